From an optimization exercise on the open Yosys and OpenROAD flow, aimed at small area; shortcuts taken in it are not production practice.
Function was checked by simulation only, so behaviour that the tests miss may differ from the original.
Order is by start time. A run may have started before the one above it ended, and the first run may already hold edits.
Not every run is shown, and edits may drop behaviour that the tests do not exercise.
No driver is modelled on the clock port, so clocking that relies on it looks cheaper here than on a real chip.
No activity file was given, so power comes from the tool's default toggle rates.

==> design/flow/run.sh <==
#!/bin/bash
# synth_recipe.tcl (not shown) runs the flow's synth.tcl, then flattens the netlist and writes it again
# the make line also repeats each setting of config.mk as NAME=value (left out here)
make -C /OpenROAD-flow-scripts/flow DESIGN_CONFIG=/design/flow/config.mk WORK_HOME=/design/flow/orfs CLKGATE_MAP_FILE= SYNTH_SCRIPT=/design/flow/synth_recipe.tcl finish
==> design/flow/config.mk <==
export PLATFORM = sky130hd
export DESIGN_NAME = top
export DESIGN_NICKNAME = top
export VERILOG_FILES = /design/flow/design.v
export SDC_FILE = /design/flow/constraint.sdc
export NUM_CORES = 4
export LEC_CHECK = 0
export CAP_MARGIN = 20
export CORE_MARGIN = 2
export CORE_UTILIZATION = 40
export SLEW_MARGIN = 20
==> design/flow/constraint.sdc <==
create_clock -name core_clock -period 20.0 [get_ports {clk}]
set_input_delay 4.0000 -clock core_clock [delete_from_list [all_inputs] [get_ports {clk}]]
set_output_delay 4.0000 -clock core_clock [all_outputs]
set_load 0.01 [all_outputs]
==> design/flow/design.v <==
module clock(
    input clk,                           
    input reset,                         
    input tick,                          
    input set_time_mode,
    input inc_minutes,
    input inc_hours,
    input inc_seconds,
    input stopwatch_mode,
    input start_stopwatch,
    input stop_stopwatch,
    input reset_stopwatch,             
    input timer_mode,
    input set_timer_mode,
    input inc_timer_hours,
    input inc_timer_minutes,
    input inc_timer_seconds,
    input start_timer,
    input stop_timer,
    input reset_timer,                 
    input set_alarm_mode,
    input inc_alarm_hours,
    input inc_alarm_minutes,
    input alarm_reset,
    output reg [5:0] seconds,
    output reg [5:0] minutes,
    output reg [4:0] hours,
    output reg [5:0] stopwatch_seconds,
    output reg [5:0] stopwatch_minutes,
    output reg [4:0] stopwatch_hours,
    output reg [5:0] timer_seconds,
    output reg [5:0] timer_minutes,
    output reg [4:0] timer_hours,
    output reg is_stopwatch_running,
    output reg is_timer_running,
    output reg timer_done,
    output reg alarm_trigger,
    output reg [4:0] debug_alarm_hours,
    output reg [5:0] debug_alarm_minutes,
    output reg [4:0] alarm_hours,
    output reg [5:0] alarm_minutes
);
    reg stopwatch_running;
    reg timer_running;
    reg prev_start_stopwatch;
    reg prev_stop_stopwatch;
    reg prev_reset_stopwatch;
    reg prev_start_timer;
    reg prev_stop_timer;
    reg prev_reset_timer;
    reg prev_alarm_reset;
    always @(posedge clk or posedge reset) begin
        if (reset) begin
            seconds <= 0;
            minutes <= 0;
            hours <= 0;
            stopwatch_seconds <= 0;
            stopwatch_minutes <= 0;
            stopwatch_hours <= 0;
            stopwatch_running <= 0;
            is_stopwatch_running <= 0;
            timer_seconds <= 0;
            timer_minutes <= 0;
            timer_hours <= 0;
            timer_running <= 0;
            is_timer_running <= 0;
            timer_done <= 0;
            alarm_hours <= 0;
            alarm_minutes <= 0;
            alarm_trigger <= 0;
            prev_start_stopwatch <= 0;
            prev_stop_stopwatch <= 0;
            prev_reset_stopwatch <= 0;
            prev_start_timer <= 0;
            prev_stop_timer <= 0;
            prev_reset_timer <= 0;
            prev_alarm_reset <= 0;
            debug_alarm_hours <= 0;
            debug_alarm_minutes <= 0;
        end else if (tick) begin
            if (stopwatch_mode && !set_alarm_mode) begin
                if (start_stopwatch && !prev_start_stopwatch)
                    stopwatch_running <= 1;
                if (stop_stopwatch && !prev_stop_stopwatch)
                    stopwatch_running <= 0;
					 if (reset_stopwatch && !prev_reset_stopwatch) begin
                    stopwatch_seconds <= 0;
                    stopwatch_minutes <= 0;
                    stopwatch_hours <= 0;
                    stopwatch_running <= 0;
                end
            end
            prev_start_stopwatch <= start_stopwatch;
            prev_stop_stopwatch <= stop_stopwatch;
            prev_reset_stopwatch <= reset_stopwatch;
            if (set_timer_mode && !set_alarm_mode) begin
                if (inc_timer_seconds)
                    timer_seconds <= (timer_seconds == 6'd59) ? 0 : timer_seconds + 1;
                if (inc_timer_minutes)
                    timer_minutes <= (timer_minutes == 6'd59) ? 0 : timer_minutes + 1;
                if (inc_timer_hours)
                    timer_hours <= (timer_hours == 5'd23) ? 0 : timer_hours + 1;
                timer_done <= 0;
            end
            if (timer_mode && !set_alarm_mode) begin
                if (start_timer && !prev_start_timer) begin
                    timer_running <= 1;
                    timer_done <= 0;
                end
                if (stop_timer && !prev_stop_timer)
                    timer_running <= 0;
                if (reset_timer && !prev_reset_timer) begin
                    timer_hours <= 0;
                    timer_minutes <= 0;
                    timer_seconds <= 0;
                    timer_running <= 0;
                    timer_done <= 0;
                end
            end
            prev_start_timer <= start_timer;
            prev_stop_timer <= stop_timer;
            prev_reset_timer <= reset_timer;
            if (set_time_mode && !set_alarm_mode) begin
                if (inc_minutes)
                    minutes <= (minutes == 6'd59) ? 0 : minutes + 1;
                if (inc_hours)
                    hours <= (hours == 5'd23) ? 0 : hours + 1;
                if (inc_seconds)
                    seconds <= (seconds == 6'd59) ? 0 : seconds + 1;
            end
            if (!set_time_mode && !set_alarm_mode) begin
                if (seconds == 6'd59) begin
                    seconds <= 0;
                    if (minutes == 6'd59) begin
                        minutes <= 0;
                        if (hours == 5'd23)
                            hours <= 0;
                        else
                            hours <= hours + 1;
                    end else begin
                        minutes <= minutes + 1;
                    end
                end else begin
                    seconds <= seconds + 1;
                end
            end
            if (stopwatch_mode && stopwatch_running && !set_alarm_mode) begin
                if (stopwatch_seconds == 6'd59) begin
                    stopwatch_seconds <= 0;
                    if (stopwatch_minutes == 6'd59) begin
                        stopwatch_minutes <= 0;
                        if (stopwatch_hours == 5'd23)
                            stopwatch_hours <= 0;
                        else
                            stopwatch_hours <= stopwatch_hours + 1;
                    end else begin
                        stopwatch_minutes <= stopwatch_minutes + 1;
                    end
                end else begin
                    stopwatch_seconds <= stopwatch_seconds + 1;
                end
            end
            if (timer_mode && timer_running && !timer_done && !set_alarm_mode) begin
                if (timer_hours == 0 && timer_minutes == 0 && timer_seconds == 0) begin
                    timer_done <= 1;
                    timer_running <= 0;
                end else begin
                    if (timer_seconds == 0) begin
                        timer_seconds <= 6'd59;
                        if (timer_minutes == 0) begin
                            timer_minutes <= 6'd59;
                            if (timer_hours != 0)
                                timer_hours <= timer_hours - 1;
                        end else begin
                            timer_minutes <= timer_minutes - 1;
                        end
                    end else begin
                        timer_seconds <= timer_seconds - 1;
                    end
                end
            end
            if (set_alarm_mode) begin
                if (inc_alarm_hours)
                    alarm_hours <= (alarm_hours == 5'd23) ? 0 : alarm_hours + 1;
                if (inc_alarm_minutes)
                    alarm_minutes <= (alarm_minutes == 6'd59) ? 0 : alarm_minutes + 1;
                alarm_trigger <= 0;
            end
            if (!alarm_trigger && !set_alarm_mode) begin
                if (hours == alarm_hours && minutes == alarm_minutes && seconds == 0)
                    alarm_trigger <= 1;
            end
            if (alarm_reset && !prev_alarm_reset)
                alarm_trigger <= 0;
            prev_alarm_reset <= alarm_reset;
            is_stopwatch_running <= stopwatch_running;
            is_timer_running <= timer_running;
            debug_alarm_hours <= alarm_hours;
            debug_alarm_minutes <= alarm_minutes;
        end
    end
endmodule
module top(
    input clk,                           
    input reset,                         
    input tick,                          
    input [5:0] SW,                      
    input [3:1] KEY,                     
    output [6:0] HEX0, HEX1, HEX2,
                   HEX3, HEX4, HEX5,
    output [16:0] LEDR
);
	wire [5:0] seconds, minutes, stopwatch_seconds, stopwatch_minutes, timer_seconds, timer_minutes;
	wire [4:0] hours, stopwatch_hours, timer_hours;
	wire [5:0] alarm_minutes;
	wire [4:0] alarm_hours;
	wire alarm_trigger;
	wire [4:0] debug_alarm_hours;
	wire [5:0] debug_alarm_minutes;
	wire stopwatch_mode = SW[1];
	wire timer_mode = SW[2] && !SW[3];
	wire set_timer_mode = SW[3];
	wire set_time_mode = SW[0];
	wire alarm_display_mode = SW[4];
	wire set_alarm_mode = SW[5];
	wire timer_display_mode = timer_mode || set_timer_mode;
	wire key1_pressed = ~KEY[1];
	wire key2_pressed = ~KEY[2];
	wire key3_pressed = ~KEY[3];
	clock clock_inst(
		 .clk(clk),
		 .reset(reset),
		 .tick(tick),
		 .set_time_mode(set_time_mode),
		 .inc_minutes(key1_pressed && set_time_mode),
		 .inc_hours(key2_pressed && set_time_mode),
		 .inc_seconds(key3_pressed && set_time_mode),
		 .stopwatch_mode(stopwatch_mode),
		 .start_stopwatch(stopwatch_mode && key3_pressed),
		 .stop_stopwatch(stopwatch_mode && key2_pressed),
		 .reset_stopwatch(stopwatch_mode && key1_pressed),
		 .timer_mode(timer_mode),
		 .set_timer_mode(set_timer_mode),
		 .inc_timer_hours(set_timer_mode && key2_pressed),
		 .inc_timer_minutes(set_timer_mode && key1_pressed),
		 .inc_timer_seconds(set_timer_mode && key3_pressed),
		 .start_timer(timer_mode && key3_pressed),
		 .stop_timer(timer_mode && key2_pressed),
		 .reset_timer(timer_mode && key1_pressed),
		 .set_alarm_mode(set_alarm_mode),
		 .inc_alarm_hours(set_alarm_mode && key2_pressed),
		 .inc_alarm_minutes(set_alarm_mode && key1_pressed),
		 .alarm_reset(key3_pressed),
		 .seconds(seconds), .minutes(minutes), .hours(hours),
		 .stopwatch_seconds(stopwatch_seconds), .stopwatch_minutes(stopwatch_minutes), .stopwatch_hours(stopwatch_hours),
		 .timer_seconds(timer_seconds), .timer_minutes(timer_minutes), .timer_hours(timer_hours),
		 .is_stopwatch_running(), .is_timer_running(), .timer_done(),
		 .alarm_trigger(alarm_trigger),
		 .debug_alarm_hours(debug_alarm_hours),
		 .debug_alarm_minutes(debug_alarm_minutes),
		 .alarm_hours(alarm_hours),
		 .alarm_minutes(alarm_minutes)
	);
	wire [5:0] display_sec = (alarm_display_mode || set_alarm_mode) ? 6'd0 :
									 stopwatch_mode ? stopwatch_seconds :
									 timer_display_mode ? timer_seconds : seconds;
	wire [5:0] display_min = (alarm_display_mode || set_alarm_mode) ? alarm_minutes :
									 stopwatch_mode ? stopwatch_minutes :
									 timer_display_mode ? timer_minutes : minutes;
	wire [4:0] display_hr  = (alarm_display_mode || set_alarm_mode) ? alarm_hours :
									 stopwatch_mode ? stopwatch_hours :
									 timer_display_mode ? timer_hours : hours;
	wire [3:0] sec_ones = display_sec % 10;
	wire [3:0] sec_tens = display_sec / 10;
	wire [3:0] min_ones = display_min % 10;
	wire [3:0] min_tens = display_min / 10;
	wire [3:0] hr_ones  = display_hr % 10;
	wire [3:0] hr_tens  = display_hr / 10;
    reg [6:0] hex0_out, hex1_out, hex2_out, hex3_out, hex4_out, hex5_out;
    always @(*) begin
        case (sec_ones)
            4'd0: hex0_out = 7'b1000000;
            4'd1: hex0_out = 7'b1111001;
            4'd2: hex0_out = 7'b0100100;
            4'd3: hex0_out = 7'b0110000;
            4'd4: hex0_out = 7'b0011001;
            4'd5: hex0_out = 7'b0010010;
            4'd6: hex0_out = 7'b0000010;
            4'd7: hex0_out = 7'b1111000;
            4'd8: hex0_out = 7'b0000000;
            4'd9: hex0_out = 7'b0010000;
            default: hex0_out = 7'b1111111;
        endcase
        case (sec_tens)
            4'd0: hex1_out = 7'b1000000;
            4'd1: hex1_out = 7'b1111001;
            4'd2: hex1_out = 7'b0100100;
            4'd3: hex1_out = 7'b0110000;
            4'd4: hex1_out = 7'b0011001;
            4'd5: hex1_out = 7'b0010010;
            4'd6: hex1_out = 7'b0000010;
            4'd7: hex1_out = 7'b1111000;
            4'd8: hex1_out = 7'b0000000;
            4'd9: hex1_out = 7'b0010000;
            default: hex1_out = 7'b1111111;
        endcase
        case (min_ones)
            4'd0: hex2_out = 7'b1000000;
            4'd1: hex2_out = 7'b1111001;
            4'd2: hex2_out = 7'b0100100;
            4'd3: hex2_out = 7'b0110000;
            4'd4: hex2_out = 7'b0011001;
            4'd5: hex2_out = 7'b0010010;
            4'd6: hex2_out = 7'b0000010;
            4'd7: hex2_out = 7'b1111000;
            4'd8: hex2_out = 7'b0000000;
            4'd9: hex2_out = 7'b0010000;
            default: hex2_out = 7'b1111111;
        endcase
        case (min_tens)
            4'd0: hex3_out = 7'b1000000;
            4'd1: hex3_out = 7'b1111001;
            4'd2: hex3_out = 7'b0100100;
            4'd3: hex3_out = 7'b0110000;
            4'd4: hex3_out = 7'b0011001;
            4'd5: hex3_out = 7'b0010010;
            4'd6: hex3_out = 7'b0000010;
            4'd7: hex3_out = 7'b1111000;
            4'd8: hex3_out = 7'b0000000;
            4'd9: hex3_out = 7'b0010000;
            default: hex3_out = 7'b1111111;
        endcase
        case (hr_ones)
            4'd0: hex4_out = 7'b1000000;
            4'd1: hex4_out = 7'b1111001;
            4'd2: hex4_out = 7'b0100100;
            4'd3: hex4_out = 7'b0110000;
            4'd4: hex4_out = 7'b0011001;
            4'd5: hex4_out = 7'b0010010;
            4'd6: hex4_out = 7'b0000010;
            4'd7: hex4_out = 7'b1111000;
            4'd8: hex4_out = 7'b0000000;
            4'd9: hex4_out = 7'b0010000;
            default: hex4_out = 7'b1111111;
        endcase
        case (hr_tens)
            4'd0: hex5_out = 7'b1000000;
            4'd1: hex5_out = 7'b1111001;
            4'd2: hex5_out = 7'b0100100;
            4'd3: hex5_out = 7'b0110000;
            4'd4: hex5_out = 7'b0011001;
            4'd5: hex5_out = 7'b0010010;
            4'd6: hex5_out = 7'b0000010;
            4'd7: hex5_out = 7'b1111000;
            4'd8: hex5_out = 7'b0000000;
            4'd9: hex5_out = 7'b0010000;
            default: hex5_out = 7'b1111111;
        endcase
    end
	assign HEX0 = hex0_out;
	assign HEX1 = hex1_out;
	assign HEX2 = hex2_out;
	assign HEX3 = hex3_out;
	assign HEX4 = hex4_out;
	assign HEX5 = hex5_out;
	assign LEDR[4] = SW[4];
	assign LEDR[5] = SW[5];
	assign LEDR[1] = ~KEY[1];
	assign LEDR[2] = ~KEY[2];
	assign LEDR[3] = ~KEY[3];
	assign LEDR[0] = alarm_trigger;
	assign LEDR[10:6] = debug_alarm_hours;
	assign LEDR[16:11] = debug_alarm_minutes;
endmodule
==> results of run 1 <==
cells in the mapped netlist (11+ instances only):
cell type,instances
nand3_1,32
o31ai_1,11
o21a_1,22
nand2b_1,19
mux2_2,18
nor2_1,67
a21oi_1,44
nand4_1,16
inv_1,54
ha_1,53
dfrtp_1,84
a21o_1,14
o21ai_0,98
nand2_1,106
xnor2_1,18
nor3_1,18
nor2b_1,14
buf_4,13
clkbuf_1,26
state kept, by name (all words and copies together), names as in the netlist, 6 cells and up:
register and flops:
clock_inst.alarm_minutes 6, clock_inst.timer_seconds 6, clock_inst.timer_minutes 6, clock_inst.minutes 6
clock_inst.stopwatch_seconds 6, clock_inst.seconds 6, clock_inst.stopwatch_minutes 6, clock_inst.debug_alarm_minutes 6
path summary, 6_finish.rpt:
path	startpoint	end	slack, ps	cells after the start
hold reg to reg	clock_inst.debug_alarm_hours[0]	clock_inst.debug_alarm_hours[0]	510	1
max in group asynchronous	reset	clock_inst.stopwatch_minutes[3]	14920	3
setup / recovery	SW[2]	HEX2[4]	6480	20
setup reg to reg	clock_inst.timer_seconds[1]	clock_inst.timer_minutes[2]	17080	12
hold / removal	clock_inst.debug_alarm_hours[0]	clock_inst.debug_alarm_hours[0]	510	1
min in group asynchronous	reset	clock_inst.timer_minutes[0]	3890	2
per-layer routing:
metal / global-route usage / wire length (um) / vias to the layer above
li1: - / - / 3439
met1: 0.263 / 9030 / 3145
met2: 0.316 / 8850 / 151
met3: 0.0219 / 680 / 20
met4: 0.0642 / 304 / 0
met5: 0 / 0 / -
power by group:
group	total, mW	switching [mW]	internal (mW)
clock	0.195	0.0723	0.122
sequential	0.277	0.0684	0.209
combinational	0.596	0.298	0.298
total	1.07	0.439	0.629
through the flow:
step                power [mW]  hold WS, ps  instances  cell area (um^2)  setup WS (ps)
floorplan                0.662          458        936              7570           8340
global placement         0.876          490       1191              8310           6600
detailed placement       0.876          494       1191              8310           6500
CTS                       1.08          515       1207              8650           6480
global route              1.15          530       1207              8650           5960
finish                    1.07          511       1207              8650           6480
cells by family after synthesis:
logic type,Yosys count,share of synthesized area
xor gates and xnor gates,27,0.0322
AOI/OAI and AO/OA,290,0.268
DFF,84,0.278
adders and majority gates,53,0.0876
muxes,31,0.0459
and+or+nand+nor,335,0.221
other,1,0.000495
buffers and inverters,115,0.0681
final cells by class:
| class | count | area, um^2 |
|---|---|---|
| Clock inverter | 6 | 113 |
| Fill cell | 1828 | 9990 |
| Inverter | 61 | 233 |
| Clock buffer | 10 | 229 |
| Tap cell | 234 | 293 |
| Multi-Input combinational cell | 737 | 4950 |
| Timing Repair Buffer | 75 | 731 |
| Sequential cell | 84 | 2100 |
==> flow_metrics.env, run 1 <==
export IMPL_grt_overflow_total=0
export IMPL_hpwl_um=13800
export IMPL_min_period_ps=13520
export IMPL_yosysUniqueCellTypes=97
export IMPL_yosysTopAreaCellShare=0.278
export IMPL_antenna_found_initial=0
export IMPL_worst_path_buf_inv=5
export IMPL_drtIter0Drc=402
export IMPL_min_delay_path_class="flip-flop to flip-flop"
export IMPL_max_vdd_ir_drop_uv=75.0
export IMPL_synth_edf_count=0
export IMPL_drtPass1Iterations=5
export IMPL_drt_wl_total_um=18900
export IMPL_diodes=0
export IMPL_fp_row_count=50
export IMPL_cpPeakStageDelay_ps=910
export IMPL_setup_viol=0
export IMPL_wire_per_inst_um=15.6
export IMPL_synth_seq_cells=84
export IMPL_final_antenna_net_count=0
export IMPL_crit_chain="clkdlybuf4s50_1, nor2_4, a211oi_2, o21ai_2, inv_1, ha_1, inv_1, ha_1, nor2b_1, nand4_1, a31oi_4, mux2i_2, a21oi_1, nor2_2, xnor2_1, inv_1, ha_1, o21a_1, a2bb2oi_1, clkdlybuf4s50_1"
export IMPL_cts_max_level=3
export IMPL_slew_viol_final=0
export IMPL_syn_area_um2=7570
export IMPL_clk_pin_slew_ps=70
export IMPL_dieArea_um2=20000
export IMPL_vias=6755
export IMPL_post_route_period_util=0.676
export IMPL_rsz0062_at_grt="false"
export IMPL_route_detailed_drc=0
export IMPL_root_buffer="clkbuf_16"
export IMPL_cp_end_kind="output pin"
export IMPL_maxSlewHeadroom=0.350
export IMPL_cts_resized=0
export IMPL_path_delay_family="buffers and inverters"
export IMPL_final_common_cell="nand2_1"
export IMPL_power_density_nw_per_um2=123
export IMPL_pin_count=71
export IMPL_grt_pass1_vias=6339
export IMPL_final_nets=1033
export IMPL_cellLeakagePower_nw=3.69
export IMPL_grt_total_usage=0.192
export IMPL_postCtsSetupBuffers=0
export IMPL_cts_hold_buf=0
export IMPL_crit_fanout=23
export IMPL_max_slew_worst_pin_slew_ps=972
export IMPL_initial_core_util=0.406
export IMPL_netlist_instances=936
export IMPL_synth_seq_area_share=0.278
export IMPL_grt_pass1_wl_um=31300
export IMPL_viasPerCell=5.60
export IMPL_synthTopCellsByArea="dfrtp_1 28%, ha_1 8.8%, o21ai_0 6.5%"
export IMPL_skew_ps=7.59
export IMPL_grt_max_degree=72
export IMPL_numCtsBuffers=9
export IMPL_cap_viol_max_count=0
export IMPL_die_y_um=142
export IMPL_ys_async_sr_fraction=1.00
export IMPL_tritoncts="done"
export IMPL_avgSynthCellArea_um2=8.09
export IMPL_yosysTopAreaCell="dfrtp_1"
export IMPL_synth_top_flop_cell="dfrtp_1"
export IMPL_crit_type="input port to output pin"
export IMPL_status="complete, no violations"
export IMPL_drive_gt1_frac=0.0935
export IMPL_final_core_util=0.464
export IMPL_slowest_stage="clkdlybuf4s50_1"
export IMPL_die_x_um=142
export IMPL_fin_tns_setup_ps=0
export IMPL_final_cell_mix="106 x nand2_1, 98 x o21ai_0, 84 x dfrtp_1, 68 x clkdlybuf4s50_1, 67 x nor2_1"
export IMPL_clkLatencyLatePin_ps=350
export IMPL_hold_violations=0
export IMPL_arrival_ps=9520
export IMPL_portBuffers=69
export IMPL_cts_max_path_buffers=2
export IMPL_area_growth_pct=14.3
export IMPL_gp_congestion=0.869
export IMPL_fmax_ghz=0.0739
export IMPL_yosysWarningCount=2
export IMPL_startpoint_type="input port"
export IMPL_required_ps=16000
export IMPL_cts_sinks=84
export IMPL_core_area_um2=18600
==> run 2, diff against run 1 <==
==> design/flow/design.v (replaced) <==
module clock(
    input clk,
    input reset,
    input tick,
    input [5:0] SW,
    input k1, k2, k3,                    
    output reg [6:0] seconds,            
    output reg [6:0] minutes,
    output reg [5:0] hours,              
    output reg [6:0] stopwatch_seconds,
    output reg [6:0] stopwatch_minutes,
    output reg [5:0] stopwatch_hours,
    output reg [6:0] timer_seconds,
    output reg [6:0] timer_minutes,
    output reg [5:0] timer_hours,
    output reg alarm_trigger,
    output reg [5:0] debug_alarm_hours,
    output reg [6:0] debug_alarm_minutes,
    output [5:0] alarm_hours,
    output [6:0] alarm_minutes
);
    function [6:0] inc60(input [6:0] v);
        if (v[3:0] == 4'd9)
            inc60 = (v[6:4] == 3'd5) ? 7'd0 : {v[6:4] + 3'd1, 4'd0};
        else
            inc60 = {v[6:4], v[3:0] + 4'd1};
    endfunction
    function [6:0] dec60(input [6:0] v);
        if (v[3:0] == 4'd0)
            dec60 = (v[6:4] == 3'd0) ? {3'd5, 4'd9} : {v[6:4] - 3'd1, 4'd9};
        else
            dec60 = {v[6:4], v[3:0] - 4'd1};
    endfunction
    function [5:0] inc24(input [5:0] v);
        if (v == {2'd2, 4'd3})
            inc24 = 6'd0;
        else if (v[3:0] == 4'd9)
            inc24 = {v[5:4] + 2'd1, 4'd0};
        else
            inc24 = {v[5:4], v[3:0] + 4'd1};
    endfunction
    function [5:0] dec24(input [5:0] v);    
        if (v[3:0] == 4'd0)
            dec24 = {v[5:4] - 2'd1, 4'd9};
        else
            dec24 = {v[5:4], v[3:0] - 4'd1};
    endfunction
    reg stopwatch_running, timer_running;
    reg pk1, pk2, pk3;                   
    reg psw1, ptm, psw5;                 
    wire set_time  = SW[0];
    wire sw_mode   = SW[1];
    wire set_timer = SW[3];
    wire tmr_mode  = SW[2] & ~SW[3];
    wire set_alarm = SW[5];
    wire run       = ~set_alarm;
    wire alarm_h_inc = pk2 & psw5;
    wire alarm_m_inc = pk1 & psw5;
    assign alarm_hours   = alarm_h_inc ? inc24(debug_alarm_hours) : debug_alarm_hours;
    assign alarm_minutes = alarm_m_inc ? inc60(debug_alarm_minutes) : debug_alarm_minutes;
    wire sw_start  = sw_mode & k3 & ~(pk3 & psw1);
    wire sw_stop   = sw_mode & k2 & ~(pk2 & psw1);
    wire sw_clear  = sw_mode & k1 & ~(pk1 & psw1);
    wire t_start   = tmr_mode & k3 & ~(pk3 & ptm);
    wire t_stop    = tmr_mode & k2 & ~(pk2 & ptm);
    wire t_clear   = tmr_mode & k1 & ~(pk1 & ptm);
    wire al_clear  = k3 & ~pk3;
    wire s59 = seconds == {3'd5, 4'd9};
    wire m59 = minutes == {3'd5, 4'd9};
    wire t_s_en = set_time ? k3 : 1'b1;
    wire t_m_en = set_time ? k1 : s59;
    wire t_h_en = set_time ? k2 : s59 & m59;
    wire sw_cnt = sw_mode & stopwatch_running;
    wire sws59 = stopwatch_seconds == {3'd5, 4'd9};
    wire swm59 = stopwatch_minutes == {3'd5, 4'd9};
    wire ts0 = timer_seconds == 7'd0;
    wire tm0 = timer_minutes == 7'd0;
    wire th0 = timer_hours == 6'd0;
    wire t_zero = ts0 & tm0 & th0;
    wire t_cnt = tmr_mode & timer_running;
    wire t_dec = t_cnt & ~t_zero;
    always @(posedge clk or posedge reset) begin
        if (reset) begin
            seconds <= 0;
            minutes <= 0;
            hours <= 0;
            stopwatch_seconds <= 0;
            stopwatch_minutes <= 0;
            stopwatch_hours <= 0;
            stopwatch_running <= 0;
            timer_seconds <= 0;
            timer_minutes <= 0;
            timer_hours <= 0;
            timer_running <= 0;
            alarm_trigger <= 0;
            debug_alarm_hours <= 0;
            debug_alarm_minutes <= 0;
            pk1 <= 0;
            pk2 <= 0;
            pk3 <= 0;
            psw1 <= 0;
            ptm <= 0;
            psw5 <= 0;
        end else if (tick) begin
            pk1 <= k1;
            pk2 <= k2;
            pk3 <= k3;
            psw1 <= sw_mode;
            ptm <= tmr_mode;
            psw5 <= set_alarm;
            debug_alarm_hours <= alarm_hours;
            debug_alarm_minutes <= alarm_minutes;
            alarm_trigger <= ~al_clear & run &
                             (alarm_trigger | (hours == alarm_hours && minutes == alarm_minutes && seconds == 7'd0));
            if (run) begin
                if (t_s_en) seconds <= inc60(seconds);
                if (t_m_en) minutes <= inc60(minutes);
                if (t_h_en) hours <= inc24(hours);
                if (sw_cnt)
                    stopwatch_seconds <= inc60(stopwatch_seconds);
                else if (sw_clear)
                    stopwatch_seconds <= 7'd0;
                if (sw_cnt & sws59)
                    stopwatch_minutes <= inc60(stopwatch_minutes);
                else if (sw_clear)
                    stopwatch_minutes <= 7'd0;
                if (sw_cnt & sws59 & swm59)
                    stopwatch_hours <= inc24(stopwatch_hours);
                else if (sw_clear)
                    stopwatch_hours <= 6'd0;
                if (sw_stop | sw_clear)
                    stopwatch_running <= 1'b0;
                else if (sw_start)
                    stopwatch_running <= 1'b1;
                if (set_timer & k3)
                    timer_seconds <= inc60(timer_seconds);
                else if (t_dec)
                    timer_seconds <= dec60(timer_seconds);
                else if (t_clear)
                    timer_seconds <= 7'd0;
                if (set_timer & k1)
                    timer_minutes <= inc60(timer_minutes);
                else if (t_dec & ts0)
                    timer_minutes <= dec60(timer_minutes);
                else if (t_clear)
                    timer_minutes <= 7'd0;
                if (set_timer & k2)
                    timer_hours <= inc24(timer_hours);
                else if (t_dec & ts0 & tm0)
                    timer_hours <= dec24(timer_hours);
                else if (t_clear)
                    timer_hours <= 6'd0;
                if (t_stop | t_clear | (t_cnt & t_zero))
                    timer_running <= 1'b0;
                else if (t_start)
                    timer_running <= 1'b1;
            end
        end
    end
endmodule
module top(
    input clk,                           
    input reset,                         
    input tick,                          
    input [5:0] SW,                      
    input [3:1] KEY,                     
    output [6:0] HEX0, HEX1, HEX2,
                   HEX3, HEX4, HEX5,
    output [16:0] LEDR
);
	wire [6:0] seconds, minutes, stopwatch_seconds, stopwatch_minutes, timer_seconds, timer_minutes;
	wire [5:0] hours, stopwatch_hours, timer_hours;
	wire [6:0] alarm_minutes, debug_alarm_minutes;
	wire [5:0] alarm_hours, debug_alarm_hours;
	wire alarm_trigger;
	clock clock_inst(
		.clk(clk), .reset(reset), .tick(tick), .SW(SW),
		.k1(~KEY[1]), .k2(~KEY[2]), .k3(~KEY[3]),
		.seconds(seconds), .minutes(minutes), .hours(hours),
		.stopwatch_seconds(stopwatch_seconds), .stopwatch_minutes(stopwatch_minutes), .stopwatch_hours(stopwatch_hours),
		.timer_seconds(timer_seconds), .timer_minutes(timer_minutes), .timer_hours(timer_hours),
		.alarm_trigger(alarm_trigger),
		.debug_alarm_hours(debug_alarm_hours), .debug_alarm_minutes(debug_alarm_minutes),
		.alarm_hours(alarm_hours), .alarm_minutes(alarm_minutes)
	);
	wire show_alarm = SW[4] | SW[5];
	wire show_sw    = SW[1];
	wire show_timer = SW[2] | SW[3];
	wire [6:0] display_sec = show_alarm ? 7'd0 : show_sw ? stopwatch_seconds : show_timer ? timer_seconds : seconds;
	wire [6:0] display_min = show_alarm ? alarm_minutes : show_sw ? stopwatch_minutes : show_timer ? timer_minutes : minutes;
	wire [5:0] display_hr  = show_alarm ? alarm_hours : show_sw ? stopwatch_hours : show_timer ? timer_hours : hours;
	function [6:0] seg7(input [3:0] d);
		reg a, b, c, e, f, g, dd;
		begin
			a  = d[3] | d[1] | (d[2] & d[0]) | (~d[2] & ~d[0]);
			b  = ~d[2] | (d[1] & d[0]) | (~d[1] & ~d[0]);
			c  = d[2] | ~d[1] | d[0];
			dd = d[3] | (~d[2] & ~d[0]) | (d[1] & ~d[0]) | (~d[2] & d[1]) | (d[2] & ~d[1] & d[0]);
			e  = (~d[2] & ~d[0]) | (d[1] & ~d[0]);
			f  = d[3] | (~d[1] & ~d[0]) | (d[2] & ~d[1]) | (d[2] & ~d[0]);
			g  = d[3] | (d[2] & ~d[1]) | (~d[2] & d[1]) | (d[1] & ~d[0]);
			seg7 = ~{g, f, e, dd, c, b, a};
		end
	endfunction
	assign HEX0 = seg7(display_sec[3:0]);
	assign HEX1 = seg7({1'b0, display_sec[6:4]});
	assign HEX2 = seg7(display_min[3:0]);
	assign HEX3 = seg7({1'b0, display_min[6:4]});
	assign HEX4 = seg7(display_hr[3:0]);
	assign HEX5 = seg7({2'b0, display_hr[5:4]});
	assign LEDR[0] = alarm_trigger;
	assign LEDR[1] = ~KEY[1];
	assign LEDR[2] = ~KEY[2];
	assign LEDR[3] = ~KEY[3];
	assign LEDR[4] = SW[4];
	assign LEDR[5] = SW[5];
	assign LEDR[10:6] = {debug_alarm_hours[5:4], 3'b0} + {debug_alarm_hours[5:4], 1'b0} + debug_alarm_hours[3:0];
	assign LEDR[16:11] = {debug_alarm_minutes[6:4], 3'b0} + {debug_alarm_minutes[6:4], 1'b0} + debug_alarm_minutes[3:0];
endmodule
--- a/design/flow/config.mk
+++ b/design/flow/config.mk
@@ -5,7 +5,8 @@
 export SDC_FILE = /design/flow/constraint.sdc
 export NUM_CORES = 4
 export LEC_CHECK = 0
+export ABC_AREA = 1
 export CAP_MARGIN = 20
 export CORE_MARGIN = 2
-export CORE_UTILIZATION = 40
+export CORE_UTILIZATION = 60
 export SLEW_MARGIN = 20
==> flow_metrics.env, run 2 <==
export IMPL_maxSlewHeadroom=0.313
export IMPL_r2r_cells=14
export IMPL_drt_wl_total_um=16900
export IMPL_rsz0062_at_grt="false"
export IMPL_tritoncts="done"
export IMPL_grt_max_degree=83
export IMPL_stdcell_count=1196
export IMPL_synth_top_flop_cell="dfrtp_1"
export IMPL_fp_row_count=38
export IMPL_syn_area_um2=6560
export IMPL_root_buffer="clkbuf_8"
export IMPL_startpoint_type="input port"
export IMPL_synth_seq_area_share=0.313
export IMPL_min_delay_start="clock_inst.minutes[6]"
export IMPL_dp_cells=1181
export IMPL_grt_pass1_wl_um=28100
export IMPL_clkLatencyLatePin_ps=370
export IMPL_fin_area_um2=7470
export IMPL_reg2reg_from="clock_inst.stopwatch_seconds[1]"
export IMPL_die_x_um=109
export IMPL_yosysTopAreaCellShare=0.313
export IMPL_max_slew_worst_pin_slew_ps=1030
export IMPL_cts_max_level=3
export IMPL_netlist_instances=995
export IMPL_grt_pass1_vias=5911
export IMPL_slew_viol_final=0
export IMPL_hold_path_end="clock_inst.minutes[6]"
export IMPL_initial_core_util=0.610
export IMPL_final_cell_mix="246 x nand2_1, 135 x inv_1, 97 x nor2_1, 92 x o21ai_0, 82 x dfrtp_1"
export IMPL_route_detailed_drc=0
export IMPL_fmax_ghz=0.0903
export IMPL_ff2ff_setup_slack_ps=17890
export IMPL_hpwl_um=13100
export IMPL_cts_max_path_buffers=2
export IMPL_max_vdd_ir_drop_uv=51.8
export IMPL_drtPass1Iterations=6
export IMPL_portBuffers=69
export IMPL_diodes=0
export IMPL_cts_sinks=82
export IMPL_required_ps=16000
export IMPL_final_nets=1092
export IMPL_power_density_nw_per_um2=98.3
export IMPL_final_antenna_net_count=0
export IMPL_core_area_um2=10700
export IMPL_cts_hold_buf=0
export IMPL_cp_end_kind="output pin"
export IMPL_cellLeakagePower_nw=3.71
export IMPL_yosysWarningCount=2
export IMPL_avgSynthCellArea_um2=6.59
export IMPL_wire_per_inst_um=14.2
export IMPL_synth_most_common_cell="nand2_1"
export IMPL_crit_fanout=21
export IMPL_hold_violations=0
export IMPL_nFillCells=966
export IMPL_arrival_ps=7070
export IMPL_postCtsSetupBuffers=0
export IMPL_place_area_um2=7300
export IMPL_clk_pin_slew_ps=80
export IMPL_synth_edf_count=0
export IMPL_min_path_cells=2
export IMPL_post_route_period_util=0.554
export IMPL_numCtsBuffers=9
export IMPL_vias=6598
export IMPL_cts_resized=0
export IMPL_fin_total_pwr_mw=0.734
export IMPL_dieArea_um2=11800
export IMPL_cap_viol_max_count=0
export IMPL_yosysTopAreaCell="dfrtp_1"
export IMPL_min_delay_path_class="flip-flop to flip-flop"
export IMPL_status="complete, no violations"
export IMPL_area_growth_pct=13.9
export IMPL_synthTopCellsByCount="246 x nand2_1, 136 x inv_1, 98 x nor2_1"
export IMPL_gp_congestion=0.907
export IMPL_die_y_um=109
export IMPL_fin_tns_setup_ps=0
export IMPL_ys_async_sr_fraction=1.00
export IMPL_grt_overflow_total=0
export IMPL_final_common_cell="nand2_1"
export IMPL_rr_endpoint="clock_inst.stopwatch_hours[4]"
export IMPL_antenna_found_initial=0
export IMPL_yosysUniqueCellTypes=46
export IMPL_viasPerCell=5.52
export IMPL_pin_count=71
export IMPL_drtIter0Drc=519
export IMPL_crit_type="input port to output pin"
export IMPL_grt_total_usage=0.306
export IMPL_synth_seq_cells=82
export IMPL_holdWs_ps=514
export IMPL_synthTopCellsByArea="dfrtp_1 31%, nand2_1 14%, inv_1 7.8%"
export IMPL_drive_gt1_frac=0.0682
export IMPL_skew_ps=11.4
export IMPL_min_period_ps=11070
export IMPL_setup_viol=0
run 2: kinds of logic (layout without fill, tap and decap cells):
group	after synthesis	after routing	share of synthesized area
simple gates	492	492	0.328
compound gates	194	194	0.166
buf+inv	181	242	0.112
flops	82	82	0.313
fa+ha+maj	28	28	0.0569
xor+xnor	17	17	0.0227
other cells	1	1	0.000572
run 2: metal layers:
metal | share of wire | vias to the layer above | GRT usage
met3 | 0.057 | 27 | 0.0422
li1 | - | 3353 | -
met2 | 0.47 | 187 | 0.502
met1 | 0.45 | 3031 | 0.414
met5 | 0 | - | 0
met4 | 0.023 | 0 | 0.106
run 2: metrics by stage:
stage	utilization	setup WS (ps)
CTS	0.695	8960
global placement	0.679	9060
global route	0.695	8580
finish	0.695	8930
detailed placement	0.679	8960
floorplan	-	10570
run 2: critical path: stages:
cell	delay, ps
clkdlybuf4s50_1	480
nor2_2	830
inv_2	320
a21oi_1	200
o21ai_0	110
o21ai_1	190
inv_1	130
o21ai_2	160
and2_1	140
clkdlybuf4s50_1	520
run 2: report_power, final:
group	internal (mW)	switching, mW	leakage, nW
Combinational	0.150	0.212	2.57
Clock	0.0512	0.0606	0.0855
Sequential	0.208	0.0529	1.05
run 2: area by class of cell:
cell class	instances	area (um^2)	share of cell area
well taps	140	175	0.0234
clock inverters	2	12.5	0.00167
repair buffers	72	717	0.0960
multi-input cells	732	3770	0.505
clock buffers	13	159	0.0213
inverters	155	583	0.0780
flip-flops and latches	82	2050	0.275
run 2: worst max path at each step:
stage	start	endpoint	cells past startpoint
after floorplan	SW[5]	HEX3[3]	10
after global placement	SW[5]	HEX4[1]	10
after detailed placement	SW[5]	HEX4[1]	10
after CTS	SW[5]	HEX4[1]	10
after global routing	SW[5]	HEX4[0]	11
final	SW[5]	HEX4[1]	10
==> run 3, diff against run 2 <==
==> design/flow/design.v (replaced) <==
module clock(
    input clk,
    input reset,
    input tick,
    input [5:0] SW,
    input k1, k2, k3,                    
    output reg [5:0] seconds,
    output reg [5:0] minutes,
    output reg [4:0] hours,
    output reg [5:0] stopwatch_seconds,
    output reg [5:0] stopwatch_minutes,
    output reg [4:0] stopwatch_hours,
    output reg [5:0] timer_seconds,
    output reg [5:0] timer_minutes,
    output reg [4:0] timer_hours,
    output reg alarm_trigger,
    output reg [4:0] debug_alarm_hours,
    output reg [5:0] debug_alarm_minutes,
    output [4:0] alarm_hours,
    output [5:0] alarm_minutes
);
    reg stopwatch_running, timer_running;
    reg pk1, pk2, pk3;                   
    reg psw1, ptm, psw5;                 
    wire set_time  = SW[0];
    wire sw_mode   = SW[1];
    wire set_timer = SW[3];
    wire tmr_mode  = SW[2] & ~SW[3];
    wire set_alarm = SW[5];
    wire run       = ~set_alarm;
    wire alarm_h_inc = pk2 & psw5;
    wire alarm_m_inc = pk1 & psw5;
    assign alarm_hours   = alarm_h_inc ? ((debug_alarm_hours == 5'd23) ? 5'd0 : debug_alarm_hours + 5'd1) : debug_alarm_hours;
    assign alarm_minutes = alarm_m_inc ? ((debug_alarm_minutes == 6'd59) ? 6'd0 : debug_alarm_minutes + 6'd1) : debug_alarm_minutes;
    wire sw_start  = sw_mode & k3 & ~(pk3 & psw1);
    wire sw_stop   = sw_mode & k2 & ~(pk2 & psw1);
    wire sw_clear  = sw_mode & k1 & ~(pk1 & psw1);
    wire t_start   = tmr_mode & k3 & ~(pk3 & ptm);
    wire t_stop    = tmr_mode & k2 & ~(pk2 & ptm);
    wire t_clear   = tmr_mode & k1 & ~(pk1 & ptm);
    wire al_clear  = k3 & ~pk3;
    wire s59 = seconds == 6'd59;
    wire m59 = minutes == 6'd59;
    wire h23 = hours == 5'd23;
    wire t_s_en = set_time ? k3 : 1'b1;
    wire t_m_en = set_time ? k1 : s59;
    wire t_h_en = set_time ? k2 : s59 & m59;
    wire sw_cnt = sw_mode & stopwatch_running;
    wire sw_clr = sw_clear;
    wire sws59 = stopwatch_seconds == 6'd59;
    wire swm59 = stopwatch_minutes == 6'd59;
    wire ts0 = timer_seconds == 6'd0;
    wire tm0 = timer_minutes == 6'd0;
    wire th0 = timer_hours == 5'd0;
    wire t_zero = ts0 & tm0 & th0;
    wire t_cnt = tmr_mode & timer_running;
    wire t_dec = t_cnt & ~t_zero;
    wire ts_inc = set_timer & k3;
    wire tm_inc = set_timer & k1;
    wire th_inc = set_timer & k2;
    wire ts_dec = t_dec;
    wire tm_dec = t_dec & ts0;
    wire th_dec = t_dec & ts0 & tm0;
    always @(posedge clk or posedge reset) begin
        if (reset) begin
            seconds <= 0;
            minutes <= 0;
            hours <= 0;
            stopwatch_seconds <= 0;
            stopwatch_minutes <= 0;
            stopwatch_hours <= 0;
            stopwatch_running <= 0;
            timer_seconds <= 0;
            timer_minutes <= 0;
            timer_hours <= 0;
            timer_running <= 0;
            alarm_trigger <= 0;
            debug_alarm_hours <= 0;
            debug_alarm_minutes <= 0;
            pk1 <= 0;
            pk2 <= 0;
            pk3 <= 0;
            psw1 <= 0;
            ptm <= 0;
            psw5 <= 0;
        end else if (tick) begin
            pk1 <= k1;
            pk2 <= k2;
            pk3 <= k3;
            psw1 <= sw_mode;
            ptm <= tmr_mode;
            psw5 <= set_alarm;
            debug_alarm_hours <= alarm_hours;
            debug_alarm_minutes <= alarm_minutes;
            alarm_trigger <= ~al_clear & run &
                             (alarm_trigger | (hours == alarm_hours && minutes == alarm_minutes && seconds == 6'd0));
            if (run) begin
                if (t_s_en) seconds <= s59 ? 6'd0 : seconds + 6'd1;
                if (t_m_en) minutes <= m59 ? 6'd0 : minutes + 6'd1;
                if (t_h_en) hours <= h23 ? 5'd0 : hours + 5'd1;
                if (sw_cnt)
                    stopwatch_seconds <= sws59 ? 6'd0 : stopwatch_seconds + 6'd1;
                else if (sw_clr)
                    stopwatch_seconds <= 6'd0;
                if (sw_cnt & sws59)
                    stopwatch_minutes <= swm59 ? 6'd0 : stopwatch_minutes + 6'd1;
                else if (sw_clr)
                    stopwatch_minutes <= 6'd0;
                if (sw_cnt & sws59 & swm59)
                    stopwatch_hours <= (stopwatch_hours == 5'd23) ? 5'd0 : stopwatch_hours + 5'd1;
                else if (sw_clr)
                    stopwatch_hours <= 5'd0;
                if (sw_stop | sw_clear)
                    stopwatch_running <= 1'b0;
                else if (sw_start)
                    stopwatch_running <= 1'b1;
                if (ts_inc)
                    timer_seconds <= (timer_seconds == 6'd59) ? 6'd0 : timer_seconds + 6'd1;
                else if (ts_dec)
                    timer_seconds <= ts0 ? 6'd59 : timer_seconds - 6'd1;
                else if (t_clear)
                    timer_seconds <= 6'd0;
                if (tm_inc)
                    timer_minutes <= (timer_minutes == 6'd59) ? 6'd0 : timer_minutes + 6'd1;
                else if (tm_dec)
                    timer_minutes <= tm0 ? 6'd59 : timer_minutes - 6'd1;
                else if (t_clear)
                    timer_minutes <= 6'd0;
                if (th_inc)
                    timer_hours <= (timer_hours == 5'd23) ? 5'd0 : timer_hours + 5'd1;
                else if (th_dec)
                    timer_hours <= timer_hours - 5'd1;
                else if (t_clear)
                    timer_hours <= 5'd0;
                if (t_stop | t_clear | (t_cnt & t_zero))
                    timer_running <= 1'b0;
                else if (t_start)
                    timer_running <= 1'b1;
            end
        end
    end
endmodule
module top(
    input clk,                           
    input reset,                         
    input tick,                          
    input [5:0] SW,                      
    input [3:1] KEY,                     
    output [6:0] HEX0, HEX1, HEX2,
                   HEX3, HEX4, HEX5,
    output [16:0] LEDR
);
	wire [5:0] seconds, minutes, stopwatch_seconds, stopwatch_minutes, timer_seconds, timer_minutes;
	wire [4:0] hours, stopwatch_hours, timer_hours;
	wire [5:0] alarm_minutes, debug_alarm_minutes;
	wire [4:0] alarm_hours, debug_alarm_hours;
	wire alarm_trigger;
	clock clock_inst(
		.clk(clk), .reset(reset), .tick(tick), .SW(SW),
		.k1(~KEY[1]), .k2(~KEY[2]), .k3(~KEY[3]),
		.seconds(seconds), .minutes(minutes), .hours(hours),
		.stopwatch_seconds(stopwatch_seconds), .stopwatch_minutes(stopwatch_minutes), .stopwatch_hours(stopwatch_hours),
		.timer_seconds(timer_seconds), .timer_minutes(timer_minutes), .timer_hours(timer_hours),
		.alarm_trigger(alarm_trigger),
		.debug_alarm_hours(debug_alarm_hours), .debug_alarm_minutes(debug_alarm_minutes),
		.alarm_hours(alarm_hours), .alarm_minutes(alarm_minutes)
	);
	wire show_alarm = SW[4] | SW[5];
	wire show_sw    = SW[1];
	wire show_timer = SW[2] | SW[3];
	wire [5:0] display_sec = show_alarm ? 6'd0 : show_sw ? stopwatch_seconds : show_timer ? timer_seconds : seconds;
	wire [5:0] display_min = show_alarm ? alarm_minutes : show_sw ? stopwatch_minutes : show_timer ? timer_minutes : minutes;
	wire [4:0] display_hr  = show_alarm ? alarm_hours : show_sw ? stopwatch_hours : show_timer ? timer_hours : hours;
	seg2 d_sec(.v(display_sec), .tens(HEX1), .ones(HEX0));
	seg2 d_min(.v(display_min), .tens(HEX3), .ones(HEX2));
	seg2 d_hr (.v({1'b0, display_hr}), .tens(HEX5), .ones(HEX4));
	assign LEDR[0] = alarm_trigger;
	assign LEDR[1] = ~KEY[1];
	assign LEDR[2] = ~KEY[2];
	assign LEDR[3] = ~KEY[3];
	assign LEDR[4] = SW[4];
	assign LEDR[5] = SW[5];
	assign LEDR[10:6] = debug_alarm_hours;
	assign LEDR[16:11] = debug_alarm_minutes;
endmodule
module seg2(input [5:0] v, output [6:0] tens, output [6:0] ones);
	wire [3:0] t = v / 10;
	wire [3:0] o = v % 10;
	seg7 st(.d(t), .seg(tens));
	seg7 so(.d(o), .seg(ones));
endmodule
module seg7(input [3:0] d, output reg [6:0] seg);
	always @(*) begin
		case (d)
			4'd0: seg = 7'b1000000;
			4'd1: seg = 7'b1111001;
			4'd2: seg = 7'b0100100;
			4'd3: seg = 7'b0110000;
			4'd4: seg = 7'b0011001;
			4'd5: seg = 7'b0010010;
			4'd6: seg = 7'b0000010;
			4'd7: seg = 7'b1111000;
			4'd8: seg = 7'b0000000;
			4'd9: seg = 7'b0010000;
			default: seg = 7'b1111111;
		endcase
	end
endmodule
==> design/flow/flow/run.sh (new file) <==
#!/bin/bash
# Layout flow: the standard ORFS flow (standard.sh) with these changes:
#  * synthesis is the standard flow's own script (synth_recipe.tcl) except that ABC maps the
#    logic with an area-oriented script (flow/area.abc) and adder cells are not
#    extracted first; registers are left exactly as the standard synthesis makes them;
#  * ports are buffered with the smallest buffer cell.
# Every tool's output goes to a log file in this folder (ORFS's own per-step logs
# are under orfs/logs).
set -euo pipefail
W=$(pwd)
{
  echo 'proc abc {args} {'
  echo '  set i [lsearch -exact $args -script]'
  echo "  if {\$i >= 0} { lset args [expr {\$i + 1}] {$W/flow/area.abc} }"
  echo '  yosys abc {*}$args'
  echo '}'
  cat synth_recipe.tcl
} > area_synth.tcl
sed "s#SYNTH_SCRIPT=[^ ]*#SYNTH_SCRIPT=$W/area_synth.tcl#" standard.sh > area_standard.sh
grep -q "SYNTH_SCRIPT=$W/area_synth.tcl" area_standard.sh
export ADDER_MAP_FILE=
export BUFFER_PORTS_ARGS="-buffer_cell sky130_fd_sc_hd__buf_1"
bash area_standard.sh > flow.log 2>&1
==> design/flow/flow/area.abc (new file) <==
strash
&get -n
&deepsyn -T 60
&put
&get -n
&dch -f
&nf -R 1000
&put
==> design/flow/standard.sh (new file) <==
#!/bin/bash
# synth_recipe.tcl (not shown) runs the flow's synth.tcl, then flattens the netlist and writes it again
# the make line also repeats each setting of config.mk as NAME=value (left out here)
make -C /OpenROAD-flow-scripts/flow DESIGN_CONFIG=/design/flow/config.mk WORK_HOME=/design/flow/orfs CLKGATE_MAP_FILE= SYNTH_SCRIPT=/design/flow/synth_recipe.tcl "${@:-finish}"
--- a/design/flow/config.mk
+++ b/design/flow/config.mk
@@ -5,7 +5,6 @@
 export SDC_FILE = /design/flow/constraint.sdc
 export NUM_CORES = 4
 export LEC_CHECK = 0
-export ABC_AREA = 1
 export CAP_MARGIN = 20
 export CORE_MARGIN = 2
 export CORE_UTILIZATION = 60
removed: design/flow/run.sh
==> flow_metrics.env, run 3 <==
export IMPL_drtIter0Drc=339
export IMPL_core_area_um2=7330
export IMPL_die_y_um=91.4
export IMPL_grt_pass1_wl_um=20600
export IMPL_cellLeakagePower_nw=2.17
export IMPL_synth_top_flop_cell="dfrtp_1"
export IMPL_yosys_area_share_adder=0.00218
export IMPL_fin_area_um2=5180
export IMPL_ys_async_sr_fraction=1.00
export IMPL_required_ps=16000
export IMPL_viasPerCell=6.23
export IMPL_crit_fanout=10
export IMPL_grt_total_usage=0.307
export IMPL_fp_row_count=31
export IMPL_postCtsSetupBuffers=0
export IMPL_cp_end_kind="output pin"
export IMPL_cts_resized=0
export IMPL_yosys_area_share_xor_xnor=0.0458
export IMPL_synthTopCellsByCount="87 x nor2_1, 71 x dfrtp_1, 54 x nand2_1"
export IMPL_syn_area_um2=4590
export IMPL_fmax_ghz=0.0834
export IMPL_route_detailed_drc=0
export IMPL_maxSlewHeadroom=0.326
export IMPL_cts_sinks=71
export IMPL_yosysTopAreaCell="dfrtp_1"
export IMPL_fin_tns_setup_ps=0
export IMPL_fin_total_pwr_mw=0.685
export IMPL_synth_most_common_cell="nor2_1"
export IMPL_clkLatencyLatePin_ps=350
export IMPL_wire_per_inst_um=16.5
export IMPL_crit_type="input port to output pin"
export IMPL_synth_seq_area_share=0.387
export IMPL_cap_viol_max_count=0
export IMPL_drtPass1Iterations=5
export IMPL_tritoncts="done"
export IMPL_synth_edf_count=0
export IMPL_portBuffers=69
export IMPL_place_area_um2=4940
export IMPL_hold_violations=0
export IMPL_nFillCells=619
export IMPL_grt_max_degree=72
export IMPL_gp_congestion=0.891
export IMPL_dieArea_um2=8360
export IMPL_numCtsBuffers=9
export IMPL_die_x_um=91.4
export IMPL_synth_top_family_by_area="simple AND/OR/NAND/NOR gates"
export IMPL_power_density_nw_per_um2=132
export IMPL_diodes=0
export IMPL_grt_pass1_vias=4122
export IMPL_pin_count=71
export IMPL_min_path_cells=1
export IMPL_startpoint_type="input port"
export IMPL_final_antenna_net_count=0
export IMPL_synth_area_mux_share=0.0308
export IMPL_area_growth_pct=13.0
export IMPL_synth_simple_gate_area_frac=0.258
export IMPL_max_slew_worst_pin_slew_ps=1010
export IMPL_drt_wl_total_um=12300
export IMPL_synth_seq_cells=71
export IMPL_setup_viol=0
export IMPL_cts_max_path_buffers=2
export IMPL_skew_ps=9.51
export IMPL_synth_compound_area_frac=0.247
export IMPL_final_nets=653
export IMPL_cts_max_level=3
export IMPL_synthTopCellsByArea="dfrtp_1 39%, nor2_1 7.1%, a21oi_1 5.7%"
export IMPL_final_cell_mix="87 x nor2_1, 71 x dfrtp_1, 69 x buf_1, 54 x nand2_1, 52 x a21oi_1"
export IMPL_cts_hold_buf=0
export IMPL_antenna_found_initial=0
export IMPL_post_route_period_util=0.600
export IMPL_rsz0062_at_grt="false"
export IMPL_initial_core_util=0.626
export IMPL_vias=4644
export IMPL_min_period_ps=11990
export IMPL_r2r_cells=11
export IMPL_final_common_cell="nor2_1"
export IMPL_clk_pin_slew_ps=80
export IMPL_root_buffer="clkbuf_8"
export IMPL_avgSynthCellArea_um2=8.12
export IMPL_grt_overflow_total=0
export IMPL_status="complete, no violations"
export IMPL_hpwl_um=8940
export IMPL_yosysTopAreaCellShare=0.387
export IMPL_max_vdd_ir_drop_uv=72.9
export IMPL_netlist_instances=565
export IMPL_slew_viol_final=0
export IMPL_drive_gt1_frac=0.0325
export IMPL_yosysUniqueCellTypes=50
export IMPL_yosysWarningCount=2
export IMPL_min_delay_path_class="flip-flop to flip-flop"
export IMPL_arrival_ps=7990
[run 3: layer usage]
layer  vias up  track usage  routed length, um
li1       2232            -                  -
met1      2208        0.430               5510
met2       182        0.501               5730
met3        22       0.0332                825
met4         0       0.0922                190
met5         -            0                  0
[run 3: stage by stage]
step           utilization  worst slack (ps)  hold WS [ps]  cells
2_1_floorplan            -              8940           474    565
3_3_place_gp         0.674              8420           491    729
3_5_place_dp         0.674              8210           503    729
4_1_cts              0.707              8160           521    745
5_1_grt              0.707              7700           544    745
6_report             0.707              8010           512    745
[run 3: worst paths after layout]
kind	slack, ps	to	start
min in group asynchronous	3870	clock_inst.debug_alarm_hours[1]	reset
setup reg to reg	17000	clock_inst.timer_seconds[4]	clock_inst.timer_minutes[0]
setup / recovery	8010	HEX3[2]	SW[5]
hold / removal	510	clock_inst.alarm_trigger	clock_inst.alarm_trigger
max in group asynchronous	15520	clock_inst.stopwatch_minutes[0]	reset
hold reg to reg	510	clock_inst.alarm_trigger	clock_inst.alarm_trigger
[run 3: cells by family after synthesis]
| family | Yosys count |
|---|---|
| mux | 13 |
| flops | 71 |
| xor+xnor | 24 |
| fa+ha+maj | 1 |
| buf+inv | 25 |
| other cells | 1 |
| compound gates | 180 |
| simple gates | 250 |
[run 3: worst max-delay path: stages]
cell and delay (ps):
buf_1 220, or2_0 490, nor3_1 830, a222oi_1 260, a21boi_0 300, or3_1 500, nor2b_1 180, nor3_1 80
a31oi_1 310, clkinv_1 110, o21ai_0 170, o211ai_1 150, nor3_1 200, buf_1 170
[run 3: final cells by class]
cell class / count / area [um^2] / share of cell area
Inverter: 17 / 63.8 / 0.0123
Clock inverter: 7 / 120 / 0.0232
Clock buffer: 9 / 124 / 0.0239
Sequential cell: 71 / 1780 / 0.343
Tap cell: 99 / 124 / 0.0239
Multi-Input combinational cell: 469 / 2690 / 0.518
Timing Repair Buffer: 73 / 289 / 0.0558
[run 3: power by group]
| part | switching, mW | internal (mW) | leakage (nW) |
|---|---|---|---|
| registers | 0.0639 | 0.182 | 0.897 |
| clock network | 0.0570 | 0.0832 | 0.120 |
| logic | 0.181 | 0.118 | 1.15 |
==> run 4, diff against run 3 <==
--- a/design/flow/flow/run.sh
+++ b/design/flow/flow/run.sh
@@ -20,4 +20,5 @@
 grep -q "SYNTH_SCRIPT=$W/area_synth.tcl" area_standard.sh
 export ADDER_MAP_FILE=
 export BUFFER_PORTS_ARGS="-buffer_cell sky130_fd_sc_hd__buf_1"
+export CTS_ARGS="-sink_clustering_enable -repair_clock_nets -dont_use_dummy_load"
 bash area_standard.sh > flow.log 2>&1
==> flow_metrics.env, run 4 <==
export IMPL_required_ps=16000
export IMPL_grt_pass1_wl_um=20500
export IMPL_initial_core_util=0.626
export IMPL_yosysWarningCount=2
export IMPL_avgSynthCellArea_um2=8.12
export IMPL_clkLatencyLatePin_ps=350
export IMPL_grt_pass1_vias=4102
export IMPL_cellLeakagePower_nw=2.12
export IMPL_min_period_ps=11920
export IMPL_skew_ps=22.1
export IMPL_rsz0062_at_grt="false"
export IMPL_tritoncts="done"
export IMPL_nFillCells=628
export IMPL_drtIter0Drc=399
export IMPL_root_buffer="clkbuf_8"
export IMPL_slew_viol_final=0
export IMPL_final_cell_mix="87 x nor2_1, 71 x dfrtp_1, 69 x buf_1, 54 x nand2_1, 52 x a21oi_1"
export IMPL_min_delay_start="clock_inst.alarm_trigger"
export IMPL_synth_seq_area_share=0.387
export IMPL_gp_congestion=0.891
export IMPL_arrival_ps=7920
export IMPL_place_area_um2=4940
export IMPL_synth_seq_cells=71
export IMPL_slowest_stage="nor3_1"
export IMPL_final_common_cell="nor2_1"
export IMPL_post_route_period_util=0.596
export IMPL_max_vdd_ir_drop_uv=67.3
export IMPL_path_delay_family="simple AND/OR/NAND/NOR gates"
export IMPL_yosysTopAreaCellShare=0.387
export IMPL_die_y_um=91.4
export IMPL_area_growth_pct=10.4
export IMPL_crit_fanout=10
export IMPL_ff2ff_setup_slack_ps=16970
export IMPL_die_x_um=91.4
export IMPL_final_core_util=0.691
export IMPL_fin_ws_ps=8080
export IMPL_fmax_ghz=0.0839
export IMPL_min_delay_path_class="flip-flop to flip-flop"
export IMPL_hpwl_um=8940
export IMPL_final_nets=653
export IMPL_route_detailed_drc=0
export IMPL_multi_input_area_um2=2690
export IMPL_syn_area_um2=4590
export IMPL_cpPeakStageDelay_ps=810
export IMPL_cts_sinks=71
export IMPL_drtPass1Iterations=5
export IMPL_ys_async_sr_fraction=1.00
export IMPL_cts_max_path_buffers=2
export IMPL_worst_path_buf_inv=3
export IMPL_yosysTopAreaCell="dfrtp_1"
export IMPL_dieArea_um2=8360
export IMPL_cts_resized=0
export IMPL_netlist_instances=565
export IMPL_yosysUniqueCellTypes=50
export IMPL_rr_endpoint="clock_inst.timer_seconds[4]"
export IMPL_synth_edf_count=0
export IMPL_r2r_cells=11
export IMPL_wire_per_inst_um=16.4
export IMPL_drive_gt1_frac=0.0219
export IMPL_fp_row_count=31
export IMPL_status="complete, no violations"
export IMPL_synth_top_flop_cell="dfrtp_1"
export IMPL_grt_total_usage=0.305
export IMPL_reg2reg_from="clock_inst.timer_minutes[0]"
export IMPL_fin_total_pwr_mw=0.630
export IMPL_grt_max_degree=72
export IMPL_hold_path_end="clock_inst.alarm_trigger"
export IMPL_vias=4589
export IMPL_maxSlewHeadroom=0.324
export IMPL_synthTopCellsByArea="dfrtp_1 39%, nor2_1 7.1%, a21oi_1 5.7%"
export IMPL_crit_chain="buf_1, or2_0, nor3_1, a222oi_1, a21boi_0, or3_1, nor2b_1, nor3_1, a31oi_1, clkinv_1, o21ai_0, o211ai_1, nor3_1, buf_1"
export IMPL_diodes=0
export IMPL_place_ws_ps=8210
export IMPL_path_common_cell="nor3_1"
export IMPL_worstSetupStartpoint="SW[5]"
export IMPL_viasPerCell=6.22
export IMPL_synth_most_common_cell="nor2_1"
export IMPL_grt_overflow_total=0
export IMPL_cap_viol_max_count=0
export IMPL_portBuffers=69
export IMPL_fin_tns_setup_ps=0
export IMPL_crit_type="input port to output pin"
export IMPL_pin_count=71
export IMPL_antenna_found_initial=0
export IMPL_clk_pin_slew_ps=60
export IMPL_cts_max_level=3
export IMPL_postCtsSetupBuffers=0
export IMPL_setup_viol=0
export IMPL_fin_area_um2=5060
export IMPL_startpoint_type="input port"
export IMPL_regArea_um2=1780
export IMPL_cp_end_kind="output pin"
export IMPL_final_antenna_net_count=0
export IMPL_max_slew_worst_pin_slew_ps=1010
export IMPL_power_density_nw_per_um2=124
export IMPL_numCtsBuffers=9
export IMPL_min_path_cells=1
export IMPL_core_area_um2=7330
export IMPL_drt_wl_total_um=12100
export IMPL_cts_hold_buf=0
export IMPL_synthTopCellsByCount="87 x nor2_1, 71 x dfrtp_1, 54 x nand2_1"
export IMPL_hold_violations=0
==> run 4: cell types whose count changed in the layout (fill, tap and decap cells not counted) <==
cell        before  now
bufinv_16        3    0
clkinv_2         1    0
clkinv_4         1    0
clkinvlp_4       1    0
inv_6            1    0
==> run 4: worst max path at each step <==
| stage | end | cells past startpoint |
|---|---|---|
| 6_report | HEX3[2] | 14 |
| 3_5_place_dp | HEX3[2] | 14 |
| 3_3_place_gp | HEX2[5] | 13 |
| 2_1_floorplan | HEX3[2] | 12 |
| 5_1_grt | HEX2[5] | 13 |
| 4_1_cts | HEX3[2] | 14 |
==> run 4: layer usage <==
metal | vias to the layer above | GRT usage | wire [um]
met5 | - | 0 | 0
met4 | 0 | 0.0960 | 209
met3 | 18 | 0.0415 | 920
met2 | 181 | 0.491 | 5660
met1 | 2172 | 0.428 | 5280
li1 | 2218 | - | -
==> run 4: stage by stage <==
step	hold slack, ps	instances
6_report	509	738
5_1_grt	541	738
4_1_cts	518	738
3_5_place_dp	503	729
3_3_place_gp	491	729
2_1_floorplan	474	565
==> run 4: logic make-up after synthesis <==
kind of cell | Yosys count | synth area share
AOI/OAI and AO/OA | 180 | 0.247
xor gates and xnor gates | 24 | 0.0458
adders and majority gates | 1 | 0.00218
buffers and inverters | 25 | 0.0270
DFF | 71 | 0.387
muxes | 13 | 0.0308
other | 1 | 0.000818
and+or+nand+nor | 250 | 0.258
==> run 4: worst reg2reg max path, delay by kind of cell (launching register included) <==
family | cells | cell delay (ps)
flops | 1 | 480
simple gates | 7 | 1810
compound gates | 4 | 630
==> run 4: power breakdown <==
group | internal [mW] | total (mW) | switching, mW
registers | 0.182 | 0.245 | 0.0632
clock network | 0.0401 | 0.0863 | 0.0462
logic | 0.118 | 0.299 | 0.180
total | 0.341 | 0.630 | 0.289
==> run 4: area by class of cell <==
class	count	share of cell area
Tap cell	99	0.0245
Sequential cell	71	0.351
Inverter	17	0.0126
Clock buffer	9	0.0245
Multi-Input combinational cell	469	0.530
Timing Repair Buffer	73	0.0571
==> run 5, diff against run 4 <==
--- a/design/flow/flow/run.sh
+++ b/design/flow/flow/run.sh
@@ -3,7 +3,8 @@
 #  * synthesis is the standard flow's own script (synth_recipe.tcl) except that ABC maps the
 #    logic with an area-oriented script (flow/area.abc) and adder cells are not
 #    extracted first; registers are left exactly as the standard synthesis makes them;
-#  * ports are buffered with the smallest buffer cell.
+#  * ports are buffered with the smallest buffer cell;
+#  * the clock tree inserts no dummy loads.
 # Every tool's output goes to a log file in this folder (ORFS's own per-step logs
 # are under orfs/logs).
 set -euo pipefail
==> flow_metrics.env, run 5 <==
export IMPL_status="complete, no violations"
export IMPL_cts_sinks=71
export IMPL_route_detailed_drc=0
export IMPL_numCtsBuffers=9
export IMPL_path_common_cell="nor3_1"
export IMPL_fmax_ghz=0.0839
export IMPL_final_common_cell="nor2_1"
export IMPL_synthTopCellsByArea="dfrtp_1 39%, nor2_1 7.1%, a21oi_1 5.7%"
export IMPL_drtIter0Drc=399
export IMPL_synth_most_common_cell="nor2_1"
export IMPL_cts_hold_buf=0
export IMPL_fp_row_count=31
export IMPL_postCtsSetupBuffers=0
export IMPL_swShare=0.459
export IMPL_rsz0062_at_grt="false"
export IMPL_cts_max_path_buffers=2
export IMPL_yosysTopAreaCellShare=0.387
export IMPL_final_nets=653
export IMPL_vias=4589
export IMPL_slew_viol_final=0
export IMPL_ff2ff_setup_slack_ps=16970
export IMPL_fin_total_pwr_mw=0.630
export IMPL_hpwl_um=8940
export IMPL_root_buffer="clkbuf_8"
export IMPL_portBuffers=69
export IMPL_grt_pass1_wl_um=20500
export IMPL_netlist_instances=565
export IMPL_initial_core_util=0.626
export IMPL_cap_viol_max_count=0
export IMPL_drtPass1Iterations=5
export IMPL_pin_count=71
export IMPL_skew_ps=22.1
export IMPL_cp_end_kind="output pin"
export IMPL_synth_edf_count=0
export IMPL_max_vdd_ir_drop_uv=67.3
export IMPL_grt_pass1_vias=4102
export IMPL_yosysUniqueCellTypes=50
export IMPL_final_antenna_net_count=0
export IMPL_drt_wl_total_um=12100
export IMPL_clkPwrFrac=0.137
export IMPL_power_density_nw_per_um2=124
export IMPL_min_period_ps=11920
export IMPL_yosysWarningCount=2
export IMPL_cts_resized=0
export IMPL_gp_congestion=0.891
export IMPL_grt_total_usage=0.305
export IMPL_slowest_stage="nor3_1"
export IMPL_power_switching_mw=0.289
export IMPL_viasPerCell=6.22
export IMPL_grt_max_degree=72
export IMPL_clk_pin_slew_ps=60
export IMPL_dieArea_um2=8360
export IMPL_wire_per_inst_um=16.4
export IMPL_stdcell_count=738
export IMPL_syn_area_um2=4590
export IMPL_fin_area_um2=5060
export IMPL_synth_seq_area_share=0.387
export IMPL_cpPeakStageDelay_ps=810
export IMPL_yosysTopAreaCell="dfrtp_1"
export IMPL_combPwrFrac=0.474
export IMPL_drive_gt1_frac=0.0219
export IMPL_clkLatencyLatePin_ps=350
export IMPL_synth_top_flop_cell="dfrtp_1"
export IMPL_cell_internal_pwr_mw=0.341
export IMPL_diodes=0
export IMPL_max_slew_worst_pin_slew_ps=1010
export IMPL_die_x_um=91.4
export IMPL_min_delay_path_class="flip-flop to flip-flop"
export IMPL_arrival_ps=7920
export IMPL_dp_cells=729
export IMPL_post_route_period_util=0.596
export IMPL_crit_fanout=10
export IMPL_synthTopCellsByCount="87 x nor2_1, 71 x dfrtp_1, 54 x nand2_1"
export IMPL_holdWs_ps=509
export IMPL_fin_tns_setup_ps=0
export IMPL_crit_type="input port to output pin"
export IMPL_required_ps=16000
export IMPL_maxSlewHeadroom=0.324
export IMPL_ys_async_sr_fraction=1.00
export IMPL_crit_chain="buf_1, or2_0, nor3_1, a222oi_1, a21boi_0, or3_1, nor2b_1, nor3_1, a31oi_1, clkinv_1, o21ai_0, o211ai_1, nor3_1, buf_1"
export IMPL_hold_violations=0
export IMPL_synth_seq_cells=71
export IMPL_tritoncts="done"
export IMPL_grt_overflow_total=0
export IMPL_antenna_found_initial=0
export IMPL_cts_max_level=3
export IMPL_core_area_um2=7330
export IMPL_place_area_um2=4940
export IMPL_avgSynthCellArea_um2=8.12
export IMPL_pwr_share_seq=0.389
export IMPL_cellLeakagePower_nw=2.12
export IMPL_area_growth_pct=10.4
export IMPL_setup_viol=0
export IMPL_final_cell_mix="87 x nor2_1, 71 x dfrtp_1, 69 x buf_1, 54 x nand2_1, 52 x a21oi_1"
export IMPL_die_y_um=91.4
export IMPL_startpoint_type="input port"
==> run 5: cell families after synthesis <==
family | after synthesis | share of synthesized area
other | 1 | 0.000818
multiplexers | 13 | 0.0308
AND/OR/NAND/NOR | 250 | 0.258
buffers and inverters | 25 | 0.0270
flip-flops | 71 | 0.387
XOR/XNOR | 24 | 0.0458
AO/OA/AOI/OAI | 180 | 0.247
adder cells (fa/ha/maj) | 1 | 0.00218
==> run 5: path summary, 6_finish.rpt <==
check                                                 start                            end  depth (start not counted)
worst min-delay path               clock_inst.alarm_trigger       clock_inst.alarm_trigger                          1
worst max register to register  clock_inst.timer_minutes[0]    clock_inst.timer_seconds[4]                         11
max in group asynchronous                             reset    clock_inst.timer_seconds[4]                          3
worst max-delay path                                  SW[5]                        HEX3[2]                         14
min in group asynchronous                             reset  clock_inst.stopwatch_hours[4]                          3
worst min register to register     clock_inst.alarm_trigger       clock_inst.alarm_trigger                          1
==> run 5: area by class of cell <==
type / instances / area, um^2
Tap cell: 99 / 124
Clock buffer: 9 / 124
Fill cell: 628 / 2270
Sequential cell: 71 / 1780
Inverter: 17 / 63.8
Multi-Input combinational cell: 469 / 2690
Timing Repair Buffer: 73 / 289
==> run 5: worst max-delay path, delay by kind of cell <==
| family | cells | cell delay, ps |
|---|---|---|
| buffers and inverters | 3 | 500 |
| AO/OA/AOI/OAI | 5 | 1170 |
| AND/OR/NAND/NOR | 6 | 2240 |
==> run 5: power groups by stage <==
stage | logic [mW] | registers (mW) | clock network (mW)
2_1_floorplan | 0.219 | 0.231 | 0
3_3_place_gp | 0.289 | 0.244 | 0
3_5_place_dp | 0.297 | 0.246 | 0
4_1_cts | 0.298 | 0.243 | 0.0881
5_1_grt | 0.338 | 0.253 | 0.0944
6_report | 0.299 | 0.245 | 0.0863
==> run 5: metrics by stage <==
stage	worst slack (ps)	utilization
final	8080	0.691
after global routing	7700	0.691
after CTS	8180	0.691
after detailed placement	8210	0.674
after global placement	8420	0.674
after floorplan	8940	-
==> run 5: layer usage <==
layer / track usage / vias to the layer above / share of wire
met5: 0 / - / 0
met4: 0.0960 / 0 / 0.017
met3: 0.0415 / 18 / 0.076
met2: 0.491 / 181 / 0.47
met1: 0.428 / 2172 / 0.44
li1: - / 2218 / -
==> run 6, diff against run 5 <==
==> design/flow/flow/run.sh (replaced) <==
#!/bin/bash
# Layout flow: the standard ORFS flow (standard.sh) with these changes:
#  * synthesis is the standard flow's own script (synth_recipe.tcl) except for the logic
#    mapping: ABC runs an area-oriented script (deepsyn, then mapping with
#    &nf) with several random seeds and the smallest result is kept, and
#    adder cells are not extracted first. Registers are not touched by ABC,
#    so they are exactly the standard synthesis's;
#  * ports are buffered with the smallest buffer cell;
#  * clock tree: clkbuf_8 cells only and no dummy loads.
# Every tool's output goes to a log file in this folder (ORFS's own per-step
# logs are under orfs/logs; flow.log has make's output).
set -euo pipefail
W=$(pwd)
SEEDS="1 2 3 4"
for s in $SEEDS; do
  printf 'strash\n&get -n\n&deepsyn -T 45 -S %s\n&put\n&get -n\n&dch -f\n&nf -R 1000\n&put\n' "$s" > "$W/area_$s.abc"
done
{
  echo "set area_seeds {$SEEDS}"
  echo "set area_dir {$W}"
  cat <<'EOT'
proc abc {args} {
  global area_seeds area_dir
  set i [lsearch -exact $args -script]
  set lib [lindex $args [expr {[lsearch -exact $args -liberty] + 1}]]
  yosys design -save area_pre_abc
  set best ""
  foreach s $area_seeds {
    yosys design -load area_pre_abc
    lset args [expr {$i + 1}] "$area_dir/area_$s.abc"
    yosys abc {*}$args
    set st [tee -q -s result.string stat -liberty $lib]
    regexp {Chip area for module[^:]*:\s*([0-9.]+)} $st -> a
    puts "AREA_SEED $s: $a"
    if {$best eq "" || $a < $best} {
      set best $a
      yosys design -save area_best
    }
  }
  yosys design -load area_best
  puts "AREA_BEST $best"
}
EOT
  cat synth_recipe.tcl
} > area_synth.tcl
sed "s#SYNTH_SCRIPT=[^ ]*#SYNTH_SCRIPT=$W/area_synth.tcl REMOVE_ABC_BUFFERS=1#" standard.sh > area_standard.sh
grep -q "SYNTH_SCRIPT=$W/area_synth.tcl" area_standard.sh
export ADDER_MAP_FILE=
export BUFFER_PORTS_ARGS="-buffer_cell sky130_fd_sc_hd__buf_1"
export CTS_ARGS="-sink_clustering_enable -repair_clock_nets -dont_use_dummy_load -buf_list sky130_fd_sc_hd__clkbuf_8"
bash area_standard.sh > flow.log 2>&1
--- a/design/flow/config.mk
+++ b/design/flow/config.mk
@@ -8,4 +8,5 @@
 export CAP_MARGIN = 20
 export CORE_MARGIN = 2
 export CORE_UTILIZATION = 60
+export GPL_TIMING_DRIVEN = 0
 export SLEW_MARGIN = 20
removed: design/flow/flow/area.abc
==> flow_metrics.env, run 6 <==
export IMPL_status="complete, no violations"
export IMPL_place_area_um2=4880
export IMPL_skew_ps=17.3
export IMPL_max_vdd_ir_drop_uv=156
export IMPL_core_area_um2=7290
export IMPL_cts_max_path_buffers=2
export IMPL_drtIter0Drc=389
export IMPL_viasPerCell=6.12
export IMPL_critPathCapture="HEX2[2]"
export IMPL_yosysWarningCount=2
export IMPL_final_cell_mix="77 x nor2_1, 74 x nand2_1, 71 x dfrtp_1, 68 x a21oi_1, 68 x buf_1"
export IMPL_numCtsBuffers=9
export IMPL_tritoncts="done"
export IMPL_initial_core_util=0.621
export IMPL_holdWs_ps=495
export IMPL_hpwl_um=8680
export IMPL_ff2ff_setup_slack_ps=16560
export IMPL_final_core_util=0.686
export IMPL_synthTopCellsByCount="77 x nor2_1, 74 x nand2_1, 71 x dfrtp_1"
export IMPL_crit_fanout=11
export IMPL_clk_pin_slew_ps=50
export IMPL_area_growth_pct=10.4
export IMPL_synth_seq_area_share=0.392
export IMPL_post_route_period_util=0.601
export IMPL_cts_sinks=71
export IMPL_gp_congestion=0.865
export IMPL_rr_endpoint="clock_inst.timer_hours[4]"
export IMPL_slew_viol_final=0
export IMPL_wire_per_inst_um=15.5
export IMPL_drt_wl_total_um=11500
export IMPL_vias=4526
export IMPL_clkLatencyLatePin_ps=360
export IMPL_startpoint_type="input port"
export IMPL_die_y_um=90.9
export IMPL_route_detailed_drc=0
export IMPL_cts_hold_buf=0
export IMPL_synth_seq_cells=71
export IMPL_syn_area_um2=4530
export IMPL_grt_pass1_wl_um=19200
export IMPL_max_slew_worst_pin_slew_ps=940
export IMPL_final_common_cell="nor2_1"
export IMPL_fp_row_count=31
export IMPL_grt_max_degree=72
export IMPL_fmax_ghz=0.0832
export IMPL_drive_gt1_frac=0.0218
export IMPL_min_delay_path_class="flip-flop to flip-flop"
export IMPL_ys_async_sr_fraction=1.00
export IMPL_cp_end_kind="output pin"
export IMPL_cts_resized=0
export IMPL_synth_most_common_cell="nor2_1"
export IMPL_avgSynthCellArea_um2=7.94
export IMPL_cts_max_level=3
export IMPL_drtPass1Iterations=5
export IMPL_fin_area_um2=5000
export IMPL_yosysTopAreaCell="dfrtp_1"
export IMPL_synth_top_flop_cell="dfrtp_1"
export IMPL_synth_edf_count=0
export IMPL_final_antenna_net_count=0
export IMPL_nFillCells=647
export IMPL_cellLeakagePower_nw=2.09
export IMPL_yosysTopAreaCellShare=0.392
export IMPL_min_period_ps=12020
export IMPL_cap_viol_max_count=0
export IMPL_required_ps=16000
export IMPL_die_x_um=90.9
export IMPL_grt_pass1_vias=4040
export IMPL_reg2reg_from="clock_inst.timer_seconds[2]"
export IMPL_setup_viol=0
export IMPL_pin_count=71
export IMPL_crit_type="input port to output pin"
export IMPL_netlist_instances=570
export IMPL_final_nets=655
export IMPL_arrival_ps=8020
export IMPL_grt_total_usage=0.287
export IMPL_postCtsSetupBuffers=0
export IMPL_diodes=0
export IMPL_yosysUniqueCellTypes=51
export IMPL_synthTopCellsByArea="dfrtp_1 39%, a21oi_1 7.5%, nor2_1 6.4%"
export IMPL_rsz0062_at_grt="false"
export IMPL_maxSlewHeadroom=0.367
export IMPL_dieArea_um2=8260
export IMPL_hold_violations=0
export IMPL_r2r_cells=9
export IMPL_antenna_found_initial=0
export IMPL_worstSetupStartpoint="SW[5]"
export IMPL_grt_overflow_total=0
export IMPL_portBuffers=69
export IMPL_fin_tns_setup_ps=0
export IMPL_power_density_nw_per_um2=130
export IMPL_root_buffer="clkbuf_8"
==> run 6: changes by cell type after synthesis, sizes merged, moves of 5 or more <==
| cell | previous run | this run |
|---|---|---|
| nand2 | 54 | 74 |
| a21oi | 52 | 68 |
| nor2 | 87 | 77 |
| mux2 | 9 | 2 |
| o21ai | 41 | 35 |
| a211oi | 7 | 2 |
| and2 | 10 | 15 |
| nor2b | 12 | 7 |
==> run 6: cell type report <==
type                       instances  area (um^2)  area share
multi-input combinational        476         2650       0.529
sequential                        71         1780       0.355
tap                               99          124      0.0248
inverter                          15         61.3      0.0123
clock buffer                       9          124      0.0248
timing repair buffer              70          268      0.0536
==> run 6: routing by layer <==
layer	vias to the layer above	track usage	routed length (um)
met5	-	0	0
met4	0	0.114	238
met3	21	0.0359	684
met2	158	0.443	5160
met1	2132	0.414	5390
li1	2215	-	-
==> run 6: how the worst min path moves through the flow <==
stage,startpoint,to,slack (ps),cells past startpoint
after detailed placement,clock_inst.alarm_trigger,clock_inst.alarm_trigger,480,2
after CTS,clock_inst.alarm_trigger,clock_inst.alarm_trigger,490,2
final,clock_inst.alarm_trigger,clock_inst.alarm_trigger,500,2
after global routing,clock_inst.alarm_trigger,clock_inst.alarm_trigger,510,2
after floorplan,clock_inst.stopwatch_minutes[5],clock_inst.stopwatch_minutes[5],460,1
after global placement,clock_inst.alarm_trigger,clock_inst.alarm_trigger,470,2
==> run 6: power by group <==
group | leakage, nW | switching (mW) | internal (mW) | total (mW)
clock network | 0.0647 | 0.0480 | 0.0401 | 0.0881
registers | 0.892 | 0.0664 | 0.184 | 0.250
logic | 1.13 | 0.191 | 0.122 | 0.313
==> run 6: per-stage QoR <==
step	instances	setup slack, ps	power [mW]
2_1_floorplan	562	8130	0.460
3_3_place_gp	730	7350	0.549
3_5_place_dp	731	8050	0.560
4_1_cts	740	8020	0.649
5_1_grt	740	7410	0.707
6_report	740	7980	0.651
==> run 6: logic make-up (layout without fill, tap and decap cells) <==
logic type / count (synthesis) / in the layout / synth area share
AOI/OAI and AO/OA: 177 / 177 / 0.240
xor gates and xnor gates: 23 / 23 / 0.0445
buffers and inverters: 23 / 94 / 0.0257
DFF: 71 / 71 / 0.392
muxes: 5 / 5 / 0.0116
other: 1 / 1 / 0.000828
and+or+nand+nor: 270 / 270 / 0.285
==> run 6: critical path, cell delays in order <==
cell      delay, ps
buf_1           180
nor2_1          550
and2_0          640
a222oi_1        190
o21a_1          210
nor2_1          210
a21o_1          160
a21boi_0        290
clkinv_1        130
nand2_1         120
nor3b_1          80
mux2i_1         210
nand3_1         100
o21ai_0         120
o21a_1          170
a21oi_1          60
nor4_1          280
and2_0          170
buf_1           150
==> run 7, diff against run 6 <==
--- a/design/flow/flow/run.sh
+++ b/design/flow/flow/run.sh
@@ -5,6 +5,8 @@
 #    &nf) with several random seeds and the smallest result is kept, and
 #    adder cells are not extracted first. Registers are not touched by ABC,
 #    so they are exactly the standard synthesis's;
+#  * the buffers synthesis puts on pass-through outputs are removed at
+#    floorplan (REMOVE_ABC_BUFFERS), as port buffering adds its own;
 #  * ports are buffered with the smallest buffer cell;
 #  * clock tree: clkbuf_8 cells only and no dummy loads.
 # Every tool's output goes to a log file in this folder (ORFS's own per-step
==> flow_metrics.env, run 7 <==
export IMPL_portBuffers=69
export IMPL_wire_per_inst_um=15.5
export IMPL_hpwl_um=8680
export IMPL_final_nets=655
export IMPL_synth_most_common_cell="nor2_1"
export IMPL_avgSynthCellArea_um2=7.94
export IMPL_grt_pass1_vias=4040
export IMPL_initial_core_util=0.621
export IMPL_worst_path_buf_inv=3
export IMPL_crit_type="input port to output pin"
export IMPL_post_route_period_util=0.601
export IMPL_netlist_instances=570
export IMPL_pin_count=71
export IMPL_diodes=0
export IMPL_power_density_nw_per_um2=130
export IMPL_max_vdd_ir_drop_uv=156
export IMPL_cap_viol_max_count=0
export IMPL_vias=4526
export IMPL_synthTopCellsByArea="dfrtp_1 39%, a21oi_1 7.5%, nor2_1 6.4%"
export IMPL_final_common_cell="nor2_1"
export IMPL_cellLeakagePower_nw=2.09
export IMPL_min_period_ps=12020
export IMPL_clkPwrFrac=0.135
export IMPL_synthTopCellsByCount="77 x nor2_1, 74 x nand2_1, 71 x dfrtp_1"
export IMPL_route_detailed_drc=0
export IMPL_root_buffer="clkbuf_8"
export IMPL_drtPass1Iterations=5
export IMPL_power_switching_mw=0.305
export IMPL_ys_async_sr_fraction=1.00
export IMPL_swShare=0.469
export IMPL_min_delay_path_class="flip-flop to flip-flop"
export IMPL_synth_top_flop_cell="dfrtp_1"
export IMPL_area_growth_pct=10.4
export IMPL_arrival_ps=8020
export IMPL_final_antenna_net_count=0
export IMPL_yosysTopAreaCell="dfrtp_1"
export IMPL_cts_hold_buf=0
export IMPL_rsz0062_at_grt="false"
export IMPL_viasPerCell=6.12
export IMPL_fmax_ghz=0.0832
export IMPL_die_x_um=90.9
export IMPL_cell_internal_pwr_mw=0.345
export IMPL_setup_viol=0
export IMPL_cpPeakStageDelay_ps=640
export IMPL_die_y_um=90.9
export IMPL_skew_ps=17.3
export IMPL_fin_tns_setup_ps=0
export IMPL_numCtsBuffers=9
export IMPL_synth_edf_count=0
export IMPL_final_cell_mix="77 x nor2_1, 74 x nand2_1, 71 x dfrtp_1, 68 x a21oi_1, 68 x buf_1"
export IMPL_place_ws_ps=8050
export IMPL_cp_end_kind="output pin"
export IMPL_tritoncts="done"
export IMPL_grt_overflow_total=0
export IMPL_syn_area_um2=4530
export IMPL_grt_max_degree=72
export IMPL_pwr_share_seq=0.384
export IMPL_cts_max_path_buffers=2
export IMPL_drtIter0Drc=389
export IMPL_core_area_um2=7290
export IMPL_yosysUniqueCellTypes=51
export IMPL_maxSlewHeadroom=0.367
export IMPL_crit_fanout=11
export IMPL_max_slew_worst_pin_slew_ps=940
export IMPL_gp_congestion=0.865
export IMPL_drive_gt1_frac=0.0218
export IMPL_combPwrFrac=0.480
export IMPL_yosysWarningCount=2
export IMPL_slowest_stage="and2_0"
export IMPL_clk_pin_slew_ps=50
export IMPL_cts_max_level=3
export IMPL_cts_resized=0
export IMPL_dieArea_um2=8260
export IMPL_crit_chain="buf_1, nor2_1, and2_0, a222oi_1, o21a_1, nor2_1, a21o_1, a21boi_0, clkinv_1, nand2_1, nor3b_1, mux2i_1, nand3_1, o21ai_0, o21a_1, a21oi_1, nor4_1, and2_0, buf_1"
export IMPL_required_ps=16000
export IMPL_path_delay_family="simple AND/OR/NAND/NOR gates"
export IMPL_hold_violations=0
export IMPL_grt_total_usage=0.287
export IMPL_fin_ws_ps=7980
export IMPL_nFillCells=647
export IMPL_drt_wl_total_um=11500
export IMPL_yosysTopAreaCellShare=0.392
export IMPL_antenna_found_initial=0
export IMPL_slew_viol_final=0
export IMPL_grt_pass1_wl_um=19200
export IMPL_fp_row_count=31
export IMPL_cts_sinks=71
export IMPL_clkLatencyLatePin_ps=360
export IMPL_startpoint_type="input port"
export IMPL_status="complete, no violations"
export IMPL_synth_seq_cells=71
export IMPL_postCtsSetupBuffers=0
export IMPL_synth_seq_area_share=0.392
==> run 7: tightest hold or removal path, stage by stage, from the launching register on <==
cell and delay (ps):
dfrtp_1 360, nand2_1 60, nand2_1 40
==> run 7: metrics by stage <==
stage                      util  cells  cell area, um^2  power [mW]  hold WS (ps)
after CTS                 0.686    740             5000       0.649           486
final                     0.686    740             5000       0.651           495
after global routing      0.686    740             5000       0.707           512
after detailed placement  0.669    731             4880       0.560           475
after global placement    0.665    730             4850       0.549           470
after floorplan               -    562             4470       0.460           463
==> run 7: cell families (layout without fill, tap and decap cells) <==
| family | Yosys count | count (layout) | synth area share |
|---|---|---|---|
| and+or+nand+nor | 270 | 270 | 0.285 |
| buffers and inverters | 23 | 94 | 0.0257 |
| DFF | 71 | 71 | 0.392 |
| muxes | 5 | 5 | 0.0116 |
| other | 1 | 1 | 0.000828 |
| AOI/OAI and AO/OA | 177 | 177 | 0.240 |
| xor gates and xnor gates | 23 | 23 | 0.0445 |
==> run 7: worst paths after layout <==
path / start / to / slack [ps] / cells after the start
worst max register to register: clock_inst.timer_seconds[2] / clock_inst.timer_hours[4] / 16560 / 9
worst min-delay path: clock_inst.alarm_trigger / clock_inst.alarm_trigger / 500 / 2
min in group asynchronous: reset / clock_inst.seconds[0] / 3720 / 2
worst min register to register: clock_inst.alarm_trigger / clock_inst.alarm_trigger / 500 / 2
max in group asynchronous: reset / clock_inst.timer_minutes[1] / 15840 / 2
worst max-delay path: SW[5] / HEX2[2] / 7980 / 19
==> run 7: area by class of cell <==
type	count	area, um^2	share of cell area
clock buffers	9	124	0.0248
repair buffers	70	268	0.0536
inverters	15	61.3	0.0123
flip-flops and latches	71	1780	0.355
well taps	99	124	0.0248
multi-input cells	476	2650	0.529
==> run 7: metal layers <==
metal	global-route usage	vias to the layer above	part of all wire
li1	-	2215	-
met1	0.414	2132	0.47
met2	0.443	158	0.45
met3	0.0359	21	0.060
met4	0.114	0	0.021
met5	0	-	0
==> run 7: power by group through the flow <==
stage | Clock [mW] | Sequential [mW] | Combinational, mW
finish | 0.0881 | 0.250 | 0.313
detailed placement | 0 | 0.250 | 0.310
CTS | 0.0890 | 0.248 | 0.312
global placement | 0 | 0.247 | 0.301
global route | 0.0947 | 0.259 | 0.354
floorplan | 0 | 0.238 | 0.222
==> run 8, diff against run 7 <==
--- a/design/flow/flow/run.sh
+++ b/design/flow/flow/run.sh
@@ -49,5 +49,5 @@
 grep -q "SYNTH_SCRIPT=$W/area_synth.tcl" area_standard.sh
 export ADDER_MAP_FILE=
 export BUFFER_PORTS_ARGS="-buffer_cell sky130_fd_sc_hd__buf_1"
-export CTS_ARGS="-sink_clustering_enable -repair_clock_nets -dont_use_dummy_load -buf_list sky130_fd_sc_hd__clkbuf_8"
+export CTS_ARGS="-sink_clustering_enable -repair_clock_nets -dont_use_dummy_load -buf_list sky130_fd_sc_hd__clkbuf_8 -sink_buffer_max_cap_derate 1.0"
 bash area_standard.sh > flow.log 2>&1
==> flow_metrics.env, run 8 <==
export IMPL_slew_viol_final=0
export IMPL_clkPwrFrac=0.135
export IMPL_worstSetupStartpoint="SW[5]"
export IMPL_final_cell_mix="77 x nor2_1, 74 x nand2_1, 71 x dfrtp_1, 68 x a21oi_1, 68 x buf_1"
export IMPL_synth_top_flop_cell="dfrtp_1"
export IMPL_cts_max_level=3
export IMPL_drive_gt1_frac=0.0218
export IMPL_startpoint_type="input port"
export IMPL_die_y_um=90.9
export IMPL_drt_wl_total_um=11500
export IMPL_fp_row_count=31
export IMPL_rr_endpoint="clock_inst.timer_hours[4]"
export IMPL_yosysWarningCount=2
export IMPL_grt_pass1_vias=4040
export IMPL_antenna_found_initial=0
export IMPL_wire_per_inst_um=15.5
export IMPL_grt_overflow_total=0
export IMPL_maxSlewHeadroom=0.367
export IMPL_cellLeakagePower_nw=2.09
export IMPL_synthTopCellsByCount="77 x nor2_1, 74 x nand2_1, 71 x dfrtp_1"
export IMPL_power_density_nw_per_um2=130
export IMPL_reg2reg_from="clock_inst.timer_seconds[2]"
export IMPL_nFillCells=647
export IMPL_crit_fanout=11
export IMPL_syn_area_um2=4530
export IMPL_yosysTopAreaCell="dfrtp_1"
export IMPL_pin_count=71
export IMPL_viasPerCell=6.12
export IMPL_synth_most_common_cell="nor2_1"
export IMPL_max_slew_worst_pin_slew_ps=940
export IMPL_arrival_ps=8020
export IMPL_setup_viol=0
export IMPL_yosysTopAreaCellShare=0.392
export IMPL_netlist_instances=570
export IMPL_vias=4526
export IMPL_fin_tns_setup_ps=0
export IMPL_max_vdd_ir_drop_uv=156
export IMPL_area_growth_pct=10.4
export IMPL_combPwrFrac=0.480
export IMPL_skew_ps=17.3
export IMPL_final_nets=655
export IMPL_pwr_share_seq=0.384
export IMPL_numCtsBuffers=9
export IMPL_cts_sinks=71
export IMPL_synth_edf_count=0
export IMPL_synth_seq_area_share=0.392
export IMPL_synth_seq_cells=71
export IMPL_avgSynthCellArea_um2=7.94
export IMPL_cp_end_kind="output pin"
export IMPL_min_period_ps=12020
export IMPL_clk_pin_slew_ps=50
export IMPL_grt_pass1_wl_um=19200
export IMPL_r2r_cells=9
export IMPL_rsz0062_at_grt="false"
export IMPL_required_ps=16000
export IMPL_cts_resized=0
export IMPL_power_switching_mw=0.305
export IMPL_diodes=0
export IMPL_gp_congestion=0.865
export IMPL_root_buffer="clkbuf_8"
export IMPL_hold_violations=0
export IMPL_status="complete, no violations"
export IMPL_cap_viol_max_count=0
export IMPL_yosysUniqueCellTypes=51
export IMPL_grt_max_degree=72
export IMPL_synthTopCellsByArea="dfrtp_1 39%, a21oi_1 7.5%, nor2_1 6.4%"
export IMPL_swShare=0.469
export IMPL_route_detailed_drc=0
export IMPL_cts_hold_buf=0
export IMPL_drtIter0Drc=389
export IMPL_fmax_ghz=0.0832
export IMPL_hpwl_um=8680
export IMPL_final_core_util=0.686
export IMPL_ys_async_sr_fraction=1.00
export IMPL_initial_core_util=0.621
export IMPL_clkLatencyLatePin_ps=360
export IMPL_dieArea_um2=8260
export IMPL_portBuffers=69
export IMPL_tritoncts="done"
export IMPL_core_area_um2=7290
export IMPL_post_route_period_util=0.601
export IMPL_grt_total_usage=0.287
export IMPL_multi_input_area_um2=2650
export IMPL_min_delay_path_class="flip-flop to flip-flop"
export IMPL_die_x_um=90.9
export IMPL_final_common_cell="nor2_1"
export IMPL_ff2ff_setup_slack_ps=16560
export IMPL_final_antenna_net_count=0
export IMPL_regArea_um2=1780
export IMPL_cts_max_path_buffers=2
export IMPL_crit_type="input port to output pin"
export IMPL_cell_internal_pwr_mw=0.345
export IMPL_drtPass1Iterations=5
export IMPL_holdWs_ps=495
export IMPL_critPathCapture="HEX2[2]"
export IMPL_postCtsSetupBuffers=0
==> run 8: cell counts in the layout (fill, tap and decap cells not counted) <==
No cell type changed its count.
==> run 8: how the worst min path moves through the flow <==
stage	from	endpoint	cells after the start
after global routing	clock_inst.alarm_trigger	clock_inst.alarm_trigger	2
after CTS	clock_inst.alarm_trigger	clock_inst.alarm_trigger	2
after floorplan	clock_inst.stopwatch_minutes[5]	clock_inst.stopwatch_minutes[5]	1
after global placement	clock_inst.alarm_trigger	clock_inst.alarm_trigger	2
after detailed placement	clock_inst.alarm_trigger	clock_inst.alarm_trigger	2
final	clock_inst.alarm_trigger	clock_inst.alarm_trigger	2
==> run 8: layer usage <==
metal  wire, um  up-vias  global-route usage
li1           -     2215                   -
met1       5390     2132               0.414
met5          0        -                   0
met2       5160      158               0.443
met3        684       21              0.0359
met4        238        0               0.114
==> run 8: area by class of cell <==
class | count | share of cell area
Clock buffer | 9 | 0.0248
Sequential cell | 71 | 0.355
Multi-Input combinational cell | 476 | 0.529
Inverter | 15 | 0.0123
Timing Repair Buffer | 70 | 0.0536
Tap cell | 99 | 0.0248
==> run 8: power by group through the flow <==
stage | Sequential [mW] | Clock, mW | Combinational (mW)
2_1_floorplan | 0.238 | 0 | 0.222
3_3_place_gp | 0.247 | 0 | 0.301
3_5_place_dp | 0.250 | 0 | 0.310
4_1_cts | 0.248 | 0.0890 | 0.312
5_1_grt | 0.259 | 0.0947 | 0.354
6_report | 0.250 | 0.0881 | 0.313
==> run 8: worst max-delay path: stages <==
cell,delay [ps]
buf_1,180
nor2_1,550
and2_0,640
a222oi_1,190
o21a_1,210
nor2_1,210
a21o_1,160
a21boi_0,290
clkinv_1,130
nand2_1,120
nor3b_1,80
mux2i_1,210
nand3_1,100
o21ai_0,120
o21a_1,170
a21oi_1,60
nor4_1,280
and2_0,170
buf_1,150
==> run 8: cell families (layout without fill, tap and decap cells) <==
kind of cell,after synthesis,count (layout),share of synthesized area
other,1,1,0.000828
buffers and inverters,23,94,0.0257
XOR/XNOR,23,23,0.0445
flip-flops,71,71,0.392
multiplexers,5,5,0.0116
AO/OA/AOI/OAI,177,177,0.240
AND/OR/NAND/NOR,270,270,0.285
==> run 8: per-stage QoR <==
stage          std cells  worst slack [ps]  area [um^2]  power, mW
3_5_place_dp         731              8050         4880      0.560
4_1_cts              740              8020         5000      0.649
6_report             740              7980         5000      0.651
3_3_place_gp         730              7350         4850      0.549
2_1_floorplan        562              8130         4470      0.460
5_1_grt              740              7410         5000      0.707
==> run 9, diff against run 8 <==
--- a/design/flow/flow/run.sh
+++ b/design/flow/flow/run.sh
@@ -8,7 +8,9 @@
 #  * the buffers synthesis puts on pass-through outputs are removed at
 #    floorplan (REMOVE_ABC_BUFFERS), as port buffering adds its own;
 #  * ports are buffered with the smallest buffer cell;
-#  * clock tree: clkbuf_8 cells only and no dummy loads.
+#  * clock tree: clkbuf_8 cells and no dummy loads, then each clock buffer
+#    is downsized to the smallest clkbuf cell that keeps the flip-flop clock
+#    pins' slew under 115 ps (flow/post_cts.tcl, run by ORFS after CTS).
 # Every tool's output goes to a log file in this folder (ORFS's own per-step
 # logs are under orfs/logs; flow.log has make's output).
 set -euo pipefail
@@ -49,5 +51,6 @@
 grep -q "SYNTH_SCRIPT=$W/area_synth.tcl" area_standard.sh
 export ADDER_MAP_FILE=
 export BUFFER_PORTS_ARGS="-buffer_cell sky130_fd_sc_hd__buf_1"
-export CTS_ARGS="-sink_clustering_enable -repair_clock_nets -dont_use_dummy_load -buf_list sky130_fd_sc_hd__clkbuf_8 -sink_buffer_max_cap_derate 1.0"
+export CTS_ARGS="-sink_clustering_enable -repair_clock_nets -dont_use_dummy_load -buf_list sky130_fd_sc_hd__clkbuf_8"
+export POST_CTS_TCL="$W/flow/post_cts.tcl"
 bash area_standard.sh > flow.log 2>&1
==> design/flow/flow/post_cts.tcl (new file) <==
set clk_sizes {sky130_fd_sc_hd__clkbuf_2 sky130_fd_sc_hd__clkbuf_4 sky130_fd_sc_hd__clkbuf_8 sky130_fd_sc_hd__clkbuf_16}
set clk_slew_limit 0.115

proc worst_clk_pin_slew {} {
  estimate_parasitics -placement
  set worst 0
  foreach pin [get_pins -hierarchical */CLK] {
    set s [get_property $pin slew_max]
    if {$s > $worst} { set worst $s }
  }
  return $worst
}

set clk_bufs {}
foreach inst [get_cells -hierarchical clkbuf_*] {
  lappend clk_bufs [get_name $inst]
}
# leaf buffers (names clkbuf_<level>_<index>__f_...) before the root
set clk_bufs [lsort -decreasing $clk_bufs]
puts "clock buffer sizing: worst flip-flop clock slew before [worst_clk_pin_slew]"
foreach name $clk_bufs {
  set orig [get_property [get_cells $name] ref_name]
  set done 0
  foreach cell $clk_sizes {
    if {$cell eq $orig} { break }
    replace_cell $name $cell
    if {[worst_clk_pin_slew] <= $clk_slew_limit} {
      puts "clock buffer sizing: $name $orig -> $cell"
      set done 1
      break
    }
  }
  if {!$done} { replace_cell $name $orig }
}
puts "clock buffer sizing: worst flip-flop clock slew after [worst_clk_pin_slew]"
detailed_placement
check_placement -verbose
==> flow_metrics.env, run 9 <==
export IMPL_status="complete, no violations"
export IMPL_hold_violations=0
export IMPL_maxSlewHeadroom=0.372
export IMPL_reg2reg_from="clock_inst.timer_seconds[2]"
export IMPL_pin_count=71
export IMPL_cp_end_kind="output pin"
export IMPL_max_slew_worst_pin_slew_ps=932
export IMPL_synthTopCellsByCount="77 x nor2_1, 74 x nand2_1, 71 x dfrtp_1"
export IMPL_fin_tns_setup_ps=0
export IMPL_route_detailed_drc=0
export IMPL_stdcell_count=740
export IMPL_rsz0062_at_grt="false"
export IMPL_netlist_instances=570
export IMPL_initial_core_util=0.621
export IMPL_cap_viol_max_count=0
export IMPL_grt_max_degree=72
export IMPL_syn_area_um2=4530
export IMPL_diodes=0
export IMPL_drtPass1Iterations=5
export IMPL_drtIter0Drc=433
export IMPL_min_delay_path_class="flip-flop to flip-flop"
export IMPL_max_vdd_ir_drop_uv=156
export IMPL_hpwl_um=8680
export IMPL_synth_edf_count=0
export IMPL_grt_overflow_total=0
export IMPL_ys_async_sr_fraction=1.00
export IMPL_cellLeakagePower_nw=2.07
export IMPL_power_switching_mw=0.304
export IMPL_fin_area_um2=4950
export IMPL_final_antenna_net_count=0
export IMPL_cell_internal_pwr_mw=0.327
export IMPL_fin_ws_ps=7950
export IMPL_wire_per_inst_um=15.6
export IMPL_clk_pin_slew_ps=80
export IMPL_synth_seq_cells=71
export IMPL_slew_viol_final=0
export IMPL_required_ps=16000
export IMPL_min_period_ps=12050
export IMPL_final_common_cell="nor2_1"
export IMPL_dp_cells=731
export IMPL_clkPwrFrac=0.106
export IMPL_final_core_util=0.678
export IMPL_pwr_share_seq=0.397
export IMPL_cts_sinks=71
export IMPL_yosysTopAreaCellShare=0.392
export IMPL_startpoint_type="input port"
export IMPL_min_delay_start="clock_inst.alarm_trigger"
export IMPL_synthTopCellsByArea="dfrtp_1 39%, a21oi_1 7.5%, nor2_1 6.4%"
export IMPL_fin_total_pwr_mw=0.630
export IMPL_arrival_ps=8050
export IMPL_tritoncts="done"
export IMPL_die_x_um=90.9
export IMPL_area_growth_pct=9.26
export IMPL_grt_pass1_vias=4021
export IMPL_final_nets=655
export IMPL_grt_pass1_wl_um=19200
export IMPL_place_ws_ps=8050
export IMPL_drive_gt1_frac=0.0218
export IMPL_holdWs_ps=501
export IMPL_crit_fanout=11
export IMPL_drt_wl_total_um=11500
export IMPL_avgSynthCellArea_um2=7.94
export IMPL_yosysTopAreaCell="dfrtp_1"
export IMPL_worstSetupStartpoint="SW[5]"
export IMPL_synth_top_flop_cell="dfrtp_1"
export IMPL_portBuffers=69
export IMPL_core_area_um2=7290
export IMPL_vias=4543
export IMPL_yosysWarningCount=2
export IMPL_synth_seq_area_share=0.392
export IMPL_yosysUniqueCellTypes=51
export IMPL_combPwrFrac=0.497
export IMPL_swShare=0.482
export IMPL_setup_viol=0
export IMPL_gp_congestion=0.865
export IMPL_die_y_um=90.9
export IMPL_power_density_nw_per_um2=127
export IMPL_fmax_ghz=0.0830
export IMPL_crit_type="input port to output pin"
export IMPL_clkLatencyLatePin_ps=520
export IMPL_place_area_um2=4880
export IMPL_synth_most_common_cell="nor2_1"
export IMPL_final_cell_mix="77 x nor2_1, 74 x nand2_1, 71 x dfrtp_1, 68 x a21oi_1, 68 x buf_1"
export IMPL_dieArea_um2=8260
export IMPL_post_route_period_util=0.603
export IMPL_grt_total_usage=0.288
export IMPL_antenna_found_initial=0
export IMPL_skew_ps=30.8
export IMPL_viasPerCell=6.14
export IMPL_fp_row_count=31
-- run 9: cell types whose count changed in the layout (fill, tap and decap cells not counted) --
cell      previous run  this run
clkbuf_2             0         1
clkbuf_8             9         1
clkbuf_4             0         7
-- run 9: worst paths after layout --
check / end / slack [ps] / cells after the start
worst min-delay path: clock_inst.alarm_trigger / 500 / 2
worst max register to register: clock_inst.timer_hours[4] / 16590 / 9
min in group asynchronous: clock_inst.seconds[0] / 3540 / 2
max in group asynchronous: clock_inst.stopwatch_seconds[3] / 15990 / 2
worst max-delay path: HEX2[2] / 7950 / 19
worst min register to register: clock_inst.alarm_trigger / 500 / 2
-- run 9: per-layer routing --
| metal | wire (um) | up-vias | global-route usage |
|---|---|---|---|
| met5 | 0 | - | 0 |
| met4 | 239 | 0 | 0.106 |
| met3 | 746 | 24 | 0.0392 |
| met2 | 5160 | 181 | 0.447 |
| met1 | 5370 | 2121 | 0.415 |
| li1 | - | 2217 | - |
-- run 9: cell type report --
type / count / area, um^2
inverters: 15 / 61.3
fillers: 662 / 2340
well taps: 99 / 124
repair buffers: 70 / 268
clock buffers: 9 / 71.3
flip-flops and latches: 71 / 1780
multi-input cells: 476 / 2650
-- run 9: power by group through the flow --
stage	Clock, mW	Combinational [mW]	Sequential [mW]
after floorplan	0	0.222	0.238
after global placement	0	0.301	0.247
after detailed placement	0	0.310	0.250
after global routing	0.0744	0.354	0.258
final	0.0671	0.313	0.250
-- run 9: critical path, cell delays in order --
cell and delay, ps:
buf_1 180, nor2_1 560, and2_0 640, a222oi_1 190, o21a_1 210, nor2_1 210, a21o_1 160, a21boi_0 290
clkinv_1 130, nand2_1 120, nor3b_1 80, mux2i_1 220, nand3_1 100, o21ai_0 120, o21a_1 170, a21oi_1 60
nor4_1 280, and2_0 170, buf_1 150
-- run 9: cells by family (layout without fill, tap and decap cells) --
| family | count (synthesis) | in the layout | synth area share |
|---|---|---|---|
| other cells | 1 | 1 | 0.000828 |
| mux | 5 | 5 | 0.0116 |
| flops | 71 | 71 | 0.392 |
| xor+xnor | 23 | 23 | 0.0445 |
| buf+inv | 23 | 94 | 0.0257 |
| compound gates | 177 | 177 | 0.240 |
| simple gates | 270 | 270 | 0.285 |

separate check: timing with driven ports:
In the flow no input, the clock included, has a driving cell. The finished layouts below were timed again as built, in two steps. Step 1 assumes that a clkbuf_16 drives the clock port and a buf_2 every other input. Step 2 adds t to the input delays and takes it off the output delays; t is the mean of the earliest and latest rising clock arrival at the registers after step 1. Input paths then give back, and output paths get back, about the clock's delay inside the block. Three values: ideal, step 1, step 2; two values: the first two.
run | t, ns | slack for setup (ns) | worst hold slack (ns)
run 1 | 0.391 | 6.477 / 6.440 / 6.440 | 0.511 / 0.511 / 0.511
run 2 | 0.395 | 8.928 / 8.900 / 8.900 | 0.514 / 0.514 / 0.514
run 3 | 0.378 | 8.005 / 7.985 / 7.985 | 0.512 / 0.512 / 0.512
run 4 | 0.371 | 8.084 / 8.064 / 8.064 | 0.509 / 0.509 / 0.509
run 5 | 0.371 | 8.084 / 8.064 / 8.064 | 0.509 / 0.509 / 0.509
run 6 | 0.378 | 7.975 / 7.954 / 7.954 | 0.495 / 0.495 / 0.495
run 7 | 0.378 | 7.975 / 7.954 / 7.954 | 0.495 / 0.495 / 0.495
run 8 | 0.378 | 7.975 / 7.954 / 7.954 | 0.495 / 0.495 / 0.495
run 9 | 0.534 | 7.949 / 7.927 / 7.927 | 0.501 / 0.501 / 0.501
After both steps every run listed still meets setup and hold. The setup slack of run 1, which loses most, moves by -0.037 ns with the drivers and by -0.037 ns with both steps.
